Background: an optimization exercise with open tools, aiming at small area. Do not read the settings as production practice.
At most, simulation tests tie the RTL to the original design; equivalence was not proved.
Runs are listed by start time; runs that overlapped did not see each other's results, and the first one shown may already differ from the original design.
Not every run is shown, and edits may drop behaviour that the tests do not exercise.
The RTL of runs 1 and 3 to 6 was laid out without a check of its function. The flow treats the clock pin as an ideal source, which a real chip does not have.

--- flow/config.mk ---
export PLATFORM = sky130hd
export DESIGN_NAME = top
export DESIGN_NICKNAME = top
export VERILOG_FILES = /design/flow/design.v
export SDC_FILE = /design/flow/constraint.sdc
export NUM_CORES = 4
export LEC_CHECK = 0
export CAP_MARGIN = 20
export CORE_MARGIN = 2
export CORE_UTILIZATION = 40
export SLEW_MARGIN = 20
--- flow/constraint.sdc ---
create_clock -name core_clock -period 8.0 [get_ports {clk}]
set_input_delay 1.6000 -clock core_clock [delete_from_list [all_inputs] [get_ports {clk}]]
set_output_delay 1.6000 -clock core_clock [all_outputs]
set_load 0.01 [all_outputs]
--- flow/design.v ---
module two(clk, rst_n, in, valid_in, last_in, out, valid_out, last_out, ready);
	input wire clk, rst_n;
	input wire [32-1:0] in;
	input wire valid_in, last_in;
	output reg [32-1:0] out;
	output reg valid_out, last_out;
	output wire ready;
	reg [32-1:0] buff;
parameter [1:0] IDLE = 2'b00, S0 = 2'b01, S1 = 2'b10, S2 = 2'b11;
	reg [1:0] state;
	reg delay_last;
	wire we;
	wire S0_enable;
	wire S1_enable;
	wire S2_enable;
	wire S0toS1;
	wire S1toS2;
	wire S2toS1, S2toIDLE;
always @(posedge clk) begin
	if (!rst_n) begin
		state <= IDLE;
	end else begin
		case (state)
		IDLE : begin
			if (valid_in) begin
				state <= S0;
			end else begin
				state <= IDLE;
			end
		end
		S0 : begin
			if (S0toS1) begin
				state <= S1;
			end else begin
				state <= S0;
			end
		end
		S1 : begin
			if (S1toS2) begin
				state <= S2;
			end else begin
				state <= S1;
			end
		end
		S2 : begin
			if (S2toIDLE) begin
				state <= IDLE;
			end else if (S2toS1) begin
				state <= S1;
			end else begin
				state <= S2;
			end
		end
		endcase
	end
end
always @(posedge clk) begin
	if (!rst_n) begin
		buff <= 0;
		valid_out <= 0;
		last_out <= 0;
	end else begin
		if (S0_enable) begin
			buff <= in;
			valid_out <= 0;
			last_out <= 0;
		end else if (S1_enable) begin
			out <= (in > buff) ? in : buff;
			valid_out <= 1;
			last_out <= 0;
			buff <= (in > buff) ? buff : in;
		end else if (S2_enable) begin
			out <= buff;
			valid_out <= 1;
			last_out <= (S2toIDLE) ? 1 : 0;
			buff <= (we) ? in : buff;
		end else begin
			valid_out <= 0;
			last_out <= 0;
		end
	end
end
always @(posedge clk) begin
	if (!rst_n) begin
		delay_last <= 0;
	end else begin
		if (last_in) begin
			delay_last <= 1;
		end else if (S2toIDLE) begin
			delay_last <= 0;
		end else begin
			delay_last <= 0;
		end
	end
end
assign ready = (state != IDLE) & valid_in;
assign we = ready;
assign S0_enable = (state == S0) & we;
assign S1_enable = (state == S1) & we;
assign S2_enable = (state == S2);
assign S0toS1 = (state == S0) & we;
assign S1toS2 = (state == S1) & we;
assign S2toS1 = (state == S2) & we & !delay_last;
assign S2toIDLE = (state == S2) & delay_last;
endmodule
module four(clk, rst_n, in, valid_in, last_in, out, valid_out, last_out);
	input wire clk, rst_n;
	input wire [32-1:0] in;
	input wire valid_in, last_in;
	output reg [32-1:0] out;
	output reg valid_out, last_out;
	reg [32-1:0] fifo [4-1:0];
	reg [2-1:0] head;
	reg [1-1:0] tail0, tail1;
parameter [2:0] S0 = 3'b001, S1 = 3'b010, S2 = 3'b011, S3 = 3'b100, S4 = 3'b101;
	reg [2:0] state;
	reg delay_last;
	wire we;	 
	wire S0_enable, S1_enable, S2_enable, S3_enable, S4_enable;
	wire S0toS1;
	wire S1toS2, S1toS3;
	wire S2toS3, S2toS4;
	wire S3toS1, S3toS0;
	wire S4toS1, S4toS0;
	wire [32-1:0] mem0, mem1, mem2, mem3;
always @(posedge clk) begin
	if (!rst_n) begin
		state <= S0;
	end else begin
		case (state)
		S0 : begin
			if (S0toS1) begin
				state <= S1;
			end else begin
				state <= S0;
			end
		end
		S1 : begin
			if (S1toS2) begin
				state <= S2;
			end else if (S1toS3) begin
				state <= S3;
			end else begin
				state <= S1;
			end
		end
		S2 : begin
			if (S2toS3) begin
				state <= S3;
			end else if (S2toS4) begin
				state <= S4;
			end else begin
				state <= S2;
			end
		end
		S3 : begin
			if (S3toS1) begin
				state <= S1;
			end else if (S3toS0) begin
				state <= S0;
			end else begin
				state <= S3;
			end
		end
		S4 : begin
			if (S4toS1) begin
				state <= S1;
			end else if (S4toS0) begin
				state <= S0;
			end else begin
				state <= S4;
			end
		end
		endcase
	end
end
always @(posedge clk) begin
	if (!rst_n) begin
		head <= 0;
		tail0 <= 0;
		tail1 <= 0;
		valid_out <= 0;
		last_out <= 0;
	end else begin
		if (S0_enable) begin
			fifo[head] <= in;
			head <= head + 1;
		end
		else if (S1_enable) begin
			fifo[head] <= (in > fifo[tail0]) ? fifo[tail0] : in;
			out <= (in > fifo[tail0]) ? in : fifo[tail0];
			valid_out <= 1;
			last_out <= 0;
			head <= head + 1;
			tail0 <= (in > fifo[tail0]) ? tail0 : tail0 + 1;
			tail1 <= (in > fifo[tail0]) ? tail1 + 1 : tail1;
		end
		else if (S2_enable) begin
			fifo[head] <= in;
			out <= (fifo[tail1+2] > fifo[tail0]) ? fifo[tail1+2] : fifo[tail0];
			valid_out <= 1;
			last_out <= 0;
			head <= (we) ? head + 1 : head;
			tail0 <= (fifo[tail1+2] > fifo[tail0]) ? tail0 : tail0 + 1;
			tail1 <= (fifo[tail1+2] > fifo[tail0]) ? tail1 + 1 : tail1;
		end
		else if (S3_enable) begin
			fifo[head] <= in;
			out <= fifo[tail0];
			valid_out <= 1;
			last_out <= (S3toS0) ? 1 : 0;
			head <= (we && !delay_last) ? head + 1 : head;
			tail0 <= tail0 + 1;
		end
		else if (S4_enable) begin
			fifo[head] <= in;
			out <= fifo[tail1+2];
			valid_out <= 1;
			last_out <= (S4toS0) ? 1 : 0;
			head <= (we && !delay_last) ? head + 1 : head;
			tail1 <= tail1 + 1;
		end
		else begin
			valid_out <= 0;
			last_out <= 0;
		end
	end
end
always @(posedge clk) begin
	if (!rst_n) begin
		delay_last <= 0;
	end else begin
		if (last_in) begin
			delay_last <= 1;
		end else if (S3toS0 || S4toS0) begin
			delay_last <= 0;
		end else begin
			delay_last <= delay_last;
		end
	end
end
assign we = valid_in;
assign S0_enable = we & (state == S0);
assign S1_enable = (state == S1);
assign S2_enable = (state == S2);
assign S3_enable = (state == S3);
assign S4_enable = (state == S4);
assign S0toS1 = (state == S0) & (head == 1);
assign S1toS2 = (state == S1) & !(in > fifo[tail0]);
assign S1toS3 = (state == S1) & (in > fifo[tail0]) & (tail1 == 1);
assign S2toS3 = (state == S2) & (fifo[tail1+2] > fifo[tail0]) & (tail1 == 1);
assign S2toS4 = (state == S2) & !(fifo[tail1+2] > fifo[tail0]) & (tail0 == 1);
assign S3toS1 = (state == S3) & (tail0 == 1) & !delay_last;
assign S3toS0 = (state == S3) & (tail0 == 1) & delay_last;
assign S4toS1 = (state == S4) & (tail1 == 1) & !delay_last;
assign S4toS0 = (state == S4) & (tail1 == 1) & delay_last;
assign mem0 = fifo[0];
assign mem1 = fifo[1];
assign mem2 = fifo[2];
assign mem3 = fifo[3];
endmodule
module eight(clk, rst_n, in, valid_in, last_in, out, valid_out, last_out);
	input wire clk, rst_n;
	input wire [32-1:0] in;
	input wire valid_in, last_in;
	output reg [32-1:0] out;
	output reg valid_out, last_out;
	reg [32-1:0] fifo [8-1:0];
	reg [3-1:0] head;
	reg [2-1:0] tail0, tail1;
parameter [2:0] S0 = 3'b001, S1 = 3'b010, S2 = 3'b011, S3 = 3'b100, S4 = 3'b101;
	reg [2:0] state;
	reg delay_last;
	wire we;	 
	wire S0_enable, S1_enable, S2_enable, S3_enable, S4_enable;
	wire S0toS1;
	wire S1toS2, S1toS3;
	wire S2toS3, S2toS4;
	wire S3toS1, S3toS0;
	wire S4toS1, S4toS0;
	wire [32-1:0] mem0, mem1, mem2, mem3, mem4, mem5, mem6, mem7;
always @(posedge clk) begin
	if (!rst_n) begin
		state <= S0;
	end else begin
		case (state)
		S0 : begin
			if (S0toS1) begin
				state <= S1;
			end else begin
				state <= S0;
			end
		end
		S1 : begin
			if (S1toS2) begin
				state <= S2;
			end else if (S1toS3) begin
				state <= S3;
			end else begin
				state <= S1;
			end
		end
		S2 : begin
			if (S2toS3) begin
				state <= S3;
			end else if (S2toS4) begin
				state <= S4;
			end else begin
				state <= S2;
			end
		end
		S3 : begin
			if (S3toS1) begin
				state <= S1;
			end else if (S3toS0) begin
				state <= S0;
			end else begin
				state <= S3;
			end
		end
		S4 : begin
			if (S4toS1) begin
				state <= S1;
			end else if (S4toS0) begin
				state <= S0;
			end else begin
				state <= S4;
			end
		end
		endcase
	end
end
always @(posedge clk) begin
	if (!rst_n) begin
		head <= 0;
		tail0 <= 0;
		tail1 <= 0;
		valid_out <= 0;
		last_out <= 0;
	end else begin
		if (S0_enable) begin
			fifo[head] <= in;
			head <= head + 1;
		end
		else if (S1_enable) begin
			fifo[head] <= (in > fifo[tail0]) ? fifo[tail0] : in;
			out <= (in > fifo[tail0]) ? in : fifo[tail0];
			valid_out <= 1;
			last_out <= 0;
			head <= head + 1;
			tail0 <= (in > fifo[tail0]) ? tail0 : tail0 + 1;
			tail1 <= (in > fifo[tail0]) ? tail1 + 1 : tail1;
		end
		else if (S2_enable) begin
			fifo[head] <= in;
			out <= (fifo[tail1+4] > fifo[tail0]) ? fifo[tail1+4] : fifo[tail0];
			valid_out <= 1;
			last_out <= 0;
			head <= (we) ? head + 1 : head;
			tail0 <= (fifo[tail1+4] > fifo[tail0]) ? tail0 : tail0 + 1;
			tail1 <= (fifo[tail1+4] > fifo[tail0]) ? tail1 + 1 : tail1;
		end
		else if (S3_enable) begin
			fifo[head] <= in;
			out <= fifo[tail0];
			valid_out <= 1;
			last_out <= (S3toS0) ? 1 : 0;
			head <= (we && !delay_last) ? head + 1 : head;
			tail0 <= tail0 + 1;
		end
		else if (S4_enable) begin
			fifo[head] <= in;
			out <= fifo[tail1+4];
			valid_out <= 1;
			last_out <= (S4toS0) ? 1 : 0;
			head <= (we && !delay_last) ? head + 1 : head;
			tail1 <= tail1 + 1;
		end
		else begin
			valid_out <= 0;
			last_out <= 0;
		end
	end
end
always @(posedge clk) begin
	if (!rst_n) begin
		delay_last <= 0;
	end else begin
		if (last_in) begin
			delay_last <= 1;
		end else if (S3toS0 || S4toS0) begin
			delay_last <= 0;
		end else begin
			delay_last <= delay_last;
		end
	end
end
assign we = valid_in;
assign S0_enable = we & (state == S0);
assign S1_enable = (state == S1);
assign S2_enable = (state == S2);
assign S3_enable = (state == S3);
assign S4_enable = (state == S4);
assign S0toS1 = (state == S0) & (head == 3);
assign S1toS2 = (state == S1) & !(in > fifo[tail0]);
assign S1toS3 = (state == S1) & (in > fifo[tail0]) & (tail1 == 3);
assign S2toS3 = (state == S2) & (fifo[tail1+4] > fifo[tail0]) & (tail1 == 3);
assign S2toS4 = (state == S2) & !(fifo[tail1+4] > fifo[tail0]) & (tail0 == 3);
assign S3toS1 = (state == S3) & (tail0 == 3) & !delay_last;
assign S3toS0 = (state == S3) & (tail0 == 3) & delay_last;
assign S4toS1 = (state == S4) & (tail1 == 3) & !delay_last;
assign S4toS0 = (state == S4) & (tail1 == 3) & delay_last;
assign mem0 = fifo[0];
assign mem1 = fifo[1];
assign mem2 = fifo[2];
assign mem3 = fifo[3];
assign mem4 = fifo[4];
assign mem5 = fifo[5];
assign mem6 = fifo[6];
assign mem7 = fifo[7];
endmodule
module steen(clk, rst_n, in, valid_in, last_in, out, valid_out, last_out);
	input wire clk, rst_n;
	input wire [32-1:0] in;
	input wire valid_in, last_in;
	output reg [32-1:0] out;
	output reg valid_out, last_out;
	reg [32-1:0] fifo [16-1:0];
	reg [4-1:0] head;
	reg [3-1:0] tail0, tail1;
parameter [2:0] S0 = 3'b001, S1 = 3'b010, S2 = 3'b011, S3 = 3'b100, S4 = 3'b101;
	reg [2:0] state;
	reg delay_last;
	wire we;	 
	wire S0_enable, S1_enable, S2_enable, S3_enable, S4_enable;
	wire S0toS1;
	wire S1toS2, S1toS3;
	wire S2toS3, S2toS4;
	wire S3toS1, S3toS0;
	wire S4toS1, S4toS0;
	wire [32-1:0] mem0, mem1, mem2, mem3, mem4, mem5, mem6, mem7;
always @(posedge clk) begin
	if (!rst_n) begin
		state <= S0;
	end else begin
		case (state)
		S0 : begin
			if (S0toS1) begin
				state <= S1;
			end else begin
				state <= S0;
			end
		end
		S1 : begin
			if (S1toS2) begin
				state <= S2;
			end else if (S1toS3) begin
				state <= S3;
			end else begin
				state <= S1;
			end
		end
		S2 : begin
			if (S2toS3) begin
				state <= S3;
			end else if (S2toS4) begin
				state <= S4;
			end else begin
				state <= S2;
			end
		end
		S3 : begin
			if (S3toS1) begin
				state <= S1;
			end else if (S3toS0) begin
				state <= S0;
			end else begin
				state <= S3;
			end
		end
		S4 : begin
			if (S4toS1) begin
				state <= S1;
			end else if (S4toS0) begin
				state <= S0;
			end else begin
				state <= S4;
			end
		end
		endcase
	end
end
always @(posedge clk) begin
	if (!rst_n) begin
		head <= 0;
		tail0 <= 0;
		tail1 <= 0;
		valid_out <= 0;
		last_out <= 0;
	end else begin
		if (S0_enable) begin
			fifo[head] <= in;
			head <= head + 1;
		end
		else if (S1_enable) begin
			fifo[head] <= (in > fifo[tail0]) ? fifo[tail0] : in;
			out <= (in > fifo[tail0]) ? in : fifo[tail0];
			valid_out <= 1;
			last_out <= 0;
			head <= head + 1;
			tail0 <= (in > fifo[tail0]) ? tail0 : tail0 + 1;
			tail1 <= (in > fifo[tail0]) ? tail1 + 1 : tail1;
		end
		else if (S2_enable) begin
			fifo[head] <= in;
			out <= (fifo[tail1+8] > fifo[tail0]) ? fifo[tail1+8] : fifo[tail0];
			valid_out <= 1;
			last_out <= 0;
			head <= (we) ? head + 1 : head;
			tail0 <= (fifo[tail1+8] > fifo[tail0]) ? tail0 : tail0 + 1;
			tail1 <= (fifo[tail1+8] > fifo[tail0]) ? tail1 + 1 : tail1;
		end
		else if (S3_enable) begin
			fifo[head] <= in;
			out <= fifo[tail0];
			valid_out <= 1;
			last_out <= (S3toS0) ? 1 : 0;
			head <= (we && !delay_last) ? head + 1 : head;
			tail0 <= tail0 + 1;
		end
		else if (S4_enable) begin
			fifo[head] <= in;
			out <= fifo[tail1+8];
			valid_out <= 1;
			last_out <= (S4toS0) ? 1 : 0;
			head <= (we && !delay_last) ? head + 1 : head;
			tail1 <= tail1 + 1;
		end
		else begin
			valid_out <= 0;
			last_out <= 0;
		end
	end
end
always @(posedge clk) begin
	if (!rst_n) begin
		delay_last <= 0;
	end else begin
		if (last_in) begin
			delay_last <= 1;
		end else if (S3toS0 || S4toS0) begin
			delay_last <= 0;
		end else begin
			delay_last <= delay_last;
		end
	end
end
assign we = valid_in;
assign S0_enable = we & (state == S0);
assign S1_enable = (state == S1);
assign S2_enable = (state == S2);
assign S3_enable = (state == S3);
assign S4_enable = (state == S4);
assign S0toS1 = (state == S0) & (head == 7);
assign S1toS2 = (state == S1) & !(in > fifo[tail0]);
assign S1toS3 = (state == S1) & (in > fifo[tail0]) & (tail1 == 7);
assign S2toS3 = (state == S2) & (fifo[tail1+8] > fifo[tail0]) & (tail1 == 7);
assign S2toS4 = (state == S2) & !(fifo[tail1+8] > fifo[tail0]) & (tail0 == 7);
assign S3toS1 = (state == S3) & (tail0 == 7) & !delay_last;
assign S3toS0 = (state == S3) & (tail0 == 7) & delay_last;
assign S4toS1 = (state == S4) & (tail1 == 7) & !delay_last;
assign S4toS0 = (state == S4) & (tail1 == 7) & delay_last;
assign mem0 = fifo[0];
assign mem1 = fifo[1];
assign mem2 = fifo[2];
assign mem3 = fifo[3];
assign mem4 = fifo[4];
assign mem5 = fifo[5];
assign mem6 = fifo[6];
assign mem7 = fifo[7];
endmodule
module thtwo(clk, rst_n, in, valid_in, last_in, out, valid_out, last_out);
	input wire clk, rst_n;
	input wire [32-1:0] in;
	input wire valid_in, last_in;
	output reg [32-1:0] out;
	output reg valid_out, last_out;
	reg [32-1:0] fifo [32-1:0];
	reg [5-1:0] head;
	reg [4-1:0] tail0, tail1;
parameter [2:0] S0 = 3'b001, S1 = 3'b010, S2 = 3'b011, S3 = 3'b100, S4 = 3'b101;
	reg [2:0] state;
	reg delay_last;
	wire we;	 
	wire S0_enable, S1_enable, S2_enable, S3_enable, S4_enable;
	wire S0toS1;
	wire S1toS2, S1toS3;
	wire S2toS3, S2toS4;
	wire S3toS1, S3toS0;
	wire S4toS1, S4toS0;
	wire [32-1:0] mem0, mem1, mem2, mem3, mem4, mem5, mem6, mem7;
always @(posedge clk) begin
	if (!rst_n) begin
		state <= S0;
	end else begin
		case (state)
		S0 : begin
			if (S0toS1) begin
				state <= S1;
			end else begin
				state <= S0;
			end
		end
		S1 : begin
			if (S1toS2) begin
				state <= S2;
			end else if (S1toS3) begin
				state <= S3;
			end else begin
				state <= S1;
			end
		end
		S2 : begin
			if (S2toS3) begin
				state <= S3;
			end else if (S2toS4) begin
				state <= S4;
			end else begin
				state <= S2;
			end
		end
		S3 : begin
			if (S3toS1) begin
				state <= S1;
			end else if (S3toS0) begin
				state <= S0;
			end else begin
				state <= S3;
			end
		end
		S4 : begin
			if (S4toS1) begin
				state <= S1;
			end else if (S4toS0) begin
				state <= S0;
			end else begin
				state <= S4;
			end
		end
		endcase
	end
end
always @(posedge clk) begin
	if (!rst_n) begin
		head <= 0;
		tail0 <= 0;
		tail1 <= 0;
		valid_out <= 0;
		last_out <= 0;
	end else begin
		if (S0_enable) begin
			fifo[head] <= in;
			head <= head + 1;
		end
		else if (S1_enable) begin
			fifo[head] <= (in > fifo[tail0]) ? fifo[tail0] : in;
			out <= (in > fifo[tail0]) ? in : fifo[tail0];
			valid_out <= 1;
			last_out <= 0;
			head <= head + 1;
			tail0 <= (in > fifo[tail0]) ? tail0 : tail0 + 1;
			tail1 <= (in > fifo[tail0]) ? tail1 + 1 : tail1;
		end
		else if (S2_enable) begin
			fifo[head] <= in;
			out <= (fifo[tail1+16] > fifo[tail0]) ? fifo[tail1+16] : fifo[tail0];
			valid_out <= 1;
			last_out <= 0;
			head <= (we) ? head + 1 : head;
			tail0 <= (fifo[tail1+16] > fifo[tail0]) ? tail0 : tail0 + 1;
			tail1 <= (fifo[tail1+16] > fifo[tail0]) ? tail1 + 1 : tail1;
		end
		else if (S3_enable) begin
			fifo[head] <= in;
			out <= fifo[tail0];
			valid_out <= 1;
			last_out <= (S3toS0) ? 1 : 0;
			head <= (we && !delay_last) ? head + 1 : head;
			tail0 <= tail0 + 1;
		end
		else if (S4_enable) begin
			fifo[head] <= in;
			out <= fifo[tail1+16];
			valid_out <= 1;
			last_out <= (S4toS0) ? 1 : 0;
			head <= (we && !delay_last) ? head + 1 : head;
			tail1 <= tail1 + 1;
		end
		else begin
			valid_out <= 0;
			last_out <= 0;
		end
	end
end
always @(posedge clk) begin
	if (!rst_n) begin
		delay_last <= 0;
	end else begin
		if (last_in) begin
			delay_last <= 1;
		end else if (S3toS0 || S4toS0) begin
			delay_last <= 0;
		end else begin
			delay_last <= delay_last;
		end
	end
end
assign we = valid_in;
assign S0_enable = we & (state == S0);
assign S1_enable = (state == S1);
assign S2_enable = (state == S2);
assign S3_enable = (state == S3);
assign S4_enable = (state == S4);
assign S0toS1 = (state == S0) & (head == 15);
assign S1toS2 = (state == S1) & !(in > fifo[tail0]);
assign S1toS3 = (state == S1) & (in > fifo[tail0]) & (tail1 == 15);
assign S2toS3 = (state == S2) & (fifo[tail1+16] > fifo[tail0]) & (tail1 == 15);
assign S2toS4 = (state == S2) & !(fifo[tail1+16] > fifo[tail0]) & (tail0 == 15);
assign S3toS1 = (state == S3) & (tail0 == 15) & !delay_last;
assign S3toS0 = (state == S3) & (tail0 == 15) & delay_last;
assign S4toS1 = (state == S4) & (tail1 == 15) & !delay_last;
assign S4toS0 = (state == S4) & (tail1 == 15) & delay_last;
assign mem0 = fifo[0];
assign mem1 = fifo[1];
assign mem2 = fifo[2];
assign mem3 = fifo[3];
assign mem4 = fifo[4];
assign mem5 = fifo[5];
assign mem6 = fifo[6];
assign mem7 = fifo[7];
endmodule
module top(clk, rst_n, in, valid_in, last_in, out, valid_out, last_out, ready);
	input wire clk, rst_n;
	input wire [32-1:0] in;
	input wire valid_in, last_in;
	output wire [32-1:0] out;
	output wire valid_out, last_out;
	output wire ready;
	wire [32-1:0] out0, out1, out2, out3;
	wire valid_out0, valid_out1, valid_out2, valid_out3;
	wire last_out0, last_out1, last_out2, last_out3;
two tw0(.clk(clk), .rst_n(rst_n), .in(in), .valid_in(valid_in), .last_in(last_in), .out(out0), .valid_out(valid_out0), .last_out(last_out0), .ready(ready));
four f0(.clk(clk), .rst_n(rst_n), .in(out0), .valid_in(valid_out0), .last_in(last_out0), .out(out1), .valid_out(valid_out1), .last_out(last_out1));
eight e0(.clk(clk), .rst_n(rst_n), .in(out1), .valid_in(valid_out1), .last_in(last_out1), .out(out2), .valid_out(valid_out2), .last_out(last_out2));
steen s0(.clk(clk), .rst_n(rst_n), .in(out2), .valid_in(valid_out2), .last_in(last_out2), .out(out3), .valid_out(valid_out3), .last_out(last_out3));
thtwo t0(.clk(clk), .rst_n(rst_n), .in(out3), .valid_in(valid_out3), .last_in(last_out3), .out(out), .valid_out(valid_out), .last_out(last_out));
endmodule
--- flow/run.sh ---
#!/bin/bash
# synth_recipe.tcl (not shown) runs the flow's synth.tcl, then flattens the netlist and writes it again
# the make line also repeats each setting of config.mk as NAME=value (left out here)
make -C /OpenROAD-flow-scripts/flow DESIGN_CONFIG=/design/flow/config.mk WORK_HOME=/design/flow/orfs CLKGATE_MAP_FILE= SYNTH_SCRIPT=/design/flow/synth_recipe.tcl finish
==> reports/summary.txt, run 1 <==
Avg Cell Area, Syn: 17.50 um2
Max-cap violations: 0
Cells after synthesis: 5,294
DRC: 0
Area contributors post-synth: edfxtp_1, mux4_2, ha_1, dfxtp_1, mux2i_1
Starting Density: 40.27%
Initial antenna violation count: 3
Via-to-Cell Ratio: 5.726
Footprint of the multi-input gates: 27,030 um2
Mapped cell area: 92,660 um2
Clock Latency Late Sink: 0.88 ns
Share of cells above drive strength 1: 21.72%
Tcrit/Tclk final: 79.91%
Final min period: 6.393 ns
Sequential area share after synthesis: 69.67%
Synth unique cells: 88
Post-synth top area share: 67.40%
Final setup viols: 0
Mapped Nets: 5,641
FF/Latch Area: 64,610 um2
TritonCTS clock tree: done
Worst-path cell chain: buf_4 -> mux4_2 -> mux2_2 -> o21ai_0 -> ha_1 -> nand4_1 -> nor4_1 -> nand2_1 -> a22o_1 -> o21ai_4 -> or2_4 -> o21ai_2 -> buf_4
Wire length per cell: 26.82 um
WL final: 234.4 mm
CTS H-tree depth: 4
Global-route wire length before repair: 343.6 mm
Total number of vias: 50,040
Die Ht: 485.3 um
Startpoint types: register
Max transition margin: 23.64%
RSZ-0062 raised after global routing: false
Slowest stage cell, crit path: o21ai_0
Final hold vios: 0
Pre-antenna DRT Iters: 6
Synth Flop Type: edfxtp_1
Clock sink count: 2,185
Yosys warning count: 5
Routed Antenna Nets: 0
Worst slew pin tran: 1.133 ns
Count of pins over their slew limit: 0
Clock root buffer: clkbuf_16
Fillers: 19,410
Routability cong.: 0.8825
Vias in the first global route: 50,170
Most common cell on crit path: buf_4
Top Ports: 71
Total GRT Usage: 19.74%
TNS Setup: 0 ns
Synth area leader: edfxtp_1
Yosys reg bits: 2,185
Die area: 235,500 um2
IO buf count: 70
Post-synthesis async set-or-reset flop share: 0%
Clock slew at reported path FFs: 0.06 ns
Row cnt: 176
Clk_skew: 0.07616 ns
Post-detail-place hpwl: 142.2 mm
Largest net degree at the start of global routing: 82
Clk buf depth: 3
CP max stage delay: 0.87 ns
Critical path endpoint category: register
CTS resizes: 0
Post-synth EDFFs: 2,080
Hold crit path type: register to register
Die extent in x: 485.3 um
Core footprint: 230,100 um2
Post CTS Setup Buffer Count: 0
Fin nets: 5,873
Critical path arrival: 6.98 ns
WP data required: 8.59 ns
CP Class: register to register
P&R area growth vs syn: 13.88%
Crit Path Max Fanout: 64
Congestion Overflow GR: 0
Status: complete, no violations
CTS buffer count: 220
Cts hold-fix bufs: 0
Fmax: 156.4 MHz
1st-iter DRT viols: 4,924
synthesized netlist by cell type (34+ instances only):
master and n:
edfxtp_1 2080, mux4_2 458, nand2_1 347, ha_1 311, o21ai_0 211, mux2i_1 207, nor2_1 204, a21oi_1 191
inv_1 170, clkbuf_1 157, dfxtp_1 105, mux2_2 87, nand3_1 75, nand4_1 58, buf_2 57, nor3_1 52
a221oi_2 46, o211ai_1 46, buf_1 36, o21a_1 35, o22ai_1 34
layout make-up:
cell class | count | area share [%]
Timing Repair Buffer | 272 | 2.222
Multi-Input combinational cell | 2675 | 25.61
Clock inverter | 122 | 1.214
Clock buffer | 284 | 5.522
Tap cell | 3026 | 3.588
Sequential cell | 2185 | 61.22
Antenna cell | 4 | 0.009485
Inverter | 172 | 0.6118
layer usage:
layer	global-route usage [%]	wire length [um]	up-vias
met4	7.840	9535	0
met5	0	0	-
met2	31.38	110500	1735
met1	27.59	100300	26110
li1	-	-	21850
met3	2.668	14120	348
state kept, by name (all words and copies together) (netlist names), 3 cells and up, named ones only:
signal	cells
s0.out	32
t0.head	5
t0.tail1	4
f0.out	32
s0.state	3
s0.tail1	3
e0.state	3
s0.tail0	3
e0.out	32
s0.head	4
t0.fifo	1024
e0.head	3
t0.state	3
s0.fifo	512
t0.out	32
e0.fifo	256
tw0.out	32
t0.tail0	4
tw0.buff	32
f0.state	3
f0.fifo	128
worst max-delay path, delay by kind of cell, from the launching register on:
| family | cells | cell delay [ns] |
|---|---|---|
| AOI/OAI and AO/OA | 4 | 1.79 |
| muxes | 2 | 0.81 |
| and+or+nand+nor | 4 | 1.45 |
| buffers and inverters | 2 | 0.84 |
| DFF | 1 | 0.85 |
| adders and majority gates | 1 | 0.27 |
layout by cell type (no fill, tap or decap), drive strengths merged, types with 191 or more instances in the layout:
master  count
edfxtp   2080
mux4      458
nand2     347
ha        311
clkbuf    285
o21ai     220
mux2i     207
nor2      204
buf       202
a21oi     191
final timing paths:
path              slack (ns)  cells after the start              to          from
hold reg to reg         0.47                      2    tw0.buff[10]  tw0.buff[10]
hold / removal          0.47                      2    tw0.buff[10]  tw0.buff[10]
setup / recovery        1.61                     13  t0.fifo[5][29]      register
setup reg to reg        1.61                     13  t0.fifo[5][29]      register
kinds of logic (layout without fill, tap and decap cells):
group           Yosys count  after routing  share of synthesized area, %
flops                  2185           2185                         69.67
simple gates            829            829                         3.998
compound gates          772            772                         5.697
mux                     752            752                         14.42
buf+inv                 434            850                         1.904
fa+ha+maj               311            311                         4.199
xor+xnor                 11             11                        0.1040
other cells               0              4                             0
through the flow:
stage,hold slack (ns),worst slack (ns),cell area [um2],std cells,util (%)
after floorplan,0.4108,2.479,92660,5294,-
after global placement,0.4529,1.671,98290,8327,42.71
after detailed placement,0.4624,1.720,98320,8328,42.72
after CTS,0.4743,1.688,105400,8734,45.81
after global routing,0.4911,1.070,105500,8739,45.86
final,0.4687,1.607,105500,8740,45.86
Power of run 1 is not shown: the default activity estimate is doubtful for this run.
==> inputs of run 2 (changes only) <==
==> flow/design.v (replaced) <==
module top(clk, rst_n, in, valid_in, last_in, out, valid_out, last_out, ready);
	input wire clk, rst_n;
	input wire [32-1:0] in;
	input wire valid_in, last_in;
	output wire [32-1:0] out;
	output wire valid_out, last_out;
	output wire ready;
	reg busy;		 
	reg [4:0] n;		 
	reg [5:0] oc;		 
	reg [32-1:0] v [0:31];
	wire take = busy & valid_in;
	wire shift = take | valid_out;
	wire [4:0] nb = take ? n : 5'd0;
	assign ready = take;
	assign valid_out = (oc >= 6'd5);
	assign last_out = (oc == 6'd36);
	assign out = v[31];
always @(posedge clk) begin
	if (!rst_n) begin
		busy <= 1'b0;
		n <= 5'd0;
		oc <= 6'd0;
	end else begin
		if (!busy & valid_in)
			busy <= 1'b1;
		else if (take & last_in)
			busy <= 1'b0;
		if (take)
			n <= last_in ? 5'd0 : n + 5'd1;
		if (take & last_in)
			oc <= 6'd1;
		else if (oc == 6'd36)
			oc <= 6'd0;
		else if (oc != 6'd0)
			oc <= oc + 6'd1;
	end
end
	wire [31:0] ge;
	function ge32;
		input [31:0] a, b;
		integer k;
		reg r;
		begin
			r = 1'b1;
			for (k = 0; k < 32; k = k + 1)
				r = (a[k] & ~b[k]) | ((a[k] | ~b[k]) & r);
			ge32 = r;
		end
	endfunction
	genvar i;
	generate
		for (i = 0; i < 32; i = i + 1) begin : g_cell
			assign ge[i] = (i >= nb) | ge32(v[i], in);
			if (i == 0) begin : c0
				always @(posedge clk)
					if (shift & ge[0])
						v[0] <= in;
			end else begin : cn
				always @(posedge clk)
					if (shift & ge[i])
						v[i] <= ge[i-1] ? v[i-1] : in;
			end
		end
	endgenerate
endmodule
==> run 2 against run 1 <==
Still clean; sequential cell count is 1149 lower; setup slack better by 0.41 ns; wire length is 3.5% lower; maximum frequency is 6.9% higher; core utilization is 0.81 points lower; register-to-register slack better by 1.4 ns; design area is 34% lower.
==> reports/summary.txt, run 2 <==
Cells after synthesis: 5,703
Commonest cells after routing, fill and taps aside: edfxtp_1, inv_1, mux2_2
Fillers: 14,170
IO buf count: 70
Clock slew at reported path FFs: 0.06 ns
Tcrit/Tclk final: 74.75%
Mapped Nets: 5,743
Core footprint: 154,400 um2
Die extent in x: 398.8 um
CTS buffer count: 115
Initial antenna violation count: 17
Clock root buffer: clkbuf_16
Crit Path Max Fanout: 32
Synth Flop Type: edfxtp_1
Count of pins over their slew limit: 0
Global-route wire length before repair: 326.8 mm
Yosys warning count: 2
Row cnt: 144
Met3 Resource Use GR: 5.743%
TNS Setup: 0 ns
GR Layer Usage met1: 34.74%
Total number of vias: 49,010
Most flop-heavy register: v
Synth area leader: edfxtp_1
Wire length per cell: 29.06 um
CTS resizes: 0
Critical path arrival: 6.39 ns
Die Ht: 398.8 um
Worst slew pin tran: 1.229 ns
Clock sink count: 1,036
Routability cong.: 0.9193
WL final: 226.2 mm
Avg Cell Area, Syn: 10.93 um2
R2R Setup Slk: 3.01 ns
Pre-antenna DRT Iters: 7
Routed Antenna Nets: 0
Critical path endpoint: v[10][8]
DRC: 0
Area contributors post-synth: edfxtp_1, mux2_2, mux2i_1, maj3_1, inv_1
Via-to-Cell Ratio: 6.297
Synth top cells by count: edfxtp_1, inv_1, mux2_2
Sequential area share after synthesis: 49.71%
Post-synth EDFFs: 1,024
TritonCTS clock tree: done
Starting Density: 40.38%
Final min period: 5.980 ns
Largest regs: v: 1024 flops, oc: 6 flops, n: 5 flops
RSZ-0062 raised after global routing: false
Reg2reg end: v[11][22]
CP Class: input port to register
Post CTS Setup Buffer Count: 0
R2R depth: 13
Crit. Startpoint: in[14]
Max FFs per register: 1,024
Synth unique cells: 90
Status: complete, no violations
WP data required: 8.41 ns
Top Ports: 71
Fmax: 167.2 MHz
Die area: 159,000 um2
Total GRT Usage: 27.87%
Post-synth top area share: 49.32%
Commonest non-fill, non-tap cell in the layout: edfxtp_1
Clk buf depth: 3
FF-to-FF Start: v[11][9]
Clk_skew: 0.03730 ns
CTS H-tree depth: 3
Share of cells above drive strength 1: 16.56%
Fin nets: 5,676
Congestion Overflow GR: 0
1st-iter DRT viols: 5,699
Startpoint types: input port
Yosys reg bits: 1,036
Cell with the most instances after synthesis: edfxtp_1
Cts hold-fix bufs: 0
Final setup viols: 0
P&R area growth vs syn: 11.57%
Hold crit path type: register to register
Largest net degree at the start of global routing: 92
Post-synthesis async set-or-reset flop share: 0%
Final hold vios: 0
Max-cap violations: 0
GRT busiest layer: met2
Post-detail-place hpwl: 157.7 mm
Vias in the first global route: 47,250
Clock Latency Late Sink: 0.78 ns
Mapped cell area: 62,340 um2
Max transition margin: 17.48%
Critical path endpoint category: register
GR Util met2: 45.55%
[run 2: cell count changes after synthesis, moves of 124 or more]
| cell | delta |
|---|---|
| mux4_2 | -458 |
| maj3_1 | +328 |
| mux2_2 | +274 |
| nand2b_1 | +124 |
| mux2i_1 | +140 |
| ha_1 | -307 |
| edfxtp_1 | -1056 |
| inv_1 | +278 |
| clkbuf_1 | +130 |
[run 2: cell type report]
class / instances / area [um2] / area share, %
Clock inverter: 79 / 907.1 / 1.304
Antenna cell: 7 / 17.52 / 0.02518
Tap cell: 2044 / 2557 / 3.677
Clock buffer: 134 / 2992 / 4.301
Sequential cell: 1036 / 30990 / 44.55
Inverter: 461 / 1730 / 2.488
Multi-Input combinational cell: 3713 / 27840 / 40.02
Timing Repair Buffer: 309 / 2530 / 3.637
[run 2: logic make-up (layout without fill, tap and decap cells)]
kind of cell | Yosys count | after routing | synth area share, %
other | 0 | 7 | 0
XOR/XNOR | 8 | 8 | 0.1124
AND/OR/NAND/NOR | 1239 | 1239 | 9.687
adder cells (fa/ha/maj) | 361 | 361 | 5.870
multiplexers | 811 | 811 | 14.04
AO/OA/AOI/OAI | 1294 | 1294 | 14.41
flip-flops | 1036 | 1036 | 49.71
buffers and inverters | 954 | 983 | 6.169
[run 2: worst min-delay path by stage]
| stage | start | endpoint | depth (start not counted) |
|---|---|---|---|
| 4_1_cts | busy | busy | 2 |
| 3_5_place_dp | busy | busy | 2 |
| 6_report | busy | busy | 2 |
| 2_1_floorplan | busy | busy | 2 |
| 5_1_grt | busy | busy | 2 |
| 3_3_place_gp | busy | busy | 2 |
[run 2: worst max-delay path, cell delays in order]
cell and delay [ns]:
buf_2 0.54, inv_2 0.40, buf_4 0.36, a222oi_1 0.34, o311ai_0 0.23, nor3_1 0.24
a21oi_1 0.13, a21oi_1 0.21, maj3_1 0.20, o21ai_0 0.13, o21ai_0 0.19, o32ai_1 0.12
maj3_1 0.41, nor2_4 0.80, nor2_4 0.38
[run 2: metrics by stage]
stage | hold slack, ns | cell area (um2) | setup WS [ns] | util [%] | instances
final | 0.4650 | 69560 | 2.020 | 45.05 | 7783
after floorplan | 0.4343 | 62340 | 0.7786 | - | 5703
after detailed placement | 0.4564 | 65560 | 1.352 | 42.46 | 7559
after global placement | 0.4475 | 65560 | 1.358 | 42.46 | 7559
after global routing | 0.5025 | 69550 | 1.827 | 45.04 | 7779
after CTS | 0.4700 | 69460 | 2.136 | 44.98 | 7772
[run 2: routing by layer]
| layer | up-vias | wire, um | part of all wire, % |
|---|---|---|---|
| met1 | 24680 | 87020 | 38 |
| met3 | 523 | 20440 | 9.0 |
| met4 | 10 | 13080 | 5.8 |
| met2 | 2441 | 105600 | 47 |
| li1 | 21360 | - | - |
| met5 | - | 69 | 0.031 |
Power of run 2 is not shown: the default activity estimate is doubtful for this run.
==> inputs of run 3 (changes only) <==
==> flow/design.v (replaced) <==
module top(clk, rst_n, in, valid_in, last_in, out, valid_out, last_out, ready);
	input wire clk, rst_n;
	input wire [32-1:0] in;
	input wire valid_in, last_in;
	output wire [32-1:0] out;
	output wire valid_out, last_out;
	output wire ready;
	reg busy;		 
	reg [4:0] n;		 
	reg [5:0] oc;		 
	reg ta, tb, la, lb;	 
	reg [32-1:0] xa, xb;	 
	reg y0;			 
	wire take = busy & valid_in;
	wire shift = tb | valid_out;
	wire [4:0] nb = tb ? n : 5'd0;
	assign ready = take;
	assign valid_out = (oc >= 6'd5);
	assign last_out = (oc == 6'd36);
always @(posedge clk) begin
	if (!rst_n) begin
		busy <= 1'b0;
		n <= 5'd0;
		oc <= 6'd0;
		ta <= 1'b0;
		tb <= 1'b0;
	end else begin
		if (!busy & valid_in)
			busy <= 1'b1;
		else if (take & last_in)
			busy <= 1'b0;
		if (tb)
			n <= lb ? 5'd0 : n + 5'd1;
		if (take & last_in)
			oc <= 6'd1;
		else if (oc == 6'd36)
			oc <= 6'd0;
		else if (oc != 6'd0)
			oc <= oc + 6'd1;
		ta <= take;
		tb <= ta;
	end
end
	function cmp11;
		input [10:0] a, b;
		input c;
		integer k;
		reg r;
		begin
			r = c;
			for (k = 0; k < 11; k = k + 1)
				r = (a[k] & ~b[k]) | ((a[k] | ~b[k]) & r);
			cmp11 = r;
		end
	endfunction
	function cmp10;
		input [9:0] a, b;
		input c;
		integer k;
		reg r;
		begin
			r = c;
			for (k = 0; k < 10; k = k + 1)
				r = (a[k] & ~b[k]) | ((a[k] | ~b[k]) & r);
			cmp10 = r;
		end
	endfunction
always @(posedge clk) begin
	la <= last_in;
	lb <= la;
	xa <= in;
	xb <= xa;
	y0 <= cmp11(xa[10:0], in[10:0], 1'b1);
end
	wire x0 = cmp11(xb[10:0], in[10:0], 1'b1);
	wire x1 = cmp11(xb[21:11], xa[21:11], y0);
	reg [32-1:0] q [0:31];
	reg [31:0] r0, r1;	 
	wire [32-1:0] v [0:31];
	wire [31:0] c0, c1, ge, h, s, l;
	genvar i;
	generate
		for (i = 0; i < 32; i = i + 1) begin : g_cell
			wire [32-1:0] d;
			assign v[i] = (i % 2) ? ~q[i] : q[i];
			assign c0[i] = cmp11(v[i][10:0], in[10:0], 1'b1);
			assign c1[i] = cmp11(v[i][21:11], xa[21:11], r0[i]);
			assign ge[i] = (i >= nb) | cmp10(v[i][31:22], xb[31:22], r1[i]);
			assign h[i] = ~(shift & ge[i]);
			if (i == 0) begin : b0
				assign s[0] = 1'b0;
				assign l[0] = shift & ge[0];
				assign d = ({32{h[0]}} & v[0]) | ({32{l[0]}} & xb);
				always @(posedge clk) begin
					r0[0] <= (h[0] & c0[0]) | (l[0] & x0);
					r1[0] <= (h[0] & c1[0]) | (l[0] & x1);
				end
			end else begin : bn
				assign s[i] = shift & ge[i] & ge[i-1];
				assign l[i] = shift & ge[i] & ~ge[i-1];
				assign d = ({32{h[i]}} & v[i]) | ({32{s[i]}} & v[i-1]) | ({32{l[i]}} & xb);
				always @(posedge clk) begin
					r0[i] <= (h[i] & c0[i]) | (s[i] & c0[i-1]) | (l[i] & x0);
					r1[i] <= (h[i] & c1[i]) | (s[i] & c1[i-1]) | (l[i] & x1);
				end
			end
			always @(posedge clk)
				q[i] <= (i % 2) ? ~d : d;
		end
	endgenerate
	assign out = v[31];
endmodule
==> flow/flow/run.sh (new file) <==
#!/bin/bash
# Layout flow: the standard flow, except that synthesis maps the logic with
# an area-oriented ABC script (flow/area.abc) instead of ORFS's speed script.
# Registers are untouched: synthesis is synth_recipe.tcl as given, with only the
# script argument of its abc call replaced.
set -euo pipefail
WORK=$(pwd)
{
	echo "proc abc {args} {"
	echo "  set i [lsearch -exact \$args -script]"
	echo "  if {\$i >= 0} { set args [lreplace \$args [expr {\$i + 1}] [expr {\$i + 1}] {$WORK/flow/area.abc}] }"
	echo "  yosys abc {*}\$args"
	echo "}"
	cat "$WORK/synth_recipe.tcl"
} > "$WORK/own_synth.tcl"
# synthesis with the area script
sed "s#SYNTH_SCRIPT=[^ ]*synth_recipe.tcl#SYNTH_SCRIPT=$WORK/own_synth.tcl#" standard.sh > own_synth.sh
bash own_synth.sh synth > "$WORK/synth.log" 2>&1
# the rest of the standard flow
bash standard.sh > "$WORK/layout.log" 2>&1
==> flow/flow/area.abc (new file) <==
&get -n
&st
&dch
&nf -R 1000
&st
&dch
&nf -R 1000
&put
topo
stime -c
==> flow/standard.sh (new file) <==
#!/bin/bash
# synth_recipe.tcl (not shown) runs the flow's synth.tcl, then flattens the netlist and writes it again
# the make line also repeats each setting of config.mk as NAME=value (left out here)
make -C /OpenROAD-flow-scripts/flow DESIGN_CONFIG=/design/flow/config.mk WORK_HOME=/design/flow/orfs CLKGATE_MAP_FILE= SYNTH_SCRIPT=/design/flow/synth_recipe.tcl "${@:-finish}"
removed: flow/run.sh
==> run 3 against run 2 <==
Wire length is 40% lower; non-clock buffer count decreased by 57; synthesized cell count fell by 10%; global-route usage decreased by 6.9 points; maximum frequency rose by 2.6%.
==> reports/summary.txt, run 3 <==
P&R area growth vs syn: 17.84%
RSZ-0062 raised after global routing: false
Clock Latency Late Sink: 0.74 ns
Post-synth EDFFs: 32
Largest net degree at the start of global routing: 61
Max FFs per register: 992
Critical path endpoint category: register
Critical path arrival: 6.44 ns
Avg Cell Area, Syn: 9.520 um2
Starting Density: 40.40%
DP Cell Count: 6,969
Yosys reg bits: 1,167
Final hold vios: 0
Clock root buffer: clkbuf_16
Synth unique cells: 46
Total GRT Usage: 20.97%
Area contributors post-synth: dfxtp_1, a221oi_1, a22oi_1, o21ai_0, nor2_1
Top Ports: 71
WL final: 135.3 mm
Die Ht: 352.6 um
CTS resizes: 0
Core footprint: 120,300 um2
Status: complete, no violations
Largest regs: q: 992 flops, xa: 32 flops, xb: 32 flops
Clock sink count: 1,167
Initial antenna violation count: 0
Post CTS Setup Buffer Count: 0
Die extent in x: 352.6 um
Sequential area share after synthesis: 48.73%
Synth area leader: dfxtp_1
Startpoint types: input port
DRC: 0
Congestion Overflow GR: 0
IO buf count: 70
Synth Area in Compound Gates: 38.55%
Mux share of post-synthesis cell area: 0.02317%
Post-detail-place hpwl: 100.6 mm
Post-Synth Simple-Gate Area: 8.169%
Worst slew pin tran: 1.035 ns
Final setup viols: 0
Adder-Cell Fraction of Synth Area: 3.506%
Clk_skew: 0.01669 ns
Fin nets: 5,533
Fillers: 11,730
1st-iter DRT viols: 2,957
Clk buf depth: 3
Fmax: 171.6 MHz
Synth Area in XOR/XNOR: 0.07209%
Final min period: 5.828 ns
CTS buffer count: 133
Routability cong.: 0.8483
Die area: 124,300 um2
Commonest non-fill, non-tap cell in the layout: dfxtp_1
Cells after synthesis: 5,105
Commonest cells after routing, fill and taps aside: dfxtp_1, nor2_1, o21ai_0
Clock slew at reported path FFs: 0.06 ns
Cts hold-fix bufs: 0
Via-to-Cell Ratio: 6.108
Largest family of logic cells by synthesized area: compound AO/OA/AOI/OAI gates
Synth Flop Type: dfxtp_1
Pre-antenna DRT Iters: 6
Global-route wire length before repair: 221.1 mm
Max transition margin: 30.46%
TNS Setup: 0 ns
Row cnt: 127
Count of pins over their slew limit: 0
Hold crit path type: register to register
Cell with the most instances after synthesis: dfxtp_1
Share of cells above drive strength 1: 7.886%
Non-filler cells, final: 7,206
Crit Path Max Fanout: 20
CTS H-tree depth: 4
Routed Antenna Nets: 0
Mapped cell area: 48,600 um2
WP data required: 8.61 ns
Placement Cell Area: 52,880 um2
Max-cap violations: 0
Post-route cell area: 57,270 um2
Most flop-heavy register: q
TritonCTS clock tree: done
Post-synth top area share: 46.75%
Tcrit/Tclk final: 72.85%
Synth top cells by count: dfxtp_1, nor2_1, o21ai_0
Mapped Nets: 5,146
CP Class: input port to register
Yosys warning count: 2
Wire length per cell: 18.78 um
Total number of vias: 44,010
Post-synthesis async set-or-reset flop share: 0%
Vias in the first global route: 42,460
[run 3: routing by layer]
layer  global-route usage (%)  wire, um  up-vias
li1                         -         -    21850
met1                    26.48     61650    21110
met2                    37.09     65160      896
met3                    3.079      6005      150
met4                    5.538      2382        2
met5                   0.5769       100        -
[run 3: cells by family (layout without fill, tap and decap cells)]
group	count (synthesis)	count (layout)
DFF	1167	1167
buffers and inverters	123	610
AOI/OAI and AO/OA	2665	2665
and+or+nand+nor	976	976
other	0	2
adders and majority gates	169	169
muxes	1	1
xor gates and xnor gates	4	4
[run 3: final timing paths]
| check | from | to | slack (ns) | cells past startpoint |
|---|---|---|---|---|
| worst min register to register | la | lb | 0.32 | 0 |
| worst min-delay path | la | lb | 0.32 | 0 |
| worst max register to register | xb[23] | r0[17] | 2.59 | 17 |
| worst max-delay path | in[1] | r0[12] | 2.17 | 15 |
[run 3: cell type report]
| type | instances | area (um2) | share of cell area, % |
|---|---|---|---|
| diodes | 2 | 5.005 | 0.008739 |
| clock buffers | 210 | 4133 | 7.216 |
| clock inverters | 25 | 247.7 | 0.4326 |
| inverters | 123 | 461.7 | 0.8062 |
| multi-input cells | 3815 | 24640 | 43.03 |
| flip-flops and latches | 1167 | 23700 | 41.38 |
| well taps | 1612 | 2017 | 3.522 |
| repair buffers | 252 | 2067 | 3.609 |
[run 3: critical path: stages]
cell and delay [ns]:
clkdlybuf4s50_1 0.52, clkinv_1 0.09, buf_4 0.23, o22ai_1 0.21, o21ai_0 0.13, maj3_1 0.39
maj3_1 0.37, maj3_1 0.36, maj3_1 0.37, maj3_1 0.37, maj3_1 0.37, maj3_1 0.37
maj3_1 0.36, maj3_1 0.38, a221o_1 0.31
[run 3: per-stage QoR]
step	hold WS, ns	worst slack, ns	utilization (%)
floorplan	0.3096	0.2397	-
global placement	0.3119	1.471	43.96
detailed placement	0.3120	1.470	43.96
CTS	0.3234	2.269	47.60
global route	0.3296	2.117	47.61
finish	0.3231	2.172	47.61
Power of run 3 is not shown: the default activity estimate is doubtful for this run.
==> inputs of run 4 (changes only) <==
==> flow/config.mk (replaced) <==
export PLATFORM = sky130hd
export DESIGN_NAME = top
export DESIGN_NICKNAME = top
export VERILOG_FILES = /design/flow/design.v
export SDC_FILE = /design/flow/constraint.sdc
export NUM_CORES = 4
export LEC_CHECK = 0
export CAP_MARGIN = 10
export CORE_MARGIN = 2
export CORE_UTILIZATION = 60
export CTS_BUF_LIST = sky130_fd_sc_hd__clkbuf_4
export SLEW_MARGIN = 10
==> run 4 against run 3 <==
Synthesized area is the same; largest cell class unchanged; still clean; design area shrank 2.3%; worst hold slack gained 0.0032 ns; via count grew 3.6%; first-iteration DRC count shrank 2.0%; clock-buffer cell count grew 265; core utilization grew 22 points.
==> reports/summary.txt, run 4 <==
Status: complete, no violations
Crit Path Max Fanout: 36
CTS buffer count: 318
Startpoint types: register
Max FFs per register: 992
Post-detail-place hpwl: 95.00 mm
DRC: 0
RSZ-0062 raised after global routing: false
Avg Cell Area, Syn: 9.520 um2
Routed Antenna Nets: 0
P&R area growth vs syn: 15.08%
Clock sink count: 1,167
Max transition margin: 12.36%
Row cnt: 104
Worst slew pin tran: 1.301 ns
Final setup viols: 0
Total number of vias: 45,610
Hold crit path type: register to register
WP data required: 8.96 ns
Final min period: 5.607 ns
Total GRT Usage: 31.13%
Largest regs: q: 992 flops, xa: 32 flops, xb: 32 flops
Cts hold-fix bufs: 0
Post-Place Worst Slack: 1.545 ns
WL final: 131.6 mm
Critical path arrival: 6.57 ns
FF/Latch Area: 23,700 um2
Clock Latency Late Sink: 1.18 ns
Post-synth top area share: 46.75%
Worst setup margin: 2.393 ns
Final hold vios: 0
Post-synth EDFFs: 32
Die extent in x: 288.6 um
Wire length per cell: 19.00 um
Commonest non-fill, non-tap cell in the layout: dfxtp_1
Mapped cell area: 48,600 um2
Post-synthesis async set-or-reset flop share: 0%
Synth area leader: dfxtp_1
Most flop-heavy register: q
Footprint of the multi-input gates: 24,640 um2
Cell with the most instances after synthesis: dfxtp_1
Routability cong.: 0.8763
Largest net degree at the start of global routing: 67
CTS resizes: 0
Tcrit/Tclk final: 70.09%
CTS H-tree depth: 5
Clk_skew: 0.06645 ns
Commonest cells after routing, fill and taps aside: dfxtp_1, nor2_1, o21ai_0
Mapped Nets: 5,146
Starting Density: 60.44%
Worst-path cell chain: clkinv_1 -> buf_4 -> o22ai_1 -> a21oi_1 -> a221oi_1 -> o2bb2ai_1 -> maj3_1 -> maj3_1 -> maj3_1 -> maj3_1 -> a21oi_1 -> o21ai_0 -> nand2_1 -> buf_4 -> nor2_2 -> buf_4 -> a22oi_1 -> o21ai_0
Sequential area share after synthesis: 48.73%
Area contributors post-synth: dfxtp_1, a221oi_1, a22oi_1, o21ai_0, nor2_1
Slowest stage cell, crit path: clkinv_1
Top Ports: 71
Critical path endpoint category: register
Fmax: 178.3 MHz
Synth Flop Type: dfxtp_1
Count of pins over their slew limit: 0
CP Class: register to register
Vias in the first global route: 43,770
Post CTS Setup Buffer Count: 0
1st-iter DRT viols: 2,898
Synth top cells by count: dfxtp_1, nor2_1, o21ai_0
Synth unique cells: 46
Fin nets: 5,711
CP max stage delay: 0.56 ns
Clock slew at reported path FFs: 0.06 ns
Core footprint: 80,420 um2
Bufs and invs on worst path: 4
Die Ht: 288.6 um
IO buf count: 70
Max-cap violations: 0
Clock root buffer: clkbuf_4
Die area: 83,290 um2
Cells after synthesis: 5,105
Congestion Overflow GR: 0
Clk buf depth: 4
Post-route cell area: 55,930 um2
Share of cells above drive strength 1: 12.40%
Via-to-Cell Ratio: 6.586
TNS Setup: 0 ns
Fillers: 6,777
R2R depth: 18
Most common cell on crit path: maj3_1
Global-route wire length before repair: 217.5 mm
CP delay by family, top: buffers and inverters
WHS Path Cells: 0
Yosys warning count: 2
Initial antenna violation count: 2
Pre-antenna DRT Iters: 8
TritonCTS clock tree: done
CP Depth: 18
Placement Cell Area: 52,140 um2
DP Cell Count: 6,410
Yosys reg bits: 1,167
Non-filler cells, final: 6,925
run 4: routing by layer:
metal,global-route usage (%),wire [um],vias up
met4,11.46,2833,0
met1,37.13,56550,21970
met2,56.15,66060,1054
li1,-,-,22360
met5,0,0,-
met3,5.158,6133,222
run 4: metrics by stage:
| stage | hold WS, ns | utilization (%) |
|---|---|---|
| 5_1_grt | 0.3334 | 69.55 |
| 3_5_place_dp | 0.3153 | 64.83 |
| 2_1_floorplan | 0.3096 | - |
| 6_report | 0.3263 | 69.55 |
| 4_1_cts | 0.3221 | 69.53 |
| 3_3_place_gp | 0.3097 | 64.83 |
run 4: final cells by class:
cell class | count | area share [%]
multi-input cells | 3815 | 44.05
clock buffers | 475 | 6.376
well taps | 1060 | 2.371
repair buffers | 245 | 3.602
clock inverters | 36 | 0.3870
flip-flops and latches | 1167 | 42.37
inverters | 123 | 0.8255
diodes | 4 | 0.01790
run 4: final timing paths:
kind	from	to	slack, ns
hold / removal	xa[31]	xb[31]	0.33
setup reg to reg	xb[23]	q[4][2]	2.39
setup / recovery	xb[23]	q[4][2]	2.39
hold reg to reg	xa[31]	xb[31]	0.33
run 4: kinds of logic after synthesis:
kind of cell	share of synthesized area, %
compound gates	38.55
xor+xnor	0.07210
fa+ha+maj	3.506
buf+inv	0.9500
flops	48.73
mux	0.02317
simple gates	8.169
run 4: worst reg2reg max path, stage by stage (launching register included):
cell,delay (ns)
dfxtp_2,0.52
clkinv_1,0.57
buf_4,0.42
o22ai_1,0.19
a21oi_1,0.06
a221oi_1,0.27
o2bb2ai_1,0.12
maj3_1,0.37
maj3_1,0.36
maj3_1,0.37
maj3_1,0.35
a21oi_1,0.11
o21ai_0,0.47
nand2_1,0.21
buf_4,0.39
nor2_2,0.08
buf_4,0.26
a22oi_1,0.17
o21ai_0,0.12
Power of run 4 is not shown: the default activity estimate is doubtful for this run.
==> inputs of run 5 (changes only) <==
--- a/flow/design.v
+++ b/flow/design.v
@@ -27,7 +27,7 @@
 	end else begin
 		if (!busy & valid_in)
 			busy <= 1'b1;
-		else if (take & last_in)
+		else if (ta & la)
 			busy <= 1'b0;
 		if (tb)
 			n <= lb ? 5'd0 : n + 5'd1;
@@ -90,7 +90,7 @@
 			if (i == 0) begin : b0
 				assign s[0] = 1'b0;
 				assign l[0] = shift & ge[0];
-				assign d = ({32{h[0]}} & v[0]) | ({32{l[0]}} & xb);
+				assign d = ({32{h[0]}} & q[0]) | ({32{l[0]}} & xb);
 				always @(posedge clk) begin
 					r0[0] <= (h[0] & c0[0]) | (l[0] & x0);
 					r1[0] <= (h[0] & c1[0]) | (l[0] & x1);
@@ -98,14 +98,14 @@
 			end else begin : bn
 				assign s[i] = shift & ge[i] & ge[i-1];
 				assign l[i] = shift & ge[i] & ~ge[i-1];
-				assign d = ({32{h[i]}} & v[i]) | ({32{s[i]}} & v[i-1]) | ({32{l[i]}} & xb);
+				assign d = ({32{h[i]}} & q[i]) | ({32{s[i]}} & ~q[i-1]) | ({32{l[i]}} & ((i % 2) ? ~xb : xb));
 				always @(posedge clk) begin
 					r0[i] <= (h[i] & c0[i]) | (s[i] & c0[i-1]) | (l[i] & x0);
 					r1[i] <= (h[i] & c1[i]) | (s[i] & c1[i-1]) | (l[i] & x1);
 				end
 			end
 			always @(posedge clk)
-				q[i] <= (i % 2) ? ~d : d;
+				q[i] <= d;
 		end
 	endgenerate
 	assign out = v[31];
--- a/flow/config.mk
+++ b/flow/config.mk
@@ -8,5 +8,7 @@
 export CAP_MARGIN = 10
 export CORE_MARGIN = 2
 export CORE_UTILIZATION = 60
-export CTS_BUF_LIST = sky130_fd_sc_hd__clkbuf_4
+export CTS_BUF_LIST = sky130_fd_sc_hd__clkbuf_8 sky130_fd_sc_hd__clkbuf_16
+export CTS_CLUSTER_DIAMETER = 60
+export CTS_CLUSTER_SIZE = 40
 export SLEW_MARGIN = 10
==> run 5 against run 4 <==
Sequential cell count unchanged; wire length grew 1.8%; highest routed layer unchanged; clock skew fell by 0.030 ns; non-clock buffer count decreased by 6.
==> reports/summary.txt, run 5 <==
RSZ-0062 raised after global routing: false
Pre-antenna DRT Iters: 6
Synth top cells by count: dfxtp_1, nand2_1, o221ai_1
Met3 Resource Use GR: 3.055%
GRT busiest layer: met2
CTS H-tree depth: 3
Worst slew pin tran: 1.216 ns
Synth Flop Type: dfxtp_1
Yosys reg bits: 1,167
GR Util met2: 56.30%
Die extent in x: 289.1 um
Status: complete, no violations
Cts hold-fix bufs: 0
Via-to-Cell Ratio: 6.825
FF/Latch Area: 23,700 um2
Sequential area share after synthesis: 48.57%
Crit Path Max Fanout: 17
Core footprint: 80,550 um2
Max FFs per register: 992
DP Cell Count: 6,451
Fin nets: 5,518
Startpoint types: input port
Starting Density: 60.54%
IO buf count: 70
Vias in the first global route: 42,460
Critical path endpoint category: register
Post-synth EDFFs: 32
CTS buffer count: 83
WP data required: 8.56 ns
CP Class: input port to register
Mapped cell area: 48,760 um2
Global-route wire length before repair: 218.3 mm
Count of pins over their slew limit: 0
Area contributors post-synth: dfxtp_1, o221ai_1, a22oi_1, o21ai_0, nand2_1
Clock Latency Late Sink: 0.68 ns
Synth Area in Compound Gates: 38.70%
Yosys warning count: 2
Post-route cell area: 55,220 um2
Mux share of post-synthesis cell area: 0.04106%
TNS Setup: 0 ns
Congestion Overflow GR: 0
Placement Cell Area: 52,120 um2
Clock sink count: 1,167
Non-filler cells, final: 6,607
Cell with the most instances after synthesis: dfxtp_1
GR Layer Usage met1: 39.60%
Avg Cell Area, Syn: 9.463 um2
DRC: 0
Most flop-heavy register: q
Cells after synthesis: 5,153
WL final: 133.9 mm
WHS Path Cells: 0
Post CTS Setup Buffer Count: 0
Largest net degree at the start of global routing: 68
Synth Area in XOR/XNOR: 0.08981%
Post-Synth Simple-Gate Area: 8.981%
Final min period: 5.818 ns
Clock root buffer: clkbuf_16
Wire length per cell: 20.27 um
Die Ht: 289.1 um
Post-synthesis async set-or-reset flop share: 0%
Top Ports: 71
Die area: 83,560 um2
P&R area growth vs syn: 13.25%
Synth area leader: dfxtp_1
Hold crit path type: register to register
Max-cap violations: 0
Routed Antenna Nets: 0
Row cnt: 104
R2R depth: 15
Commonest non-fill, non-tap cell in the layout: dfxtp_1
Post-Place Worst Slack: 1.517 ns
Largest regs: q: 992 flops, xa: 32 flops, xb: 32 flops
Clk_skew: 0.03617 ns
Post-synth top area share: 46.60%
Worst setup margin: 2.182 ns
Critical path arrival: 6.38 ns
Fillers: 6,705
Post-detail-place hpwl: 96.55 mm
CTS resizes: 0
Adder-Cell Fraction of Synth Area: 2.715%
Share of cells above drive strength 1: 6.364%
Largest family of logic cells by synthesized area: compound AO/OA/AOI/OAI gates
Mapped Nets: 5,194
Commonest cells after routing, fill and taps aside: dfxtp_1, nand2_1, o221ai_1
Clk buf depth: 3
Tcrit/Tclk final: 72.72%
1st-iter DRT viols: 3,183
Final hold vios: 0
Total number of vias: 45,090
Routability cong.: 0.8672
Initial antenna violation count: 1
Final setup viols: 0
Diode count: 0
Clock slew at reported path FFs: 0.10 ns
Total GRT Usage: 31.24%
Max transition margin: 18.95%
Footprint of the multi-input gates: 24,700 um2
Synth unique cells: 46
Fmax: 171.9 MHz
TritonCTS clock tree: done
==> run 5: worst max-delay path: stages <==
cell	delay, ns
clkdlybuf4s50_1	0.48
clkinv_1	0.06
buf_4	0.22
o22ai_1	0.15
o21ai_0	0.11
maj3_1	0.37
maj3_1	0.42
maj3_1	0.38
maj3_1	0.38
maj3_1	0.36
maj3_1	0.37
maj3_1	0.36
maj3_1	0.37
maj3_1	0.40
a221o_1	0.35
==> run 5: cell type report <==
cell class / instances / share of cell area [%]
multi-input combinational: 3868 / 44.74
sequential: 1167 / 42.91
clock buffer: 84 / 3.786
timing repair buffer: 239 / 3.585
tap: 1060 / 2.402
clock inverter: 71 / 1.779
inverter: 118 / 0.8021
==> run 5: routing by layer <==
| metal | part of all wire [%] | routed length [um] | vias to the layer above |
|---|---|---|---|
| met5 | 0 | 0 | - |
| met4 | 2.3 | 3118 | 0 |
| met3 | 4.8 | 6443 | 183 |
| met2 | 49 | 66070 | 1179 |
| met1 | 44 | 58260 | 21850 |
| li1 | - | - | 21880 |
==> run 5: cell families (layout without fill, tap and decap cells) <==
group / after synthesis / in the layout
compound gates: 2658 / 2658
buf+inv: 118 / 512
simple gates: 1072 / 1072
xor+xnor: 5 / 5
flops: 1167 / 1167
mux: 2 / 2
fa+ha+maj: 131 / 131
==> run 5: final timing paths <==
path / startpoint / endpoint / slack (ns)
setup reg to reg: xb[23] / q[16][2] / 2.58
hold reg to reg: xa[27] / xb[27] / 0.33
hold / removal: xa[27] / xb[27] / 0.33
setup / recovery: in[0] / r0[11] / 2.18
==> run 5: metrics by stage <==
| stage | hold slack [ns] | utilization [%] |
|---|---|---|
| final | 0.3307 | 68.56 |
| after floorplan | 0.3096 | - |
| after global placement | 0.3103 | 64.71 |
| after CTS | 0.3302 | 68.52 |
| after detailed placement | 0.3120 | 64.71 |
| after global routing | 0.3336 | 68.56 |
Power of run 5 is not shown: the default activity estimate is doubtful for this run.
==> inputs of run 6 (changes only) <==
--- a/flow/design.v
+++ b/flow/design.v
@@ -27,7 +27,7 @@
 	end else begin
 		if (!busy & valid_in)
 			busy <= 1'b1;
-		else if (ta & la)
+		else if (take & last_in)
 			busy <= 1'b0;
 		if (tb)
 			n <= lb ? 5'd0 : n + 5'd1;
@@ -90,7 +90,7 @@
 			if (i == 0) begin : b0
 				assign s[0] = 1'b0;
 				assign l[0] = shift & ge[0];
-				assign d = ({32{h[0]}} & q[0]) | ({32{l[0]}} & xb);
+				assign d = ({32{h[0]}} & v[0]) | ({32{l[0]}} & xb);
 				always @(posedge clk) begin
 					r0[0] <= (h[0] & c0[0]) | (l[0] & x0);
 					r1[0] <= (h[0] & c1[0]) | (l[0] & x1);
@@ -98,14 +98,14 @@
 			end else begin : bn
 				assign s[i] = shift & ge[i] & ge[i-1];
 				assign l[i] = shift & ge[i] & ~ge[i-1];
-				assign d = ({32{h[i]}} & q[i]) | ({32{s[i]}} & ~q[i-1]) | ({32{l[i]}} & ((i % 2) ? ~xb : xb));
+				assign d = ({32{h[i]}} & v[i]) | ({32{s[i]}} & v[i-1]) | ({32{l[i]}} & xb);
 				always @(posedge clk) begin
 					r0[i] <= (h[i] & c0[i]) | (s[i] & c0[i-1]) | (l[i] & x0);
 					r1[i] <= (h[i] & c1[i]) | (s[i] & c1[i-1]) | (l[i] & x1);
 				end
 			end
 			always @(posedge clk)
-				q[i] <= d;
+				q[i] <= (i % 2) ? ~d : d;
 		end
 	endgenerate
 	assign out = v[31];
--- a/flow/config.mk
+++ b/flow/config.mk
@@ -8,7 +8,6 @@
 export CAP_MARGIN = 10
 export CORE_MARGIN = 2
 export CORE_UTILIZATION = 60
-export CTS_BUF_LIST = sky130_fd_sc_hd__clkbuf_8 sky130_fd_sc_hd__clkbuf_16
-export CTS_CLUSTER_DIAMETER = 60
-export CTS_CLUSTER_SIZE = 40
+export CTS_BUF_LIST = sky130_fd_sc_hd__clkbuf_8
+export CTS_CLUSTER_SIZE = 25
 export SLEW_MARGIN = 10
==> run 6 against run 5 <==
Still clean; sequential cell count did not move; critical path depth unchanged; global-route usage down 0.24 points; design area is 1.2% higher; via count shrank 0.26%; maximum frequency increased by 4.2%; register-to-register slack worse by 0.14 ns; sequential share of layout area decreased by 0.53 points; critical endpoint is now r0[13].
==> reports/summary.txt, run 6 <==
Post-synthesis async set-or-reset flop share: 0%
Critical path arrival: 6.32 ns
Fillers: 6,786
Yosys warning count: 2
DP Cell Count: 6,410
Mapped Nets: 5,146
Commonest non-fill, non-tap cell in the layout: dfxtp_1
Synth Flop Type: dfxtp_1
Mapped cell area: 48,600 um2
Hold crit path type: register to register
Fin nets: 5,584
Final min period: 5.583 ns
Wire length per cell: 19.39 um
Core footprint: 80,420 um2
Routed Antenna Nets: 0
Via-to-Cell Ratio: 6.657
Max transition margin: 10.38%
CTS buffer count: 191
TNS Setup: 0 ns
Cts hold-fix bufs: 0
Total GRT Usage: 30.99%
Worst slew pin tran: 1.330 ns
CTS H-tree depth: 4
Synth top cells by count: dfxtp_1, nor2_1, o21ai_0
Crit Path Max Fanout: 20
Die extent in x: 288.6 um
Clock slew at reported path FFs: 0.06 ns
Commonest cells after routing, fill and taps aside: dfxtp_1, nor2_1, o21ai_0
DRC: 0
Tcrit/Tclk final: 69.78%
Die Ht: 288.6 um
Area contributors post-synth: dfxtp_1, a221oi_1, a22oi_1, o21ai_0, nor2_1
Starting Density: 60.44%
Clk_skew: 0.03679 ns
Share of cells above drive strength 1: 8.680%
Clock root buffer: clkbuf_8
1st-iter DRT viols: 2,924
Max FFs per register: 992
Sequential area share after synthesis: 48.73%
Yosys reg bits: 1,167
Top Ports: 71
Row cnt: 104
Non-filler cells, final: 6,757
Post-synth top area share: 46.75%
Clock Latency Late Sink: 0.87 ns
Clock sink count: 1,167
Avg Cell Area, Syn: 9.520 um2
Routability cong.: 0.8763
Largest regs: q: 992 flops, xa: 32 flops, xb: 32 flops
Min Hold Slack: 0.3254 ns
WL final: 131.0 mm
WP data required: 8.74 ns
IO buf count: 70
Post-route cell area: 55,900 um2
Count of pins over their slew limit: 0
R2R Setup Slk: 2.44 ns
Critical path endpoint category: register
Cells after synthesis: 5,105
Synth unique cells: 46
CTS resizes: 0
P&R area growth vs syn: 15.03%
Total number of vias: 44,980
RSZ-0062 raised after global routing: false
Congestion Overflow GR: 0
CP Class: input port to register
Global-route wire length before repair: 216.0 mm
Startpoint types: input port
Final setup viols: 0
Status: complete, no violations
Die area: 83,290 um2
Max-cap violations: 0
Post-synth EDFFs: 32
Most flop-heavy register: q
Placement Cell Area: 52,140 um2
Vias in the first global route: 42,740
TritonCTS clock tree: done
Largest net degree at the start of global routing: 67
Synth area leader: dfxtp_1
Clk buf depth: 3
Initial antenna violation count: 1
Fmax: 179.1 MHz
Pre-antenna DRT Iters: 6
Post-detail-place hpwl: 95.00 mm
Cell with the most instances after synthesis: dfxtp_1
Post CTS Setup Buffer Count: 0
Final hold vios: 0
## run 6: cell types whose count changed in the layout (fill, tap and decap cells not counted), moves of 71 or more
| cell | delta |
|---|---|
| nand2_1 | -573 |
| o221ai_1 | -551 |
| a221oi_1 | +518 |
| nor2_1 | +472 |
| clkbuf_8 | +241 |
| clkbuf_16 | -83 |
| inv_1 | +77 |
| a22oi_1 | +71 |
## run 6: worst paths after layout
kind	from	endpoint	cells past startpoint
hold reg to reg	xa[31]	xb[31]	0
setup reg to reg	xb[23]	r0[4]	17
hold / removal	xa[31]	xb[31]	0
setup / recovery	in[1]	r0[13]	15
## run 6: cell families after synthesis
group / synth area share [%]
compound gates: 38.55
xor+xnor: 0.07210
fa+ha+maj: 3.506
buf+inv: 0.9500
flops: 48.73
mux: 0.02317
simple gates: 8.169
## run 6: final cells by class
class | instances | area, um2 | area share (%)
Sequential cell | 1167 | 23700 | 42.38
Multi-Input combinational cell | 3815 | 24640 | 44.07
Clock buffer | 242 | 3331 | 5.958
Tap cell | 1060 | 1326 | 2.372
Inverter | 123 | 461.7 | 0.8259
Timing Repair Buffer | 245 | 2014 | 3.603
Antenna cell | 6 | 15.01 | 0.02686
Clock inverter | 99 | 424.2 | 0.7587
## run 6: through the flow
stage / util (%) / setup WS, ns
global placement: 64.83 / 1.600
floorplan: - / 0.2397
CTS: 69.50 / 2.483
detailed placement: 64.83 / 1.545
global route: 69.52 / 2.169
finish: 69.52 / 2.418
## run 6: metal layers
| metal | vias to the layer above | global-route usage [%] | part of all wire, % |
|---|---|---|---|
| met5 | - | 0 | 0 |
| met4 | 0 | 9.910 | 2.0 |
| met3 | 182 | 5.190 | 5.3 |
| met2 | 1092 | 55.96 | 50 |
| met1 | 21730 | 37.47 | 43 |
| li1 | 21980 | - | - |
## run 6: critical path: stages
cell and delay (ns):
clkdlybuf4s50_1 0.48, clkinv_1 0.06, buf_4 0.22, o22ai_1 0.18, o21ai_0 0.12, maj3_1 0.38, maj3_1 0.36, maj3_1 0.39
maj3_1 0.37, maj3_1 0.37, maj3_1 0.36, maj3_1 0.37, maj3_1 0.37, maj3_1 0.38, a221o_1 0.29
Power of run 6 is not shown: the default activity estimate is doubtful for this run.
==> inputs of run 7 (changes only) <==
==> flow/design.v (replaced) <==
module top(clk, rst_n, in, valid_in, last_in, out, valid_out, last_out, ready);
	input wire clk, rst_n;
	input wire [32-1:0] in;
	input wire valid_in, last_in;
	output wire [32-1:0] out;
	output wire valid_out, last_out;
	output wire ready;
	reg busy;		 
	reg [4:0] n;		 
	reg [5:0] oc;		 
	reg ta, la;		 
	reg [32-1:0] xa;	 
	wire take = busy & valid_in;
	wire shift = ta | valid_out;
	wire [4:0] nb = ta ? n : 5'd0;
	assign ready = take;
	assign valid_out = (oc >= 6'd5);
	assign last_out = (oc == 6'd36);
always @(posedge clk) begin
	if (!rst_n) begin
		busy <= 1'b0;
		n <= 5'd0;
		oc <= 6'd0;
		ta <= 1'b0;
	end else begin
		if (!busy & valid_in)
			busy <= 1'b1;
		else if (ta & la)
			busy <= 1'b0;
		if (ta)
			n <= la ? 5'd0 : n + 5'd1;
		if (take & last_in)
			oc <= 6'd1;
		else if (oc == 6'd36)
			oc <= 6'd0;
		else if (oc != 6'd0)
			oc <= oc + 6'd1;
		ta <= take;
	end
end
	function cmp16;
		input [15:0] a, b;
		input c;
		integer k;
		reg r;
		begin
			r = c;
			for (k = 0; k < 16; k = k + 1)
				r = (a[k] & ~b[k]) | ((a[k] | ~b[k]) & r);
			cmp16 = r;
		end
	endfunction
always @(posedge clk) begin
	la <= last_in;
	xa <= in;
end
	wire x0 = cmp16(xa[15:0], in[15:0], 1'b1);
	reg [32-1:0] q0;			 
	reg [32-1:0] q [1:31];		 
	wire [32-1:0] qo [0:31];		 
	reg [31:0] r0;		 
	wire [32-1:0] v [0:31];
	wire [31:0] c0, ge, h, s, l;
	genvar i;
	generate
		for (i = 0; i < 32; i = i + 1) begin : g_cell
			wire [32-1:0] d;
			assign v[i] = ((i + 1) % 2) ? ~qo[i] : qo[i];
			assign c0[i] = cmp16(v[i][15:0], in[15:0], 1'b1);
			assign ge[i] = (i >= nb) | cmp16(v[i][31:16], xa[31:16], r0[i]);
			assign h[i] = ~(shift & ge[i]);
			if (i == 0) begin : b0
				assign s[0] = 1'b0;
				assign l[0] = shift & ge[0];
				assign qo[0] = q0;
				assign d = ({32{h[0]}} & q0) | ({32{l[0] & ta}} & ~xa);
				always @(posedge clk) begin
					q0 <= d;
					r0[0] <= (h[0] & c0[0]) | (l[0] & x0);
				end
			end else begin : bn
				assign s[i] = shift & ge[i] & ge[i-1];
				assign l[i] = shift & ge[i] & ~ge[i-1];
				assign qo[i] = q[i];
				assign d = ({32{h[i]}} & q[i]) | ({32{s[i]}} & ~qo[i-1]) | ({32{l[i]}} & (((i + 1) % 2) ? ~xa : xa));
				always @(posedge clk) begin
					q[i] <= d;
					r0[i] <= (h[i] & c0[i]) | (s[i] & c0[i-1]) | (l[i] & x0);
				end
			end
		end
	endgenerate
	assign out = v[31];
endmodule
--- a/flow/flow/run.sh
+++ b/flow/flow/run.sh
@@ -1,6 +1,7 @@
 #!/bin/bash
 # Layout flow: the standard flow, except that synthesis maps the logic with
-# an area-oriented ABC script (flow/area.abc) instead of ORFS's speed script.
+# an area-oriented ABC script (flow/area.abc) instead of ORFS's speed script,
+# and the clock tree uses fewer, smaller buffers.
 # Registers are untouched: synthesis is synth_recipe.tcl as given, with only the
 # script argument of its abc call replaced.
 set -euo pipefail
@@ -16,5 +17,7 @@
 # synthesis with the area script
 sed "s#SYNTH_SCRIPT=[^ ]*synth_recipe.tcl#SYNTH_SCRIPT=$WORK/own_synth.tcl#" standard.sh > own_synth.sh
 bash own_synth.sh synth > "$WORK/synth.log" 2>&1
-# the rest of the standard flow
+# the rest of the standard flow; clock tree with large clusters of flip-flops
+# on clkbuf_8 leaves and no dummy loads
+export CTS_ARGS="-sink_clustering_enable -repair_clock_nets -sink_clustering_size 20 -sink_clustering_max_diameter 60 -buf_list sky130_fd_sc_hd__clkbuf_8 -dont_use_dummy_load"
 bash standard.sh > "$WORK/layout.log" 2>&1
--- a/flow/config.mk
+++ b/flow/config.mk
@@ -7,7 +7,5 @@
 export LEC_CHECK = 0
 export CAP_MARGIN = 10
 export CORE_MARGIN = 2
-export CORE_UTILIZATION = 60
-export CTS_BUF_LIST = sky130_fd_sc_hd__clkbuf_8
-export CTS_CLUSTER_SIZE = 25
+export CORE_UTILIZATION = 65
 export SLEW_MARGIN = 10
==> run 7 against run 6 <==
Cell count decreased by 7.7%; setup slack got worse by 0.79 ns; core utilization up 2.3 points; clock skew increased by 0.032 ns; clock-buffer cell count is 168 lower; highest routed layer unchanged; register-to-register slack worse by 0.02 ns.
==> reports/summary.txt, run 7 <==
Status: complete, no violations
DRC: 0
Cts hold-fix bufs: 0
Critical path endpoint: r0[10]
Cell with the most instances after synthesis: dfxtp_1
Row cnt: 97
Yosys warning count: 2
Via-to-Cell Ratio: 6.964
Critical path endpoint category: register
Tcrit/Tclk final: 79.61%
Fin nets: 5,340
Largest net degree at the start of global routing: 69
Worst slew pin tran: 1.222 ns
Post-detail-place hpwl: 87.46 mm
P&R area growth vs syn: 8.931%
Post-Synth Simple-Gate Area: 8.516%
Routability cong.: 0.8645
Wire length per cell: 19.14 um
Die extent in x: 271.3 um
Total number of vias: 43,440
Clock Latency Late Sink: 0.72 ns
Routed Antenna Nets: 0
Sequential area share after synthesis: 47.47%
Post-synth EDFFs: 0
Avg Cell Area, Syn: 9.287 um2
Clock sink count: 1,101
Reg2reg end: q[26][22]
Crit. Startpoint: in[3]
Critical path arrival: 6.95 ns
WL final: 119.4 mm
Max-cap violations: 0
Commonest cells after routing, fill and taps aside: dfxtp_1, o21ai_0, nand2_1
Synth Area in Compound Gates: 41.06%
Adder-Cell Fraction of Synth Area: 2.226%
Cells after synthesis: 4,999
Mux share of post-synthesis cell area: 0.02156%
Largest family of logic cells by synthesized area: compound AO/OA/AOI/OAI gates
TritonCTS clock tree: done
Synth unique cells: 45
1st-iter DRT viols: 3,174
CP Class: input port to register
Commonest non-fill, non-tap cell in the layout: dfxtp_1
Max transition margin: 17.65%
Total GRT Usage: 31.42%
Post-synth top area share: 47.47%
Largest regs: q: 992 flops, q0: 32 flops, xa: 32 flops
Die Ht: 271.3 um
Mapped Nets: 5,040
Fillers: 5,704
Post-synthesis async set-or-reset flop share: 0%
Post CTS Setup Buffer Count: 0
Congestion Overflow GR: 0
CTS H-tree depth: 3
Pre-antenna DRT Iters: 6
R2R Setup Slk: 2.42 ns
Clock root buffer: clkbuf_8
Mapped cell area: 46,430 um2
Crit Path Max Fanout: 30
Clk_skew: 0.06864 ns
Yosys reg bits: 1,101
Die area: 73,580 um2
Clock slew at reported path FFs: 0.11 ns
Hold crit path type: register to register
Global-route wire length before repair: 200.0 mm
WP data required: 8.58 ns
Area contributors post-synth: dfxtp_1, o221ai_1, a22oi_1, o21ai_0, nand2_1
Final min period: 6.369 ns
Synth Area in XOR/XNOR: 0.09432%
CTS buffer count: 74
Fmax: 157.0 MHz
Most flop-heavy register: q
Vias in the first global route: 40,840
Synth Flop Type: dfxtp_1
Startpoint types: input port
Max FFs per register: 992
Share of cells above drive strength 1: 4.965%
RSZ-0062 raised after global routing: false
Non-filler cells, final: 6,238
Top Ports: 71
R2R depth: 18
Final hold vios: 0
Core footprint: 70,390 um2
Count of pins over their slew limit: 0
Final setup viols: 0
Synth top cells by count: dfxtp_1, o21ai_0, nand2_1
Initial antenna violation count: 2
DP Cell Count: 6,162
IO buf count: 70
Starting Density: 65.95%
FF-to-FF Start: xa[16]
CTS resizes: 0
TNS Setup: 0 ns
Synth area leader: dfxtp_1
Clk buf depth: 3
Min Hold Slack: 0.4536 ns
run 7: cell types whose count changed in the layout (fill, tap and decap cells not counted), sizes merged, moves of 25 or more:
cell | before | now
nand2 | 146 | 669
nor2 | 697 | 198
a221oi | 599 | 105
o221ai | 53 | 533
clkbuf | 242 | 74
inv | 78 | 0
maj3 | 164 | 97
clkinv | 139 | 75
o21ai | 618 | 681
dfxtp | 1135 | 1101
edfxtp | 32 | 0
o22ai | 279 | 311
and3 | 32 | 6
a21oi | 246 | 221
run 7: final cells by class:
| type | instances | area, um2 | area share, % |
|---|---|---|---|
| multi-input cells | 3823 | 24170 | 47.79 |
| flip-flops and latches | 1101 | 22060 | 43.62 |
| repair buffers | 224 | 1864 | 3.686 |
| well taps | 940 | 1176 | 2.326 |
| clock buffers | 74 | 1018 | 2.014 |
| inverters | 75 | 281.5 | 0.5567 |
| diodes | 1 | 2.502 | 0.004948 |
run 7: worst max-delay path, stage by stage:
cell and delay (ns):
clkdlybuf4s50_1 0.49, clkinv_1 0.10, buf_4 0.25, a221oi_1 0.29
o2bb2ai_1 0.14, maj3_1 0.42, maj3_1 0.37, maj3_1 0.36
maj3_1 0.37, maj3_1 0.36, maj3_1 0.36, maj3_1 0.36
maj3_1 0.37, maj3_1 0.37, maj3_1 0.37, nor2b_1 0.14
a21oi_1 0.12, o21ai_0 0.10
run 7: worst min-delay path by stage:
stage	start	end	cells past startpoint
6_report	q[14][15]	q[15][15]	1
4_1_cts	q[14][15]	q[15][15]	1
3_3_place_gp	q[4][16]	q[5][16]	1
5_1_grt	q[12][13]	q[13][13]	1
2_1_floorplan	busy	busy	1
3_5_place_dp	q[8][16]	q[9][16]	1
run 7: cells by family (layout without fill, tap and decap cells):
family	count (synthesis)	after routing
compound gates	2733	2733
mux	1	1
simple gates	982	982
xor+xnor	5	5
other cells	0	1
flops	1101	1101
fa+ha+maj	102	102
buf+inv	75	373
run 7: per-stage QoR:
step	cell area (um2)	worst slack [ns]	util, %
5_1_grt	50570	1.491	71.85
3_5_place_dp	49540	0.9138	70.37
3_3_place_gp	49540	0.9349	70.37
6_report	50570	1.631	71.85
4_1_cts	50560	1.686	71.82
2_1_floorplan	46430	0.0007416	-
run 7: per-layer routing:
metal	routed length (um)	vias up	global-route usage, %
met2	60780	1036	58.28
li1	-	21200	-
met3	5891	128	3.538
met1	51020	21080	39.01
met5	0	-	0
met4	1736	0	6.839
Power of run 7 is not shown: the default activity estimate is doubtful for this run.
==> inputs of run 8 (changes only) <==
--- a/flow/flow/run.sh
+++ b/flow/flow/run.sh
@@ -18,6 +18,6 @@
 sed "s#SYNTH_SCRIPT=[^ ]*synth_recipe.tcl#SYNTH_SCRIPT=$WORK/own_synth.tcl#" standard.sh > own_synth.sh
 bash own_synth.sh synth > "$WORK/synth.log" 2>&1
 # the rest of the standard flow; clock tree with large clusters of flip-flops
-# on clkbuf_8 leaves and no dummy loads
-export CTS_ARGS="-sink_clustering_enable -repair_clock_nets -sink_clustering_size 20 -sink_clustering_max_diameter 60 -buf_list sky130_fd_sc_hd__clkbuf_8 -dont_use_dummy_load"
+# on clkbuf_16 leaves and no dummy loads
+export CTS_ARGS="-sink_clustering_enable -repair_clock_nets -sink_clustering_size 30 -sink_clustering_max_diameter 100 -buf_list sky130_fd_sc_hd__clkbuf_16 -dont_use_dummy_load"
 bash standard.sh > "$WORK/layout.log" 2>&1
--- a/flow/config.mk
+++ b/flow/config.mk
@@ -7,5 +7,5 @@
 export LEC_CHECK = 0
 export CAP_MARGIN = 10
 export CORE_MARGIN = 2
-export CORE_UTILIZATION = 65
+export CORE_UTILIZATION = 70
 export SLEW_MARGIN = 10
==> run 8 against run 7 <==
Still clean on timing, DRC and antenna; critical path depth is 1 higher; via count is 0.64% higher; clock skew is 0.041 ns lower; sequential cell count stayed put; die area is 7.0% lower; design area is 0.17% lower; cell count is 1.8% lower; register-to-register slack worse by 0.18 ns; core utilization is 4.9 points higher; critical path type unchanged.
==> reports/summary.txt, run 8 <==
Max FFs per register: 992
TNS Setup: 0 ns
1st-iter DRT viols: 3,723
GR Util met2: 63.23%
CP Depth: 19
Die extent in x: 261.5 um
Status: complete, no violations
Max transition margin: 17.44%
R2R depth: 18
Total number of vias: 43,720
Avg Cell Area, Syn: 9.287 um2
Die area: 68,400 um2
Clock root buffer: clkbuf_16
Clk buf depth: 3
Most flop-heavy register: q
Final Util: 76.79%
Commonest cells after routing, fill and taps aside: dfxtp_1, o21ai_0, nand2_1
Total GRT Usage: 33.89%
TritonCTS clock tree: done
Critical path endpoint category: register
Row cnt: 94
Hold Startpoint: q[22][16]
Max-cap violations: 0
Synth unique cells: 45
Fillers: 4,978
Sequential area share after synthesis: 47.47%
Hold EP: q[23][16]
CTS resizes: 0
Die Ht: 261.5 um
Fmax: 154.5 MHz
Starting Density: 70.62%
Reg2reg end: q[26][2]
WHS Path Cells: 1
Final setup viols: 0
Post CTS Setup Buffer Count: 0
Startpoint types: input port
Largest regs: q: 992 flops, q0: 32 flops, xa: 32 flops
Share of cells above drive strength 1: 4.333%
Post-synth top area share: 47.47%
Clock Latency Late Sink: 0.64 ns
FF-to-FF Start: xa[16]
Met3 Resource Use GR: 3.397%
Post-synthesis async set-or-reset flop share: 0%
CTS H-tree depth: 2
GRT busiest layer: met2
Congestion Overflow GR: 0
GR Layer Usage met1: 41.26%
Clock slew at reported path FFs: 0.11 ns
Clock sink count: 1,101
P&R area growth vs syn: 8.742%
WP data required: 8.50 ns
Clk_skew: 0.02799 ns
Crit Path Max Fanout: 3
Crit. Startpoint: in[2]
Top Ports: 71
Commonest non-fill, non-tap cell in the layout: dfxtp_1
Yosys reg bits: 1,101
Final min period: 6.473 ns
Vias in the first global route: 41,410
Mapped Nets: 5,040
Synth top cells by count: dfxtp_1, o21ai_0, nand2_1
Cell with the most instances after synthesis: dfxtp_1
CP Class: input port to register
Yosys warning count: 2
Routed Antenna Nets: 0
Worst-path cell chain: clkdlybuf4s50_1 -> clkinv_1 -> a22oi_1 -> a21oi_1 -> a221oi_1 -> o2bb2ai_1 -> maj3_1 -> maj3_1 -> maj3_1 -> maj3_1 -> maj3_1 -> maj3_1 -> maj3_1 -> maj3_1 -> maj3_1 -> maj3_1 -> nor2b_1 -> a21oi_1 -> o21ai_0
Diode count: 0
Routability cong.: 0.8649
CP max stage delay: 0.48 ns
Largest net degree at the start of global routing: 69
Global-route wire length before repair: 198.5 mm
Core footprint: 65,750 um2
Fin nets: 5,305
Final hold vios: 0
RSZ-0062 raised after global routing: false
Post-synth EDFFs: 0
IO buf count: 70
Synth area leader: dfxtp_1
R2R Setup Slk: 2.24 ns
Hold crit path type: register to register
CTS buffer count: 42
CP delay by family, top: adder cells
Via-to-Cell Ratio: 7.137
Post-detail-place hpwl: 85.92 mm
Worst slew pin tran: 1.238 ns
Initial antenna violation count: 1
WL final: 119.1 mm
Count of pins over their slew limit: 0
Pre-antenna DRT Iters: 8
DRC: 0
Slowest stage cell, crit path: clkdlybuf4s50_1
Bufs and invs on worst path: 2
Cts hold-fix bufs: 0
Wire length per cell: 19.44 um
Synth Flop Type: dfxtp_1
Tcrit/Tclk final: 80.91%
Most common cell on crit path: maj3_1
Cells after synthesis: 4,999
Mapped cell area: 46,430 um2
Area contributors post-synth: dfxtp_1, o221ai_1, a22oi_1, o21ai_0, nand2_1
Critical path arrival: 6.97 ns
run 8: cell counts after synthesis:
Identical to the previous run, type by type.
run 8: area by class of cell:
cell class              count  area (um2)  area share (%)
clock buffers              42        1051           2.082
inverters                  75       281.5          0.5576
multi-input cells        3823       24170           47.87
flip-flops and latches   1101       22060           43.70
well taps                 864        1081           2.141
repair buffers            221        1842           3.648
run 8: stage by stage:
| stage | area, um2 | cells | hold WS [ns] | setup slack [ns] |
|---|---|---|---|---|
| after global placement | 49420 | 6083 | 0.4537 | 0.8716 |
| final | 50490 | 6126 | 0.4743 | 1.527 |
| after CTS | 50470 | 6125 | 0.4756 | 1.557 |
| after floorplan | 46430 | 4999 | 0.4376 | 0.0007416 |
| after global routing | 50490 | 6126 | 0.4958 | 1.344 |
| after detailed placement | 49420 | 6083 | 0.4636 | 0.9330 |
run 8: cell families after synthesis:
logic type	synth area share, %
AOI/OAI and AO/OA	41.06
DFF	47.47
and+or+nand+nor	8.516
adders and majority gates	2.226
buffers and inverters	0.6064
xor gates and xnor gates	0.09434
muxes	0.02156
run 8: how the worst max path moves through the flow:
stage	to	slack [ns]
CTS	r0[10]	1.56
floorplan	r0[11]	0.0007
finish	r0[10]	1.53
global route	r0[10]	1.34
detailed placement	r0[10]	0.93
global placement	r0[10]	0.87
run 8: metal layers:
metal	share of wire (%)	up-vias
met2	51	1243
li1	-	21120
met5	0.011	-
met3	5.4	161
met1	42	21190
met4	1.7	2
run 8: worst register-to-register path: cells and delay by family (launching register included):
kind	cells	cell delay [ns]
buf+inv	1	0.07
simple gates	3	0.96
fa+ha+maj	6	2.18
compound gates	8	2.09
flops	1	0.34
Power of run 8 is not shown: the default activity estimate is doubtful for this run.
==> inputs of run 9 (changes only) <==
--- a/flow/design.v
+++ b/flow/design.v
@@ -50,30 +50,36 @@
 			cmp16 = r;
 		end
 	endfunction
+	reg p;
+always @(posedge clk) begin
+	if (!rst_n)
+		p <= 1'b0;
+	else
+		p <= ~p;
+end
 always @(posedge clk) begin
 	la <= last_in;
-	xa <= in;
+	xa <= in ^ {32{~p}};
 end
-	wire x0 = cmp16(xa[15:0], in[15:0], 1'b1);
+	wire [15:0] inp = in[15:0] ^ {16{p}};	 
+	wire x0 = cmp16(xa[15:0], inp, ~p);
 	reg [32-1:0] q0;			 
 	reg [32-1:0] q [1:31];		 
 	wire [32-1:0] qo [0:31];		 
 	reg [31:0] r0;		 
-	wire [32-1:0] v [0:31];
 	wire [31:0] c0, ge, h, s, l;
 	genvar i;
 	generate
 		for (i = 0; i < 32; i = i + 1) begin : g_cell
 			wire [32-1:0] d;
-			assign v[i] = ((i + 1) % 2) ? ~qo[i] : qo[i];
-			assign c0[i] = cmp16(v[i][15:0], in[15:0], 1'b1);
-			assign ge[i] = (i >= nb) | cmp16(v[i][31:16], xa[31:16], r0[i]);
+			assign c0[i] = cmp16(qo[i][15:0], inp, ~p);
+			assign ge[i] = (i >= nb) | (p ^ cmp16(qo[i][31:16], xa[31:16], ~r0[i]));
 			assign h[i] = ~(shift & ge[i]);
 			if (i == 0) begin : b0
 				assign s[0] = 1'b0;
 				assign l[0] = shift & ge[0];
 				assign qo[0] = q0;
-				assign d = ({32{h[0]}} & q0) | ({32{l[0] & ta}} & ~xa);
+				assign d = ~(({32{h[0]}} & q0) | ({32{l[0] & ta}} & xa));
 				always @(posedge clk) begin
 					q0 <= d;
 					r0[0] <= (h[0] & c0[0]) | (l[0] & x0);
@@ -82,7 +88,7 @@
 				assign s[i] = shift & ge[i] & ge[i-1];
 				assign l[i] = shift & ge[i] & ~ge[i-1];
 				assign qo[i] = q[i];
-				assign d = ({32{h[i]}} & q[i]) | ({32{s[i]}} & ~qo[i-1]) | ({32{l[i]}} & (((i + 1) % 2) ? ~xa : xa));
+				assign d = ~(({32{h[i]}} & q[i]) | ({32{s[i]}} & qo[i-1]) | ({32{l[i]}} & xa));
 				always @(posedge clk) begin
 					q[i] <= d;
 					r0[i] <= (h[i] & c0[i]) | (s[i] & c0[i-1]) | (l[i] & x0);
@@ -90,5 +96,5 @@
 			end
 		end
 	endgenerate
-	assign out = v[31];
+	assign out = q[31] ^ {32{p}};
 endmodule
==> flow/flow/area.abc (replaced) <==
&get -n
&st
&dch
&nf -R 1000
&put
topo
stime -c
==> run 9 against run 8 <==
Still clean on timing, DRC and antenna; via count shrank 14%; synthesized area shrank 2.2%; core utilization grew 1.1 points; synthesized cell count shrank 23%; wire length shrank 8.8%; cell count shrank 19%; first-iteration DRC count grew 62%; largest cell class unchanged.
==> reports/summary.txt, run 9 <==
Status: complete, no violations
Clk buf depth: 3
Tcrit/Tclk final: 98.17%
Hold crit path type: register to register
CP Class: input port to register
Crit Path Max Fanout: 16
CP delay by family, top: adder cells
P&R area growth vs syn: 10.19%
Total number of vias: 37,460
Commonest non-fill, non-tap cell in the layout: dfxtp_1
Post-synth top area share: 48.59%
Cell with the most instances after synthesis: dfxtp_1
Routability cong.: 0.8797
Diode count: 0
Clock Latency Late Sink: 0.63 ns
DRC: 0
Clock root buffer: clkbuf_16
CTS H-tree depth: 2
Final min period: 7.853 ns
Pre-antenna DRT Iters: 11
Top Ports: 71
Share of cells above drive strength 1: 7.677%
Total GRT Usage: 31.46%
Mapped Nets: 3,885
Largest regs: q: 992 flops, q0: 32 flops, xa: 32 flops
Die area: 66,910 um2
R2R depth: 25
Synth Flop Type: dfxtp_1
CTS buffer count: 42
Initial antenna violation count: 0
Die extent in x: 258.7 um
Fillers: 4,333
Cts hold-fix bufs: 0
Max FFs per register: 992
Max transition margin: 19.78%
Congestion Overflow GR: 0
Count of pins over their slew limit: 0
Post-detail-place hpwl: 79.95 mm
Wire length per cell: 21.80 um
Max-cap violations: 0
Fmax: 127.3 MHz
Final setup viols: 0
Area contributors post-synth: dfxtp_1, a222oi_1, maj3_1, clkinv_1, a21oi_1
Post-synthesis async set-or-reset flop share: 0%
Startpoint types: input port
Cells after synthesis: 3,844
CP Depth: 20
Starting Density: 70.69%
Critical path endpoint category: register
Slowest stage cell, crit path: clkdlybuf4s50_1
Bufs and invs on worst path: 3
Commonest cells after routing, fill and taps aside: dfxtp_1, a222oi_1, maj3_1
Avg Cell Area, Syn: 11.81 um2
TritonCTS clock tree: done
Routed Antenna Nets: 0
Yosys reg bits: 1,102
Critical path arrival: 8.36 ns
Worst-path cell chain: clkdlybuf4s50_1 -> xnor2_2 -> buf_12 -> buf_4 -> maj3_1 -> maj3_1 -> maj3_1 -> maj3_1 -> maj3_1 -> maj3_1 -> maj3_1 -> maj3_1 -> maj3_1 -> maj3_1 -> maj3_1 -> maj3_1 -> maj3_1 -> maj3_1 -> maj3_2 -> a221o_1
RSZ-0062 raised after global routing: true
Synth unique cells: 41
Vias in the first global route: 37,180
Most flop-heavy register: q
WHS Path Cells: 1
Post-synth EDFFs: 0
WP data required: 8.51 ns
Clock slew at reported path FFs: 0.11 ns
Post-route cell area: 50,030 um2
Most common cell on crit path: maj3_1
CP max stage delay: 0.44 ns
Fin nets: 4,172
Largest net degree at the start of global routing: 50
IO buf count: 70
Core footprint: 64,230 um2
Placement Cell Area: 48,890 um2
Yosys warning count: 2
Synth area leader: dfxtp_1
Row cnt: 93
WL final: 108.6 mm
Sequential area share after synthesis: 48.59%
1st-iter DRT viols: 6,013
Clk_skew: 0.04081 ns
Global-route wire length before repair: 183.5 mm
Die Ht: 258.7 um
Clock sink count: 1,102
Synth top cells by count: dfxtp_1, a222oi_1, maj3_1
Mapped cell area: 45,400 um2
Worst slew pin tran: 1.203 ns
Via-to-Cell Ratio: 7.517
Final hold vios: 0
==> run 9: logic make-up after synthesis <==
| family | count (synthesis) | share of synthesized area, % |
|---|---|---|
| compound gates | 1429 | 28.42 |
| flops | 1102 | 48.59 |
| fa+ha+maj | 764 | 16.87 |
| simple gates | 274 | 2.731 |
| buf+inv | 174 | 1.439 |
| xor+xnor | 100 | 1.929 |
| mux | 1 | 0.02480 |
==> run 9: layout make-up <==
cell class                      instances  area, um2  share of cell area (%)
Tap cell                              855       1070                   2.138
Multi-Input combinational cell       2568      23060                   46.10
Inverter                              174      658.1                   1.316
Sequential cell                      1102      22070                   44.12
Clock buffer                           42       1051                   2.101
Timing Repair Buffer                  243       2111                   4.219
==> run 9: stage by stage <==
step	std cells	util, %	hold WS [ns]	setup WS (ns)	setup TNS, ns
floorplan	3844	-	0.4266	-0.07960	-1.286
global placement	4940	76.12	0.4357	-0.5400	-13.22
detailed placement	4940	76.12	0.4496	-0.5389	-14.13
CTS	4982	77.76	0.4673	0.06112	0
global route	4984	77.88	0.4841	-0.02496	-0.04583
finish	4984	77.88	0.4680	0.1467	0
==> run 9: worst paths after layout <==
kind                     to      start  slack, ns
setup / recovery     r0[30]      in[1]       0.15
hold / removal    q[31][25]  q[30][25]       0.47
setup reg to reg   q[18][8]     xa[17]       0.70
hold reg to reg   q[31][25]  q[30][25]       0.47
==> run 9: repair_timing <==
item	CTS	global route
endpoints found under the setup margin	0	24
buffers inserted	0	1
resized for setup	0	11
==> run 9: routing by layer <==
metal	vias up	global-route usage, %	wire length (um)
li1	17720	-	-
met1	18450	37.49	44340
met2	1163	59.76	56570
met3	131	3.374	6031
met4	0	8.365	1693
met5	-	0	0
Power of run 9 is not shown: the default activity estimate is doubtful for this run.
==> inputs of run 10 (changes only) <==
==> flow/flow/area.abc (replaced) <==
&get -n
&st
&dch -f
&nf -R 1000
&st
&dch -f
&nf -R 1000
&st
&dch -f
&nf -R 1000
&put
topo
stime -c
==> run 10 against run 9 <==
Non-clock buffer count decreased by 2; design area decreased by 0.52%; critical endpoint unchanged; via count increased by 6.8%; worst hold slack got worse by 0.0064 ns; register-to-register slack better by 1.0 ns.
==> reports/summary.txt, run 10 <==
Status: complete, no violations
Area contributors post-synth: dfxtp_1, a222oi_1, maj3_1, o22ai_1, a21oi_1
CP Class: input port to register
Worst setup margin: 1.156 ns
Cells after synthesis: 4,116
Most flop-heavy register: q
WL final: 110.8 mm
Clock root buffer: clkbuf_16
Die extent in x: 258.3 um
Commonest non-fill, non-tap cell in the layout: dfxtp_1
Clock slew at reported path FFs: 0.11 ns
Max FFs per register: 992
Via-to-Cell Ratio: 7.618
P&R area growth vs syn: 9.951%
Post-synthesis async set-or-reset flop share: 0%
Fillers: 4,570
TritonCTS clock tree: done
Die area: 66,710 um2
Post-detail-place hpwl: 81.19 mm
Hold crit path type: register to register
Final min period: 6.844 ns
Min Hold Slack: 0.4616 ns
Commonest cells after routing, fill and taps aside: dfxtp_1, a222oi_1, maj3_1
Routability cong.: 0.8738
Clock Latency Late Sink: 0.63 ns
Share of cells above drive strength 1: 6.683%
GR Layer Usage met1: 39.74%
R2R Setup Slk: 1.73 ns
GR Util met2: 58.90%
Tcrit/Tclk final: 85.55%
Synth top cells by count: dfxtp_1, a222oi_1, maj3_1
RSZ-0062 raised after global routing: false
Fin nets: 4,442
Synth unique cells: 41
CTS buffer count: 42
Congestion Overflow GR: 0
Synth area leader: dfxtp_1
DP Cell Count: 5,209
Met3 Resource Use GR: 3.091%
Cell with the most instances after synthesis: dfxtp_1
Total GRT Usage: 31.78%
Largest regs: q: 992 flops, q0: 32 flops, xa: 32 flops
Synth Flop Type: dfxtp_1
Post-synth top area share: 48.74%
Max transition margin: 20.45%
Clock sink count: 1,102
Largest net degree at the start of global routing: 62
Fmax: 146.1 MHz
Routed Antenna Nets: 0
Startpoint types: input port
Wire length per cell: 21.09 um
Final setup viols: 0
Max-cap violations: 0
Mapped Nets: 4,157
Final hold vios: 0
Avg Cell Area, Syn: 11.00 um2
Post CTS Setup Buffer Count: 0
Mapped cell area: 45,260 um2
Non-filler cells, final: 5,254
GRT busiest layer: met2
Sequential area share after synthesis: 48.74%
Core footprint: 64,230 um2
Yosys reg bits: 1,102
Clk_skew: 0.03130 ns
Critical path endpoint category: register
Top Ports: 71
Total number of vias: 40,020
Count of pins over their slew limit: 0
CTS resizes: 0
Post-Place Worst Slack: 0.5856 ns
Row cnt: 93
Final Util: 77.48%
Pre-antenna DRT Iters: 12
Clk buf depth: 3
Cts hold-fix bufs: 0
Vias in the first global route: 38,010
DRC: 0
Initial antenna violation count: 0
Global-route wire length before repair: 186.5 mm
1st-iter DRT viols: 6,131
Yosys warning count: 2
Post-synth EDFFs: 0
Crit Path Max Fanout: 24
CTS H-tree depth: 2
Worst slew pin tran: 1.190 ns
Die Ht: 258.3 um
WP data required: 8.51 ns
Critical path arrival: 7.35 ns
Diode count: 0
Starting Density: 70.47%
IO buf count: 70
run 10: cell types whose count changed after synthesis, sizes merged, moves of 18 or more:
| cell | before | now |
|---|---|---|
| maj3 | 759 | 364 |
| clkinv | 174 | 59 |
| nor2 | 67 | 126 |
| a222oi | 969 | 876 |
| nand2b | 25 | 7 |
| nand2 | 111 | 234 |
| o22ai | 73 | 249 |
| nor2b | 30 | 11 |
| o21ai | 28 | 142 |
| a22oi | 64 | 126 |
| a22o | 37 | 132 |
| a21oi | 119 | 291 |
| xor2 | 54 | 34 |
| a221oi | 44 | 97 |
run 10: worst paths after layout:
path / start / cells after the start / endpoint
min reg2reg: q[17][10] / 1 / q[17][10]
max reg2reg: xa[16] / 23 / q[23][1]
min: q[17][10] / 1 / q[17][10]
max: in[0] / 21 / r0[30]
run 10: critical path: stages:
cell and delay (ns):
clkdlybuf4s50_1 0.44, clkinv_1 0.17, nand2_1 0.23, buf_4 0.32, o221ai_1 0.10, a21oi_1 0.09
a221oi_1 0.28, nor2_1 0.08, a221oi_1 0.23, o21ai_0 0.16, maj3_1 0.37, maj3_1 0.37
maj3_1 0.37, maj3_1 0.36, maj3_1 0.37, maj3_1 0.37, maj3_1 0.36, maj3_1 0.50
buf_4 0.25, a22oi_1 0.21, o21ai_0 0.11
run 10: metrics by stage:
stage	area [um2]	TNS [ns]
4_1_cts	49720	0
3_3_place_gp	48670	0
2_1_floorplan	45270	-0.09535
5_1_grt	49770	0
6_report	49770	0
3_5_place_dp	48670	0
run 10: final cells by class:
cell class              instances  area (um2)  share of cell area [%]
multi-input cells            2955       23290                   46.80
flip-flops and latches       1102       22070                   44.34
repair buffers                241        2069                   4.158
well taps                     855        1070                   2.150
clock buffers                  42        1051                   2.112
inverters                      59       221.5                  0.4450
run 10: logic make-up (layout without fill, tap and decap cells):
group / count (synthesis) / count (layout) / synth area share (%)
xor+xnor: 96 / 96 / 1.858
simple gates: 435 / 435 / 3.975
mux: 2 / 2 / 0.04699
fa+ha+maj: 369 / 369 / 8.188
flops: 1102 / 1102 / 48.74
compound gates: 2053 / 2053 / 36.70
buf+inv: 59 / 342 / 0.4893
run 10: metal layers:
layer	part of all wire, %	up-vias
met5	0	-
met4	1.4	0
met3	5.2	104
met2	51	1121
met1	42	19740
li1	-	19060
Power of run 10 is not shown: the default activity estimate is doubtful for this run.
==> inputs of run 11 (changes only) <==
--- a/flow/flow/run.sh
+++ b/flow/flow/run.sh
@@ -20,4 +20,6 @@
 # the rest of the standard flow; clock tree with large clusters of flip-flops
 # on clkbuf_16 leaves and no dummy loads
 export CTS_ARGS="-sink_clustering_enable -repair_clock_nets -sink_clustering_size 30 -sink_clustering_max_diameter 100 -buf_list sky130_fd_sc_hd__clkbuf_16 -dont_use_dummy_load"
+# every port still gets its own buffer, of the platform's smallest buffer cell
+export BUFFER_PORTS_ARGS="-buffer_cell sky130_fd_sc_hd__buf_1"
 bash standard.sh > "$WORK/layout.log" 2>&1
==> run 11 against run 10 <==
Cell count shrank 0.29%; synthesized area is the same; largest cell class unchanged; register-to-register slack lost 0.13 ns; clock skew grew 0.0056 ns.
==> reports/summary.txt, run 11 <==
Clk_skew: 0.03695 ns
Post-detail-place hpwl: 81.41 mm
Clock root buffer: clkbuf_16
CP Class: input port to register
Final setup viols: 0
Share of cells above drive strength 1: 6.387%
Largest net degree at the start of global routing: 65
Fmax: 150.1 MHz
Critical path endpoint category: register
Diode count: 0
IO buf count: 70
Vias in the first global route: 38,360
Cells after synthesis: 4,116
Wire length per cell: 21.61 um
Core footprint: 64,230 um2
Commonest non-fill, non-tap cell in the layout: dfxtp_1
Post-synth top area share: 48.74%
Die extent in x: 258.3 um
R2R Setup Slk: 1.60 ns
Avg Cell Area, Syn: 11.00 um2
Synth top cells by count: dfxtp_1, a222oi_1, maj3_1
Max-cap violations: 0
TritonCTS clock tree: done
1st-iter DRT viols: 6,292
Clock slew at reported path FFs: 0.11 ns
Max transition margin: 17.81%
Fin nets: 4,427
Count of pins over their slew limit: 0
Post CTS Setup Buffer Count: 0
Clock Latency Late Sink: 0.62 ns
Total number of vias: 40,370
Worst slew pin tran: 1.233 ns
Yosys warning count: 2
Final hold vios: 0
Largest regs: q: 992 flops, q0: 32 flops, xa: 32 flops
Clock sink count: 1,102
Via-to-Cell Ratio: 7.705
P&R area growth vs syn: 8.671%
Pre-antenna DRT Iters: 11
Area contributors post-synth: dfxtp_1, a222oi_1, maj3_1, o22ai_1, a21oi_1
WL final: 113.2 mm
WP data required: 8.50 ns
Startpoint types: input port
TNS Setup: 0 ns
Global-route wire length before repair: 189.4 mm
Yosys reg bits: 1,102
Post-synthesis async set-or-reset flop share: 0%
Synth area leader: dfxtp_1
Congestion Overflow GR: 0
Post-Place Worst Slack: 0.7782 ns
Cts hold-fix bufs: 0
Commonest cells after routing, fill and taps aside: dfxtp_1, a222oi_1, maj3_1
Sequential area share after synthesis: 48.74%
Tcrit/Tclk final: 83.26%
Routability cong.: 0.8709
Mapped Nets: 4,157
Initial antenna violation count: 0
Most flop-heavy register: q
Die area: 66,710 um2
Starting Density: 70.47%
CTS H-tree depth: 2
Max FFs per register: 992
Synth Flop Type: dfxtp_1
Final min period: 6.660 ns
Worst setup margin: 1.340 ns
Row cnt: 93
Die Ht: 258.3 um
Top Ports: 71
Total GRT Usage: 32.48%
DRC: 0
Routed Antenna Nets: 0
Status: complete, no violations
Hold crit path type: register to register
CTS resizes: 0
Critical path arrival: 7.16 ns
Synth unique cells: 41
Cell with the most instances after synthesis: dfxtp_1
Crit Path Max Fanout: 17
Mapped cell area: 45,260 um2
Post-synth EDFFs: 0
CTS buffer count: 42
Clk buf depth: 3
RSZ-0062 raised after global routing: false
## run 11: cell counts after synthesis
Identical to the previous run, type by type.
## run 11: logic make-up (layout without fill, tap and decap cells)
logic type      Yosys count  count (layout)  share of synthesized area, %
buf+inv                  59             327                        0.4893
fa+ha+maj               369             369                         8.188
mux                       2               2                       0.04699
simple gates            435             435                         3.975
xor+xnor                 96              96                         1.858
compound gates         2053            2053                         36.70
flops                  1102            1102                         48.74
## run 11: metrics by stage
| step | cells | utilization (%) | hold WS (ns) | area, um2 |
|---|---|---|---|---|
| final | 5239 | 76.58 | 0.4378 | 49190 |
| after global routing | 5239 | 76.58 | 0.4731 | 49190 |
| after CTS | 5239 | 76.56 | 0.4482 | 49180 |
| after detailed placement | 5197 | 74.92 | 0.4404 | 48120 |
| after global placement | 5197 | 74.92 | 0.4355 | 48120 |
| after floorplan | 4116 | - | 0.4190 | 45270 |
## run 11: metal layers
layer  up-vias  wire length (um)  global-route usage, %
met5         -                 0                      0
met4         0              2002                  9.168
met3       142              5951                  2.983
met2      1286             58300                  59.71
met1     19950             46970                  40.58
li1      18990                 -                      -
## run 11: path summary, 6_finish.rpt
check / startpoint / end / depth (start not counted)
min: q[7][17] / q[8][17] / 1
min reg2reg: q[7][17] / q[8][17] / 1
max reg2reg: xa[18] / q[9][21] / 18
max: in[0] / r0[30] / 19
## run 11: area by class of cell
cell class              count  area [um2]
clock buffers              42        1051
fillers                  4623       15040
inverters                  59       221.5
multi-input cells        2955       23290
flip-flops and latches   1102       22070
well taps                 855        1070
repair buffers            226        1484
## run 11: critical path: stages
cell      delay [ns]
buf_1           0.11
clkinv_1        0.37
o221ai_1        0.33
a21oi_1         0.09
a221oi_1        0.23
nor2_1          0.08
a221oi_1        0.35
o21ai_0         0.17
maj3_1          0.38
maj3_1          0.36
maj3_1          0.37
maj3_1          0.36
maj3_1          0.37
maj3_1          0.36
maj3_1          0.37
maj3_1          0.60
buf_4           0.32
a22oi_1         0.21
o21ai_0         0.11
Power of run 11 is not shown: the default activity estimate is doubtful for this run.
==> inputs of run 12 (changes only) <==
--- a/flow/design.v
+++ b/flow/design.v
@@ -68,7 +68,7 @@
 	wire [32-1:0] qo [0:31];		 
 	reg [31:0] r0;		 
 	wire [31:0] c0, ge, h, s, l;
-	genvar i;
+	genvar i, j;
 	generate
 		for (i = 0; i < 32; i = i + 1) begin : g_cell
 			wire [32-1:0] d;
@@ -79,7 +79,9 @@
 				assign s[0] = 1'b0;
 				assign l[0] = shift & ge[0];
 				assign qo[0] = q0;
-				assign d = ~(({32{h[0]}} & q0) | ({32{l[0] & ta}} & xa));
+				for (j = 0; j < 32; j = j + 1) begin : b
+					aoi22 u(.y(d[j]), .a0(h[0]), .a1(q0[j]), .b0(l[0] & ta), .b1(xa[j]));
+				end
 				always @(posedge clk) begin
 					q0 <= d;
 					r0[0] <= (h[0] & c0[0]) | (l[0] & x0);
@@ -88,7 +90,9 @@
 				assign s[i] = shift & ge[i] & ge[i-1];
 				assign l[i] = shift & ge[i] & ~ge[i-1];
 				assign qo[i] = q[i];
-				assign d = ~(({32{h[i]}} & q[i]) | ({32{s[i]}} & qo[i-1]) | ({32{l[i]}} & xa));
+				for (j = 0; j < 32; j = j + 1) begin : b
+					aoi222 u(.y(d[j]), .a0(h[i]), .a1(q[i][j]), .b0(s[i]), .b1(qo[i-1][j]), .c0(l[i]), .c1(xa[j]));
+				end
 				always @(posedge clk) begin
 					q[i] <= d;
 					r0[i] <= (h[i] & c0[i]) | (s[i] & c0[i-1]) | (l[i] & x0);
@@ -98,3 +102,13 @@
 	endgenerate
 	assign out = q[31] ^ {32{p}};
 endmodule
+module aoi222(y, a0, a1, b0, b1, c0, c1);
+	output wire y;
+	input wire a0, a1, b0, b1, c0, c1;
+	assign y = ~((a0 & a1) | (b0 & b1) | (c0 & c1));
+endmodule
+module aoi22(y, a0, a1, b0, b1);
+	output wire y;
+	input wire a0, a1, b0, b1;
+	assign y = ~((a0 & a1) | (b0 & b1));
+endmodule
--- a/flow/flow/run.sh
+++ b/flow/flow/run.sh
@@ -3,7 +3,8 @@
 # an area-oriented ABC script (flow/area.abc) instead of ORFS's speed script,
 # and the clock tree uses fewer, smaller buffers.
 # Registers are untouched: synthesis is synth_recipe.tcl as given, with only the
-# script argument of its abc call replaced.
+# script argument of its abc call replaced and two small modules kept apart
+# until its final flatten.
 set -euo pipefail
 WORK=$(pwd)
 {
@@ -16,7 +17,9 @@
 } > "$WORK/own_synth.tcl"
 # synthesis with the area script
 sed "s#SYNTH_SCRIPT=[^ ]*synth_recipe.tcl#SYNTH_SCRIPT=$WORK/own_synth.tcl#" standard.sh > own_synth.sh
-bash own_synth.sh synth > "$WORK/synth.log" 2>&1
+# with each storage bit's and-or-invert (modules aoi222, aoi22 in top.v) mapped
+# on its own, then flattened as synth_recipe.tcl does
+SYNTH_KEEP_MODULES="aoi222 aoi22" bash own_synth.sh synth > "$WORK/synth.log" 2>&1
 # the rest of the standard flow; clock tree with large clusters of flip-flops
 # on clkbuf_16 leaves and no dummy loads
 export CTS_ARGS="-sink_clustering_enable -repair_clock_nets -sink_clustering_size 30 -sink_clustering_max_diameter 100 -buf_list sky130_fd_sc_hd__clkbuf_16 -dont_use_dummy_load"
==> run 12 against run 11 <==
Critical endpoint is now r0[11]; clock skew shrank 0.0069 ns; maximum frequency shrank 8.3%; sequential share of layout area grew 0.30 points; synthesized area shrank 0.91%; synthesized cell count shrank 4.8%; non-clock buffer count grew 7; global-route usage shrank 1.3 points; critical path type unchanged; register-to-register slack lost 0.48 ns; sequential cell count is the same.
==> reports/summary.txt, run 12 <==
Met3 Resource Use GR: 3.270%
Commonest cells after routing, fill and taps aside: dfxtp_1, a222oi_1, maj3_1
Status: complete, no violations
Post-synth EDFFs: 0
Post-route cell area: 48,860 um2
Clock Latency Late Sink: 0.63 ns
Initial antenna violation count: 1
GRT busiest layer: met2
Share of cells above drive strength 1: 6.894%
Pre-antenna DRT Iters: 14
Post-detail-place hpwl: 79.35 mm
Total number of vias: 38,740
TritonCTS clock tree: done
Congestion Overflow GR: 0
GR Util met2: 59.41%
Worst slew pin tran: 1.192 ns
Avg Cell Area, Syn: 11.45 um2
Critical path endpoint category: register
Total GRT Usage: 31.17%
Worst setup margin: 0.7352 ns
Cts hold-fix bufs: 0
Row cnt: 92
WP data required: 8.51 ns
Clk_skew: 0.03008 ns
CTS H-tree depth: 2
Max transition margin: 20.43%
Count of pins over their slew limit: 0
Post-Place Worst Slack: 0.08132 ns
Most common cell on crit path: maj3_1
Final hold vios: 0
Area contributors post-synth: dfxtp_1, a222oi_1, maj3_1, o22ai_1, a22oi_1
Commonest non-fill, non-tap cell in the layout: dfxtp_1
Wire length per cell: 21.45 um
Hold crit path type: register to register
CP Class: input port to register
Sequential area share after synthesis: 49.19%
Synth Flop Type: dfxtp_1
Die Ht: 257.1 um
Max-cap violations: 0
Largest regs: q: 992 flops, q0: 32 flops, xa: 32 flops
Global-route wire length before repair: 180.3 mm
Top Ports: 71
Fin nets: 4,234
Cell with the most instances after synthesis: dfxtp_1
Starting Density: 70.97%
FF/Latch Area: 22,070 um2
Clock slew at reported path FFs: 0.11 ns
Largest net degree at the start of global routing: 63
Cells after synthesis: 3,917
Clock root buffer: clkbuf_16
Max FFs per register: 992
Crit Path Max Fanout: 22
Mapped Nets: 3,957
Footprint of the multi-input gates: 22,930 um2
Final min period: 7.265 ns
DRC: 0
RSZ-0062 raised after global routing: false
CTS buffer count: 42
Die extent in x: 257.1 um
Routability cong.: 0.8602
TNS Setup: 0 ns
Post CTS Setup Buffer Count: 0
Fmax: 137.6 MHz
Most flop-heavy register: q
Core footprint: 63,200 um2
IO buf count: 70
Startpoint types: input port
Critical path arrival: 7.78 ns
Synth area leader: dfxtp_1
CP max stage delay: 0.39 ns
Routed Antenna Nets: 0
Final setup viols: 0
P&R area growth vs syn: 8.935%
Placement Cell Area: 47,800 um2
Vias in the first global route: 37,850
Fillers: 4,291
Yosys warning count: 3
Via-to-Cell Ratio: 7.688
Die area: 66,120 um2
Mapped cell area: 44,850 um2
CTS resizes: 0
Post-synthesis async set-or-reset flop share: 0%
Slowest stage cell, crit path: maj3_1
GR Layer Usage met1: 36.58%
Tcrit/Tclk final: 90.81%
WL final: 108.1 mm
Synth top cells by count: dfxtp_1, a222oi_1, maj3_1
1st-iter DRT viols: 6,127
Clk buf depth: 3
Post-synth top area share: 49.19%
Synth unique cells: 47
Worst-path cell chain: clkbuf_2 -> nor2_2 -> buf_12 -> buf_12 -> a21oi_1 -> nor2_1 -> a221oi_1 -> o21ai_0 -> maj3_1 -> maj3_1 -> maj3_1 -> maj3_1 -> maj3_1 -> maj3_1 -> maj3_1 -> maj3_1 -> maj3_1 -> maj3_1 -> maj3_1 -> maj3_1 -> a222oi_1 -> clkinv_1
Yosys reg bits: 1,102
Clock sink count: 1,102
run 12: metal layers:
layer / wire length, um / part of all wire [%] / up-vias
li1: - / - / 18310
met1: 43750 / 40 / 19000
met2: 56910 / 53 / 1257
met3: 5581 / 5.2 / 173
met4: 1858 / 1.7 / 0
met5: 0 / 0 / -
run 12: worst paths after layout:
| check | from | end | slack [ns] | cells after the start |
|---|---|---|---|---|
| worst max-delay path | in[0] | r0[11] | 0.74 | 22 |
| worst min-delay path | q[15][16] | q[16][16] | 0.46 | 1 |
| worst max register to register | p | r0[11] | 1.12 | 21 |
| worst min register to register | q[15][16] | q[16][16] | 0.46 | 1 |
run 12: through the flow:
| stage | hold slack [ns] | cells | utilization (%) |
|---|---|---|---|
| 2_1_floorplan | 0.4392 | 3917 | - |
| 3_3_place_gp | 0.4468 | 4996 | 75.64 |
| 3_5_place_dp | 0.4563 | 4996 | 75.64 |
| 4_1_cts | 0.4608 | 5038 | 77.30 |
| 5_1_grt | 0.4828 | 5038 | 77.31 |
| 6_report | 0.4564 | 5039 | 77.31 |
run 12: cell type report:
type / instances / area share, %
multi-input combinational: 2766 / 46.94
sequential: 1102 / 45.16
timing repair buffer: 233 / 3.198
tap: 846 / 2.166
clock buffer: 42 / 2.151
inverter: 49 / 0.3764
antenna: 1 / 0.005122
run 12: worst max-delay path: cells and delay by family:
kind,cells,cell delay [ns]
buf+inv,4,0.69
fa+ha+maj,12,4.43
simple gates,2,0.15
compound gates,4,0.86
run 12: cell families after synthesis:
family	Yosys count	synth area share, %
AOI/OAI and AO/OA	1752	33.48
xor gates and xnor gates	94	1.836
adders and majority gates	500	11.18
buffers and inverters	49	0.4101
DFF	1102	49.19
muxes	2	0.04742
and+or+nand+nor	418	3.858
run 12: Yosys stat by module, one instance, submodules excluded:
module / cells / cell area [um2] / flops+latches
aoi22: 1 / 7.507 / 0
aoi222: 1 / 10.01 / 0
top: 2893 / 34680 / 1102
Power of run 12 is not shown: the default activity estimate is doubtful for this run.
==> inputs of run 13 (changes only) <==
--- a/flow/config.mk
+++ b/flow/config.mk
@@ -7,5 +7,5 @@
 export LEC_CHECK = 0
 export CAP_MARGIN = 10
 export CORE_MARGIN = 2
-export CORE_UTILIZATION = 70
+export CORE_UTILIZATION = 80
 export SLEW_MARGIN = 10
==> run 13 against run 12 <==
Critical path depth down 1; worst hold slack better by 0.0048 ns; wire length up 11%; global-route usage up 8.9 points; critical endpoint is now r0[22].
==> reports/summary.txt, run 13 <==
Clock Latency Late Sink: 0.64 ns
Post-synth top area share: 49.19%
Clk buf depth: 3
Yosys warning count: 3
Congestion Overflow GR: 0
CP Class: input port to register
Max FFs per register: 992
Row cnt: 86
Synth Flop Type: dfxtp_1
Post-detail-place hpwl: 83.21 mm
Hold crit path type: register to register
1st-iter DRT viols: 7,780
Final min period: 7.464 ns
Diode count: 0
Metal-1 WL: 44.65 mm
RSZ-0062 raised after global routing: false
Die Ht: 240.8 um
Routability cong.: 0.8862
WP data required: 8.51 ns
Core footprint: 55,310 um2
Starting Density: 81.09%
Worst slew pin tran: 1.244 ns
Post-synthesis async set-or-reset flop share: 0%
CP max stage delay: 0.41 ns
Mapped Nets: 3,957
Crit Path Max Fanout: 22
Initial antenna violation count: 0
Largest net degree at the start of global routing: 63
IO buf count: 70
Fmax: 134.0 MHz
Wire length per cell: 24.35 um
CTS buffer count: 42
Share of cells above drive strength 1: 6.942%
Commonest non-fill, non-tap cell in the layout: dfxtp_1
Mapped cell area: 44,850 um2
Total GRT Usage: 40.10%
Pre-antenna DRT Iters: 15
Routed length on met2: 62.70 mm
TNS Setup: 0 ns
Uppermost routed layer: met4
Synth area leader: dfxtp_1
Clock slew at reported path FFs: 0.11 ns
Die extent in x: 240.8 um
DRC: 0
Clk_skew: 0.02962 ns
Critical path endpoint category: register
Final setup viols: 0
Most flop-heavy register: q
Synth top cells by count: dfxtp_1, a222oi_1, maj3_1
Area contributors post-synth: dfxtp_1, a222oi_1, maj3_1, o22ai_1, a22oi_1
Cell with the most instances after synthesis: dfxtp_1
Cts hold-fix bufs: 0
Fin nets: 4,234
Critical path arrival: 7.97 ns
Status: complete, no violations
Largest regs: q: 992 flops, q0: 32 flops, xa: 32 flops
Clock root buffer: clkbuf_16
Avg Cell Area, Syn: 11.45 um2
Most common cell on crit path: maj3_1
Final hold vios: 0
Clock sink count: 1,102
P&R area growth vs syn: 8.659%
CTS H-tree depth: 2
Max transition margin: 17.09%
Sequential area share after synthesis: 49.19%
Die area: 57,980 um2
Synth unique cells: 47
Startpoint types: input port
Fillers: 2,712
TritonCTS clock tree: done
Tcrit/Tclk final: 93.30%
Max-cap violations: 0
Via-to-Cell Ratio: 8.281
Worst-path cell chain: clkbuf_2 -> buf_4 -> buf_4 -> a21oi_1 -> nor2_1 -> a221oi_1 -> o21ai_0 -> maj3_1 -> maj3_1 -> maj3_1 -> maj3_1 -> maj3_1 -> maj3_1 -> maj3_1 -> maj3_1 -> maj3_1 -> maj3_1 -> maj3_1 -> maj3_1 -> a222oi_1 -> clkinv_1
Cells after synthesis: 3,917
Total number of vias: 40,910
Slowest stage cell, crit path: maj3_1
Yosys reg bits: 1,102
Top Ports: 71
WL final: 120.3 mm
Post-synth EDFFs: 0
Vias in the first global route: 40,310
Commonest cells after routing, fill and taps aside: dfxtp_1, a222oi_1, maj3_1
Global-route wire length before repair: 195.5 mm
Met3 WL: 8.775 mm
Count of pins over their slew limit: 0
Routed Antenna Nets: 0
run 13: cells by family after synthesis:
family,after synthesis,share of synthesized area [%]
AO/OA/AOI/OAI,1752,33.48
XOR/XNOR,94,1.836
adder cells (fa/ha/maj),500,11.18
buffers and inverters,49,0.4101
flip-flops,1102,49.19
multiplexers,2,0.04742
AND/OR/NAND/NOR,418,3.858
run 13: path summary, 6_finish.rpt:
kind               end  slack (ns)  cells past startpoint      start
max             r0[22]        0.54                     21      in[0]
min          q[24][16]        0.46                      1  q[23][16]
max reg2reg  q[16][15]        0.97                     21     xa[17]
min reg2reg  q[24][16]        0.46                      1  q[23][16]
run 13: area by class of cell:
type	instances	area (um2)	share of cell area (%)
timing repair buffer	233	1548	3.176
tap	748	935.9	1.920
inverter	49	187.7	0.3851
clock buffer	42	1051	2.157
sequential	1102	22070	45.28
multi-input combinational	2766	22950	47.08
run 13: layer usage:
| metal | vias up | global-route usage, % |
|---|---|---|
| met5 | - | 0 |
| li1 | 18270 | - |
| met1 | 19890 | 46.33 |
| met3 | 459 | 5.170 |
| met2 | 2288 | 73.70 |
| met4 | 0 | 18.63 |
run 13: metrics by stage:
stage	setup WS, ns	std cells	hold WS [ns]	cell area, um2	util (%)
after floorplan	0.07387	3917	0.4392	44880	-
after global placement	0.1957	4895	0.4472	47620	86.09
after detailed placement	0.05628	4895	0.4558	47620	86.09
after CTS	0.5332	4937	0.4578	48670	87.99
after global routing	0.2848	4940	0.4873	48740	88.12
final	0.5363	4940	0.4612	48740	88.12
run 13: critical path: cells and delay by family:
family	cells	cell delay, ns
fa+ha+maj	12	4.58
compound gates	4	0.94
buf+inv	4	0.78
simple gates	1	0.07
run 13: repair_timing:
action	in CTS	in global routing
gates resized for setup	0	2
setup buffers	0	0
endpoints found under the setup margin	0	33
run 13: Yosys stat by module, one instance, submodules excluded:
module,cell area [um2],flops+latches
top,34680,1102
aoi222,10.01,0
aoi22,7.507,0
Power of run 13 is not shown: the default activity estimate is doubtful for this run.
==> inputs of run 14 (changes only) <==
==> flow/config.mk (replaced) <==
export PLATFORM = sky130hd
export DESIGN_NAME = top
export DESIGN_NICKNAME = top
export VERILOG_FILES = /design/flow/design.v
export SDC_FILE = /design/flow/constraint.sdc
export NUM_CORES = 4
export LEC_CHECK = 0
export CAP_MARGIN = 0
export CORE_MARGIN = 2
export CORE_UTILIZATION = 70
export SLEW_MARGIN = 0
==> run 14 against run 13 <==
Still clean; clock-buffer cell count unchanged; via count down 5.7%; design area increased by 0.24%; wire length shrank 10%; worst hold slack lost 0.0088 ns; synthesized cell count stayed put; synthesized area stayed put; setup slack better by 0.20 ns; non-clock buffer count stayed put; critical path depth up 1; die area grew 14%; largest cell class unchanged.
==> reports/summary.txt, run 14 <==
Count of pins over their slew limit: 0
Post-detail-place hpwl: 79.35 mm
Routed Antenna Nets: 0
DRC: 0
Final hold vios: 0
Row cnt: 92
Clock root buffer: clkbuf_16
Initial antenna violation count: 1
Fin nets: 4,234
Max-cap violations: 0
Status: complete, no violations
Tcrit/Tclk final: 90.85%
Total GRT Usage: 31.17%
CTS resizes: 0
TNS Setup: 0 ns
IO buf count: 70
Clock sink count: 1,102
Final setup viols: 0
CTS buffer count: 42
Wire length per cell: 21.39 um
Final Util: 77.30%
Synth Flop Type: dfxtp_1
Mapped Nets: 3,957
Congestion Overflow GR: 0
Clk buf depth: 3
DP Cell Count: 4,996
Synth top cells by count: dfxtp_1, a222oi_1, maj3_1
Cts hold-fix bufs: 0
Clock slew at reported path FFs: 0.11 ns
Clk_skew: 0.03259 ns
Fillers: 4,294
WP data required: 8.51 ns
Global-route wire length before repair: 180.3 mm
Total number of vias: 38,590
1st-iter DRT viols: 5,843
Critical path arrival: 7.78 ns
Post-Place Worst Slack: 0.08132 ns
Hold crit path type: register to register
Mapped cell area: 44,850 um2
Synth unique cells: 47
WL final: 107.8 mm
Sequential area share after synthesis: 49.19%
Synth area leader: dfxtp_1
Worst slew pin tran: 1.304 ns
Crit Path Max Fanout: 22
CP Class: input port to register
Avg Cell Area, Syn: 11.45 um2
RSZ-0062 raised after global routing: false
Post CTS Setup Buffer Count: 0
Fmax: 137.6 MHz
Via-to-Cell Ratio: 7.659
Yosys reg bits: 1,102
Startpoint types: input port
Non-filler cells, final: 5,039
Largest regs: q: 992 flops, q0: 32 flops, xa: 32 flops
Die extent in x: 257.1 um
Cell with the most instances after synthesis: dfxtp_1
Post-synth EDFFs: 0
Clock Latency Late Sink: 0.63 ns
Starting Density: 70.97%
Top Ports: 71
Final min period: 7.268 ns
Vias in the first global route: 37,850
CTS H-tree depth: 2
Largest net degree at the start of global routing: 63
Critical path endpoint category: register
Routability cong.: 0.8602
Die area: 66,120 um2
TritonCTS clock tree: done
Max FFs per register: 992
Die Ht: 257.1 um
P&R area growth vs syn: 8.919%
Worst setup margin: 0.7322 ns
Post-synth top area share: 49.19%
Share of cells above drive strength 1: 6.799%
Cells after synthesis: 3,917
Pre-antenna DRT Iters: 14
Post-synthesis async set-or-reset flop share: 0%
Max transition margin: 13.07%
Area contributors post-synth: dfxtp_1, a222oi_1, maj3_1, o22ai_1, a22oi_1
Commonest non-fill, non-tap cell in the layout: dfxtp_1
Most flop-heavy register: q
Commonest cells after routing, fill and taps aside: dfxtp_1, a222oi_1, maj3_1
Yosys warning count: 3
Core footprint: 63,200 um2
-- run 14: cell counts after synthesis --
Identical to the previous run, type by type.
-- run 14: Yosys stat by module, one instance, submodules excluded --
| module | copies in the design | flops+latches | cells | area [um2] |
|---|---|---|---|---|
| aoi22 | 32 | 0 | 1 | 7.507 |
| top | 1 | 1102 | 2893 | 34680 |
| aoi222 | 992 | 0 | 1 | 10.01 |
-- run 14: worst paths after layout --
check             startpoint         to  slack (ns)  depth (start not counted)
hold / removal     q[20][16]  q[21][16]        0.45                          1
setup reg to reg           p     r0[11]        1.13                         21
hold reg to reg    q[20][16]  q[21][16]        0.45                          1
setup / recovery       in[0]     r0[11]        0.73                         22
-- run 14: final cells by class --
| type | count | area [um2] | area share, % |
|---|---|---|---|
| timing repair buffer | 233 | 1563 | 3.199 |
| antenna | 1 | 2.502 | 0.005122 |
| inverter | 49 | 183.9 | 0.3765 |
| clock buffer | 42 | 1051 | 2.151 |
| multi-input combinational | 2766 | 22930 | 46.93 |
| sequential | 1102 | 22070 | 45.17 |
| tap | 846 | 1059 | 2.167 |
-- run 14: cell families (layout without fill, tap and decap cells) --
| logic type | after synthesis | in the layout | synth area share, % |
|---|---|---|---|
| and+or+nand+nor | 418 | 418 | 3.858 |
| adders and majority gates | 500 | 500 | 11.18 |
| xor gates and xnor gates | 94 | 94 | 1.836 |
| muxes | 2 | 2 | 0.04742 |
| other | 0 | 1 | 0 |
| DFF | 1102 | 1102 | 49.19 |
| buffers and inverters | 49 | 324 | 0.4101 |
| AOI/OAI and AO/OA | 1752 | 1752 | 33.48 |
-- run 14: metrics by stage --
step                      cell area, um2  hold WS, ns
after floorplan                    44880       0.4392
after global placement             47800       0.4468
after detailed placement           47800       0.4563
after CTS                          48850       0.4608
after global routing               48850       0.4828
final                              48850       0.4524
-- run 14: metal layers --
layer,global-route usage (%),share of wire (%),up-vias
li1,-,-,18310
met1,36.58,40,18880
met2,59.41,53,1229
met3,3.270,5.1,173
met4,9.173,1.8,0
met5,0,0,-
-- run 14: critical path, stage by stage --
cell	delay, ns
clkbuf_2	0.24
nor2_2	0.09
buf_12	0.18
buf_12	0.16
a21oi_1	0.12
nor2_1	0.06
a221oi_1	0.22
o21ai_0	0.16
maj3_1	0.37
maj3_1	0.39
maj3_1	0.37
maj3_1	0.37
maj3_1	0.36
maj3_1	0.37
maj3_1	0.36
maj3_1	0.36
maj3_1	0.36
maj3_1	0.37
maj3_1	0.36
maj3_1	0.38
a222oi_1	0.36
clkinv_1	0.12
Power of run 14 is not shown: the default activity estimate is doubtful for this run.

## port drivers added, routing unchanged
The results above use ideal ports. As a check the final layouts listed here were re-extracted and re-timed, cells and wires unchanged.
Step 1 sets driving cells, clkbuf_16 on the clock port and buf_2 on the other inputs (assumed; they add their load-dependent delay and slew).
Step 2 moves the port delays by t, midway between the first and last clock arrival at a register: inputs arrive t later, outputs are due t later. That takes back most of the time a late clock gives input paths.
a / b / c = ideal ports / drivers / drivers and shift; a / b = the first two.
| run | shift t [ns] | slack for setup (ns) | worst register clock-pin slew, ns |
|---|---|---|---|
| run 1 | 0.933 | 1.607 / 1.607 / 1.607 | 0.07 / 0.07 |
| run 2 | 0.841 | 2.020 / 2.083 / 1.241 | 0.07 / 0.07 |
| run 3 | 0.794 | 2.172 / 2.213 / 1.420 | 0.06 / 0.06 |
| run 4 | 1.211 | 2.393 / 2.393 / 1.533 | 0.07 / 0.07 |
| run 5 | 0.734 | 2.182 / 2.229 / 1.495 | 0.10 / 0.10 |
| run 6 | 0.918 | 2.417 / 2.440 / 1.539 | 0.07 / 0.07 |
| run 7 | 0.758 | 1.631 / 1.675 / 0.917 | 0.12 / 0.12 |
| run 8 | 0.692 | 1.527 / 1.569 / 0.877 | 0.12 / 0.12 |
| run 9 | 0.679 | 0.147 / 0.182 / -0.498 | 0.12 / 0.12 |
| run 10 | 0.685 | 1.156 / 1.202 / 0.517 | 0.12 / 0.12 |
| run 11 | 0.671 | 1.340 / 1.387 / 0.716 | 0.12 / 0.12 |
| run 12 | 0.689 | 0.735 / 0.779 / 0.090 | 0.11 / 0.11 |
| run 13 | 0.698 | 0.536 / 0.578 / -0.120 | 0.12 / 0.12 |
| run 14 | 0.687 | 0.732 / 0.773 / 0.086 | 0.11 / 0.11 |
Met with ideal ports but missed after step 2: setup timing in run 9 and run 13. The setup slack of run 6, which loses most, moves by +0.023 ns with the drivers and by -0.878 ns with both steps.
